This is an optimization exercise on Yosys and OpenROAD, whose aim is small area and a short achievable clock period, not a production implementation.
Only simulation tests tie the RTL to the original design; equivalence was not proved.
Runs are listed by start time; runs that overlapped did not see each other's results, and the first one shown may already differ from the original design.
Not every run is shown, and edits may drop behaviour that the tests do not exercise.
Power and IR drop assume default switching activity.

$ cat flow/run.sh
#!/bin/bash
# synth_recipe.tcl (not shown) runs the flow's synth.tcl, then flattens the netlist and writes it again
# the make line also repeats each setting of config.mk as NAME=value (left out here)
make -C /OpenROAD-flow-scripts/flow DESIGN_CONFIG=/design/flow/config.mk WORK_HOME=/design/flow/orfs CLKGATE_MAP_FILE= SYNTH_SCRIPT=/design/flow/synth_recipe.tcl finish
$ cat flow/constraint.sdc
create_clock -name core_clock -period 16.0 [get_ports {clock}]
set_input_delay 3.2000 -clock core_clock [delete_from_list [all_inputs] [get_ports {clock}]]
set_output_delay 3.2000 -clock core_clock [all_outputs]
set_load 0.01 [all_outputs]
$ cat flow/config.mk
export PLATFORM = sky130hd
export DESIGN_NAME = CPU
export DESIGN_NICKNAME = CPU
export VERILOG_FILES = /design/flow/design.v
export SDC_FILE = /design/flow/constraint.sdc
export NUM_CORES = 4
export LEC_CHECK = 0
export CAP_MARGIN = 20
export CORE_MARGIN = 2
export CORE_UTILIZATION = 20
export PLACE_DENSITY = 0.26
export SETUP_SLACK_MARGIN = 0.2
export SLEW_MARGIN = 20
$ cat flow/design.v
module RegisterFile(
  input         clock,
  input         reset,
  input         io_write_enable,
  input  [4:0]  io_write_address,
  input  [31:0] io_write_data,
  input  [4:0]  io_read_address1,
  input  [4:0]  io_read_address2,
  output [31:0] io_read_data1,
  output [31:0] io_read_data2,
  input  [4:0]  io_debug_read_address,
  output [31:0] io_debug_read_data
);
  reg [31:0] registers_0;
  reg [31:0] registers_1;
  reg [31:0] registers_2;
  reg [31:0] registers_3;
  reg [31:0] registers_4;
  reg [31:0] registers_5;
  reg [31:0] registers_6;
  reg [31:0] registers_7;
  reg [31:0] registers_8;
  reg [31:0] registers_9;
  reg [31:0] registers_10;
  reg [31:0] registers_11;
  reg [31:0] registers_12;
  reg [31:0] registers_13;
  reg [31:0] registers_14;
  reg [31:0] registers_15;
  reg [31:0] registers_16;
  reg [31:0] registers_17;
  reg [31:0] registers_18;
  reg [31:0] registers_19;
  reg [31:0] registers_20;
  reg [31:0] registers_21;
  reg [31:0] registers_22;
  reg [31:0] registers_23;
  reg [31:0] registers_24;
  reg [31:0] registers_25;
  reg [31:0] registers_26;
  reg [31:0] registers_27;
  reg [31:0] registers_28;
  reg [31:0] registers_29;
  reg [31:0] registers_30;
  wire [4:0] _T_5 = io_write_address - 5'h1;
  wire  _io_read_data1_T = io_read_address1 == 5'h0;
  wire [4:0] _io_read_data1_T_2 = io_read_address1 - 5'h1;
  wire [31:0] _GEN_94 = 5'h1 == _io_read_data1_T_2 ? registers_1 : registers_0;
  wire [31:0] _GEN_95 = 5'h2 == _io_read_data1_T_2 ? registers_2 : _GEN_94;
  wire [31:0] _GEN_96 = 5'h3 == _io_read_data1_T_2 ? registers_3 : _GEN_95;
  wire [31:0] _GEN_97 = 5'h4 == _io_read_data1_T_2 ? registers_4 : _GEN_96;
  wire [31:0] _GEN_98 = 5'h5 == _io_read_data1_T_2 ? registers_5 : _GEN_97;
  wire [31:0] _GEN_99 = 5'h6 == _io_read_data1_T_2 ? registers_6 : _GEN_98;
  wire [31:0] _GEN_100 = 5'h7 == _io_read_data1_T_2 ? registers_7 : _GEN_99;
  wire [31:0] _GEN_101 = 5'h8 == _io_read_data1_T_2 ? registers_8 : _GEN_100;
  wire [31:0] _GEN_102 = 5'h9 == _io_read_data1_T_2 ? registers_9 : _GEN_101;
  wire [31:0] _GEN_103 = 5'ha == _io_read_data1_T_2 ? registers_10 : _GEN_102;
  wire [31:0] _GEN_104 = 5'hb == _io_read_data1_T_2 ? registers_11 : _GEN_103;
  wire [31:0] _GEN_105 = 5'hc == _io_read_data1_T_2 ? registers_12 : _GEN_104;
  wire [31:0] _GEN_106 = 5'hd == _io_read_data1_T_2 ? registers_13 : _GEN_105;
  wire [31:0] _GEN_107 = 5'he == _io_read_data1_T_2 ? registers_14 : _GEN_106;
  wire [31:0] _GEN_108 = 5'hf == _io_read_data1_T_2 ? registers_15 : _GEN_107;
  wire [31:0] _GEN_109 = 5'h10 == _io_read_data1_T_2 ? registers_16 : _GEN_108;
  wire [31:0] _GEN_110 = 5'h11 == _io_read_data1_T_2 ? registers_17 : _GEN_109;
  wire [31:0] _GEN_111 = 5'h12 == _io_read_data1_T_2 ? registers_18 : _GEN_110;
  wire [31:0] _GEN_112 = 5'h13 == _io_read_data1_T_2 ? registers_19 : _GEN_111;
  wire [31:0] _GEN_113 = 5'h14 == _io_read_data1_T_2 ? registers_20 : _GEN_112;
  wire [31:0] _GEN_114 = 5'h15 == _io_read_data1_T_2 ? registers_21 : _GEN_113;
  wire [31:0] _GEN_115 = 5'h16 == _io_read_data1_T_2 ? registers_22 : _GEN_114;
  wire [31:0] _GEN_116 = 5'h17 == _io_read_data1_T_2 ? registers_23 : _GEN_115;
  wire [31:0] _GEN_117 = 5'h18 == _io_read_data1_T_2 ? registers_24 : _GEN_116;
  wire [31:0] _GEN_118 = 5'h19 == _io_read_data1_T_2 ? registers_25 : _GEN_117;
  wire [31:0] _GEN_119 = 5'h1a == _io_read_data1_T_2 ? registers_26 : _GEN_118;
  wire [31:0] _GEN_120 = 5'h1b == _io_read_data1_T_2 ? registers_27 : _GEN_119;
  wire [31:0] _GEN_121 = 5'h1c == _io_read_data1_T_2 ? registers_28 : _GEN_120;
  wire [31:0] _GEN_122 = 5'h1d == _io_read_data1_T_2 ? registers_29 : _GEN_121;
  wire [31:0] _GEN_123 = 5'h1e == _io_read_data1_T_2 ? registers_30 : _GEN_122;
  wire  _io_read_data2_T = io_read_address2 == 5'h0;
  wire [4:0] _io_read_data2_T_2 = io_read_address2 - 5'h1;
  wire [31:0] _GEN_125 = 5'h1 == _io_read_data2_T_2 ? registers_1 : registers_0;
  wire [31:0] _GEN_126 = 5'h2 == _io_read_data2_T_2 ? registers_2 : _GEN_125;
  wire [31:0] _GEN_127 = 5'h3 == _io_read_data2_T_2 ? registers_3 : _GEN_126;
  wire [31:0] _GEN_128 = 5'h4 == _io_read_data2_T_2 ? registers_4 : _GEN_127;
  wire [31:0] _GEN_129 = 5'h5 == _io_read_data2_T_2 ? registers_5 : _GEN_128;
  wire [31:0] _GEN_130 = 5'h6 == _io_read_data2_T_2 ? registers_6 : _GEN_129;
  wire [31:0] _GEN_131 = 5'h7 == _io_read_data2_T_2 ? registers_7 : _GEN_130;
  wire [31:0] _GEN_132 = 5'h8 == _io_read_data2_T_2 ? registers_8 : _GEN_131;
  wire [31:0] _GEN_133 = 5'h9 == _io_read_data2_T_2 ? registers_9 : _GEN_132;
  wire [31:0] _GEN_134 = 5'ha == _io_read_data2_T_2 ? registers_10 : _GEN_133;
  wire [31:0] _GEN_135 = 5'hb == _io_read_data2_T_2 ? registers_11 : _GEN_134;
  wire [31:0] _GEN_136 = 5'hc == _io_read_data2_T_2 ? registers_12 : _GEN_135;
  wire [31:0] _GEN_137 = 5'hd == _io_read_data2_T_2 ? registers_13 : _GEN_136;
  wire [31:0] _GEN_138 = 5'he == _io_read_data2_T_2 ? registers_14 : _GEN_137;
  wire [31:0] _GEN_139 = 5'hf == _io_read_data2_T_2 ? registers_15 : _GEN_138;
  wire [31:0] _GEN_140 = 5'h10 == _io_read_data2_T_2 ? registers_16 : _GEN_139;
  wire [31:0] _GEN_141 = 5'h11 == _io_read_data2_T_2 ? registers_17 : _GEN_140;
  wire [31:0] _GEN_142 = 5'h12 == _io_read_data2_T_2 ? registers_18 : _GEN_141;
  wire [31:0] _GEN_143 = 5'h13 == _io_read_data2_T_2 ? registers_19 : _GEN_142;
  wire [31:0] _GEN_144 = 5'h14 == _io_read_data2_T_2 ? registers_20 : _GEN_143;
  wire [31:0] _GEN_145 = 5'h15 == _io_read_data2_T_2 ? registers_21 : _GEN_144;
  wire [31:0] _GEN_146 = 5'h16 == _io_read_data2_T_2 ? registers_22 : _GEN_145;
  wire [31:0] _GEN_147 = 5'h17 == _io_read_data2_T_2 ? registers_23 : _GEN_146;
  wire [31:0] _GEN_148 = 5'h18 == _io_read_data2_T_2 ? registers_24 : _GEN_147;
  wire [31:0] _GEN_149 = 5'h19 == _io_read_data2_T_2 ? registers_25 : _GEN_148;
  wire [31:0] _GEN_150 = 5'h1a == _io_read_data2_T_2 ? registers_26 : _GEN_149;
  wire [31:0] _GEN_151 = 5'h1b == _io_read_data2_T_2 ? registers_27 : _GEN_150;
  wire [31:0] _GEN_152 = 5'h1c == _io_read_data2_T_2 ? registers_28 : _GEN_151;
  wire [31:0] _GEN_153 = 5'h1d == _io_read_data2_T_2 ? registers_29 : _GEN_152;
  wire [31:0] _GEN_154 = 5'h1e == _io_read_data2_T_2 ? registers_30 : _GEN_153;
  wire  _io_debug_read_data_T = io_debug_read_address == 5'h0;
  wire [4:0] _io_debug_read_data_T_2 = io_debug_read_address - 5'h1;
  wire [31:0] _GEN_156 = 5'h1 == _io_debug_read_data_T_2 ? registers_1 : registers_0;
  wire [31:0] _GEN_157 = 5'h2 == _io_debug_read_data_T_2 ? registers_2 : _GEN_156;
  wire [31:0] _GEN_158 = 5'h3 == _io_debug_read_data_T_2 ? registers_3 : _GEN_157;
  wire [31:0] _GEN_159 = 5'h4 == _io_debug_read_data_T_2 ? registers_4 : _GEN_158;
  wire [31:0] _GEN_160 = 5'h5 == _io_debug_read_data_T_2 ? registers_5 : _GEN_159;
  wire [31:0] _GEN_161 = 5'h6 == _io_debug_read_data_T_2 ? registers_6 : _GEN_160;
  wire [31:0] _GEN_162 = 5'h7 == _io_debug_read_data_T_2 ? registers_7 : _GEN_161;
  wire [31:0] _GEN_163 = 5'h8 == _io_debug_read_data_T_2 ? registers_8 : _GEN_162;
  wire [31:0] _GEN_164 = 5'h9 == _io_debug_read_data_T_2 ? registers_9 : _GEN_163;
  wire [31:0] _GEN_165 = 5'ha == _io_debug_read_data_T_2 ? registers_10 : _GEN_164;
  wire [31:0] _GEN_166 = 5'hb == _io_debug_read_data_T_2 ? registers_11 : _GEN_165;
  wire [31:0] _GEN_167 = 5'hc == _io_debug_read_data_T_2 ? registers_12 : _GEN_166;
  wire [31:0] _GEN_168 = 5'hd == _io_debug_read_data_T_2 ? registers_13 : _GEN_167;
  wire [31:0] _GEN_169 = 5'he == _io_debug_read_data_T_2 ? registers_14 : _GEN_168;
  wire [31:0] _GEN_170 = 5'hf == _io_debug_read_data_T_2 ? registers_15 : _GEN_169;
  wire [31:0] _GEN_171 = 5'h10 == _io_debug_read_data_T_2 ? registers_16 : _GEN_170;
  wire [31:0] _GEN_172 = 5'h11 == _io_debug_read_data_T_2 ? registers_17 : _GEN_171;
  wire [31:0] _GEN_173 = 5'h12 == _io_debug_read_data_T_2 ? registers_18 : _GEN_172;
  wire [31:0] _GEN_174 = 5'h13 == _io_debug_read_data_T_2 ? registers_19 : _GEN_173;
  wire [31:0] _GEN_175 = 5'h14 == _io_debug_read_data_T_2 ? registers_20 : _GEN_174;
  wire [31:0] _GEN_176 = 5'h15 == _io_debug_read_data_T_2 ? registers_21 : _GEN_175;
  wire [31:0] _GEN_177 = 5'h16 == _io_debug_read_data_T_2 ? registers_22 : _GEN_176;
  wire [31:0] _GEN_178 = 5'h17 == _io_debug_read_data_T_2 ? registers_23 : _GEN_177;
  wire [31:0] _GEN_179 = 5'h18 == _io_debug_read_data_T_2 ? registers_24 : _GEN_178;
  wire [31:0] _GEN_180 = 5'h19 == _io_debug_read_data_T_2 ? registers_25 : _GEN_179;
  wire [31:0] _GEN_181 = 5'h1a == _io_debug_read_data_T_2 ? registers_26 : _GEN_180;
  wire [31:0] _GEN_182 = 5'h1b == _io_debug_read_data_T_2 ? registers_27 : _GEN_181;
  wire [31:0] _GEN_183 = 5'h1c == _io_debug_read_data_T_2 ? registers_28 : _GEN_182;
  wire [31:0] _GEN_184 = 5'h1d == _io_debug_read_data_T_2 ? registers_29 : _GEN_183;
  wire [31:0] _GEN_185 = 5'h1e == _io_debug_read_data_T_2 ? registers_30 : _GEN_184;
  assign io_read_data1 = _io_read_data1_T ? 32'h0 : _GEN_123;
  assign io_read_data2 = _io_read_data2_T ? 32'h0 : _GEN_154;
  assign io_debug_read_data = _io_debug_read_data_T ? 32'h0 : _GEN_185;
  always @(posedge clock) begin
    if (reset) begin
      registers_0 <= 32'h0;
    end else if (~reset) begin
      if (io_write_enable & io_write_address != 5'h0) begin
        if (5'h0 == _T_5) begin
          registers_0 <= io_write_data;
        end
      end
    end
    if (reset) begin
      registers_1 <= 32'h0;
    end else if (~reset) begin
      if (io_write_enable & io_write_address != 5'h0) begin
        if (5'h1 == _T_5) begin
          registers_1 <= io_write_data;
        end
      end
    end
    if (reset) begin
      registers_2 <= 32'h0;
    end else if (~reset) begin
      if (io_write_enable & io_write_address != 5'h0) begin
        if (5'h2 == _T_5) begin
          registers_2 <= io_write_data;
        end
      end
    end
    if (reset) begin
      registers_3 <= 32'h0;
    end else if (~reset) begin
      if (io_write_enable & io_write_address != 5'h0) begin
        if (5'h3 == _T_5) begin
          registers_3 <= io_write_data;
        end
      end
    end
    if (reset) begin
      registers_4 <= 32'h0;
    end else if (~reset) begin
      if (io_write_enable & io_write_address != 5'h0) begin
        if (5'h4 == _T_5) begin
          registers_4 <= io_write_data;
        end
      end
    end
    if (reset) begin
      registers_5 <= 32'h0;
    end else if (~reset) begin
      if (io_write_enable & io_write_address != 5'h0) begin
        if (5'h5 == _T_5) begin
          registers_5 <= io_write_data;
        end
      end
    end
    if (reset) begin
      registers_6 <= 32'h0;
    end else if (~reset) begin
      if (io_write_enable & io_write_address != 5'h0) begin
        if (5'h6 == _T_5) begin
          registers_6 <= io_write_data;
        end
      end
    end
    if (reset) begin
      registers_7 <= 32'h0;
    end else if (~reset) begin
      if (io_write_enable & io_write_address != 5'h0) begin
        if (5'h7 == _T_5) begin
          registers_7 <= io_write_data;
        end
      end
    end
    if (reset) begin
      registers_8 <= 32'h0;
    end else if (~reset) begin
      if (io_write_enable & io_write_address != 5'h0) begin
        if (5'h8 == _T_5) begin
          registers_8 <= io_write_data;
        end
      end
    end
    if (reset) begin
      registers_9 <= 32'h0;
    end else if (~reset) begin
      if (io_write_enable & io_write_address != 5'h0) begin
        if (5'h9 == _T_5) begin
          registers_9 <= io_write_data;
        end
      end
    end
    if (reset) begin
      registers_10 <= 32'h0;
    end else if (~reset) begin
      if (io_write_enable & io_write_address != 5'h0) begin
        if (5'ha == _T_5) begin
          registers_10 <= io_write_data;
        end
      end
    end
    if (reset) begin
      registers_11 <= 32'h0;
    end else if (~reset) begin
      if (io_write_enable & io_write_address != 5'h0) begin
        if (5'hb == _T_5) begin
          registers_11 <= io_write_data;
        end
      end
    end
    if (reset) begin
      registers_12 <= 32'h0;
    end else if (~reset) begin
      if (io_write_enable & io_write_address != 5'h0) begin
        if (5'hc == _T_5) begin
          registers_12 <= io_write_data;
        end
      end
    end
    if (reset) begin
      registers_13 <= 32'h0;
    end else if (~reset) begin
      if (io_write_enable & io_write_address != 5'h0) begin
        if (5'hd == _T_5) begin
          registers_13 <= io_write_data;
        end
      end
    end
    if (reset) begin
      registers_14 <= 32'h0;
    end else if (~reset) begin
      if (io_write_enable & io_write_address != 5'h0) begin
        if (5'he == _T_5) begin
          registers_14 <= io_write_data;
        end
      end
    end
    if (reset) begin
      registers_15 <= 32'h0;
    end else if (~reset) begin
      if (io_write_enable & io_write_address != 5'h0) begin
        if (5'hf == _T_5) begin
          registers_15 <= io_write_data;
        end
      end
    end
    if (reset) begin
      registers_16 <= 32'h0;
    end else if (~reset) begin
      if (io_write_enable & io_write_address != 5'h0) begin
        if (5'h10 == _T_5) begin
          registers_16 <= io_write_data;
        end
      end
    end
    if (reset) begin
      registers_17 <= 32'h0;
    end else if (~reset) begin
      if (io_write_enable & io_write_address != 5'h0) begin
        if (5'h11 == _T_5) begin
          registers_17 <= io_write_data;
        end
      end
    end
    if (reset) begin
      registers_18 <= 32'h0;
    end else if (~reset) begin
      if (io_write_enable & io_write_address != 5'h0) begin
        if (5'h12 == _T_5) begin
          registers_18 <= io_write_data;
        end
      end
    end
    if (reset) begin
      registers_19 <= 32'h0;
    end else if (~reset) begin
      if (io_write_enable & io_write_address != 5'h0) begin
        if (5'h13 == _T_5) begin
          registers_19 <= io_write_data;
        end
      end
    end
    if (reset) begin
      registers_20 <= 32'h0;
    end else if (~reset) begin
      if (io_write_enable & io_write_address != 5'h0) begin
        if (5'h14 == _T_5) begin
          registers_20 <= io_write_data;
        end
      end
    end
    if (reset) begin
      registers_21 <= 32'h0;
    end else if (~reset) begin
      if (io_write_enable & io_write_address != 5'h0) begin
        if (5'h15 == _T_5) begin
          registers_21 <= io_write_data;
        end
      end
    end
    if (reset) begin
      registers_22 <= 32'h0;
    end else if (~reset) begin
      if (io_write_enable & io_write_address != 5'h0) begin
        if (5'h16 == _T_5) begin
          registers_22 <= io_write_data;
        end
      end
    end
    if (reset) begin
      registers_23 <= 32'h0;
    end else if (~reset) begin
      if (io_write_enable & io_write_address != 5'h0) begin
        if (5'h17 == _T_5) begin
          registers_23 <= io_write_data;
        end
      end
    end
    if (reset) begin
      registers_24 <= 32'h0;
    end else if (~reset) begin
      if (io_write_enable & io_write_address != 5'h0) begin
        if (5'h18 == _T_5) begin
          registers_24 <= io_write_data;
        end
      end
    end
    if (reset) begin
      registers_25 <= 32'h0;
    end else if (~reset) begin
      if (io_write_enable & io_write_address != 5'h0) begin
        if (5'h19 == _T_5) begin
          registers_25 <= io_write_data;
        end
      end
    end
    if (reset) begin
      registers_26 <= 32'h0;
    end else if (~reset) begin
      if (io_write_enable & io_write_address != 5'h0) begin
        if (5'h1a == _T_5) begin
          registers_26 <= io_write_data;
        end
      end
    end
    if (reset) begin
      registers_27 <= 32'h0;
    end else if (~reset) begin
      if (io_write_enable & io_write_address != 5'h0) begin
        if (5'h1b == _T_5) begin
          registers_27 <= io_write_data;
        end
      end
    end
    if (reset) begin
      registers_28 <= 32'h0;
    end else if (~reset) begin
      if (io_write_enable & io_write_address != 5'h0) begin
        if (5'h1c == _T_5) begin
          registers_28 <= io_write_data;
        end
      end
    end
    if (reset) begin
      registers_29 <= 32'h0;
    end else if (~reset) begin
      if (io_write_enable & io_write_address != 5'h0) begin
        if (5'h1d == _T_5) begin
          registers_29 <= io_write_data;
        end
      end
    end
    if (reset) begin
      registers_30 <= 32'h0;
    end else if (~reset) begin
      if (io_write_enable & io_write_address != 5'h0) begin
        if (5'h1e == _T_5) begin
          registers_30 <= io_write_data;
        end
      end
    end
  end
endmodule
module InstructionFetch(
  input         clock,
  input         reset,
  input         io_jump_flag_id,
  input  [31:0] io_jump_address_id,
  input         io_interrupt_assert,
  input  [31:0] io_interrupt_handler_address,
  input  [31:0] io_instruction_read_data,
  input         io_instruction_valid,
  output [31:0] io_instruction_address,
  output [31:0] io_instruction
);
  reg [31:0] pc;
  wire [31:0] next_pc_sequential = pc + 32'h4;
  assign io_instruction_address = pc;
  assign io_instruction = io_instruction_valid ? io_instruction_read_data : 32'h13;
  always @(posedge clock) begin
    if (reset) begin
      pc <= 32'h1000;
    end else if (io_instruction_valid) begin
      if (io_interrupt_assert) begin
        pc <= io_interrupt_handler_address;
      end else if (io_jump_flag_id) begin
        pc <= io_jump_address_id;
      end else begin
        pc <= next_pc_sequential;
      end
    end
  end
endmodule
module InstructionDecode(
  input  [31:0] io_instruction,
  output [4:0]  io_regs_reg1_read_address,
  output [4:0]  io_regs_reg2_read_address,
  output [31:0] io_ex_immediate,
  output        io_ex_aluop1_source,
  output        io_ex_aluop2_source,
  output        io_memory_read_enable,
  output        io_memory_write_enable,
  output [1:0]  io_wb_reg_write_source,
  output        io_reg_write_enable,
  output [4:0]  io_reg_write_address,
  output [11:0] io_csr_reg_address,
  output        io_csr_reg_write_enable
);
  wire [6:0] opcode = io_instruction[6:0];
  wire [2:0] funct3 = io_instruction[14:12];
  wire [4:0] rs1 = io_instruction[19:15];
  wire [4:0] rs2 = io_instruction[24:20];
  wire [4:0] rd = io_instruction[11:7];
  wire  isLoad = opcode == 7'h3;
  wire  isStore = opcode == 7'h23;
  wire  isOpImm = opcode == 7'h13;
  wire  isOp = opcode == 7'h33;
  wire  isLui = opcode == 7'h37;
  wire  isAuipc = opcode == 7'h17;
  wire  isJal = opcode == 7'h6f;
  wire  isJalr = opcode == 7'h67;
  wire  isBranch = opcode == 7'h63;
  wire  isSystem = opcode == 7'h73;
  wire  isCsr = isSystem & funct3 != 3'h0;
  wire  csrImmIsZero = rs1 == 5'h0;
  wire  csrUsesImmediate = funct3[2] & isCsr;
  wire  _csrSourceZero_T_1 = ~csrUsesImmediate;
  wire  csrSourceZero = csrUsesImmediate & csrImmIsZero | ~csrUsesImmediate & csrImmIsZero;
  wire  _usesRs1_T_1 = isLoad | isStore | isOpImm;
  wire  usesRs1 = isLoad | isStore | isOpImm | isOp | isBranch | isJalr | isCsr & _csrSourceZero_T_1;
  wire  usesRs2 = isStore | isOp | isBranch;
  wire  _regWrite_T = isLoad | isOpImm;
  wire [1:0] _GEN_0 = isJal | isJalr ? 2'h3 : 2'h0;
  wire [1:0] _GEN_1 = isCsr ? 2'h2 : _GEN_0;
  wire  _T_4 = _regWrite_T | isJalr;
  wire [1:0] _GEN_6 = isStore ? 2'h2 : {{1'd0}, _T_4};
  wire [1:0] _GEN_7 = isBranch ? 2'h3 : _GEN_6;
  wire [2:0] _GEN_8 = isLui | isAuipc ? 3'h4 : {{1'd0}, _GEN_7};
  wire [2:0] immKind = isJal ? 3'h5 : _GEN_8;
  wire  _csrWrites_T_1 = funct3 == 3'h5;
  wire  _csrWrites_T_2 = funct3 == 3'h1 | _csrWrites_T_1;
  wire  _csrWrites_T_5 = funct3 == 3'h3;
  wire  _csrWrites_T_6 = funct3 == 3'h2 | _csrWrites_T_5;
  wire  _csrWrites_T_7 = funct3 == 3'h6;
  wire  _csrWrites_T_8 = _csrWrites_T_6 | _csrWrites_T_7;
  wire  _csrWrites_T_9 = funct3 == 3'h7;
  wire  _csrWrites_T_10 = _csrWrites_T_8 | _csrWrites_T_9;
  wire  _csrWrites_T_11 = ~csrSourceZero & _csrWrites_T_10;
  wire  _csrWrites_T_12 = _csrWrites_T_2 | _csrWrites_T_11;
  wire [19:0] _immI_T_1 = io_instruction[31] ? 20'hfffff : 20'h0;
  wire [31:0] immI = {_immI_T_1,io_instruction[31:20]};
  wire [31:0] immS = {_immI_T_1,io_instruction[31:25],rd};
  wire [18:0] _immB_T_1 = io_instruction[31] ? 19'h7ffff : 19'h0;
  wire [31:0] immB = {_immB_T_1,io_instruction[31],io_instruction[7],io_instruction[30:25],io_instruction[11:8],1'h0};
  wire [31:0] immU = {io_instruction[31:12],12'h0};
  wire [10:0] _immJ_T_1 = io_instruction[31] ? 11'h7ff : 11'h0;
  wire [31:0] immJ = {_immJ_T_1,io_instruction[31],io_instruction[19:12],io_instruction[20],io_instruction[30:21],1'h0};
  wire [31:0] _immediate_T_7 = 3'h1 == immKind ? immI : 32'h0;
  wire [31:0] _immediate_T_9 = 3'h2 == immKind ? immS : _immediate_T_7;
  wire [31:0] _immediate_T_11 = 3'h3 == immKind ? immB : _immediate_T_9;
  wire [31:0] _immediate_T_13 = 3'h4 == immKind ? immU : _immediate_T_11;
  assign io_regs_reg1_read_address = usesRs1 ? rs1 : 5'h0;
  assign io_regs_reg2_read_address = usesRs2 ? rs2 : 5'h0;
  assign io_ex_immediate = 3'h5 == immKind ? immJ : _immediate_T_13;
  assign io_ex_aluop1_source = isBranch | isAuipc | isJal;
  assign io_ex_aluop2_source = _usesRs1_T_1 | isBranch | isLui | isAuipc | isJal | isJalr;
  assign io_memory_read_enable = opcode == 7'h3;
  assign io_memory_write_enable = opcode == 7'h23;
  assign io_wb_reg_write_source = isLoad ? 2'h1 : _GEN_1;
  assign io_reg_write_enable = (isLoad | isOpImm | isOp | isLui | isAuipc | isJal | isJalr | isCsr) & rd != 5'h0;
  assign io_reg_write_address = io_instruction[11:7];
  assign io_csr_reg_address = io_instruction[31:20];
  assign io_csr_reg_write_enable = isCsr & _csrWrites_T_12;
endmodule
module ALU(
  input  [3:0]  io_func,
  input  [31:0] io_op1,
  input  [31:0] io_op2,
  output [31:0] io_result
);
  wire [31:0] _io_result_T_1 = io_op1 + io_op2;
  wire [31:0] _io_result_T_3 = io_op1 - io_op2;
  wire [62:0] _GEN_10 = {{31'd0}, io_op1};
  wire [62:0] _io_result_T_5 = _GEN_10 << io_op2[4:0];
  wire [31:0] _io_result_T_6 = io_op1;
  wire [31:0] _io_result_T_7 = io_op2;
  wire [31:0] _io_result_T_9 = io_op1 ^ io_op2;
  wire [31:0] _io_result_T_10 = io_op1 | io_op2;
  wire [31:0] _io_result_T_11 = io_op1 & io_op2;
  wire [31:0] _io_result_T_13 = io_op1 >> io_op2[4:0];
  wire [31:0] _io_result_T_17 = $signed(io_op1) >>> io_op2[4:0];
  wire  _GEN_0 = 4'ha == io_func & io_op1 < io_op2;
  wire [31:0] _GEN_1 = 4'h9 == io_func ? _io_result_T_17 : {{31'd0}, _GEN_0};
  wire [31:0] _GEN_2 = 4'h8 == io_func ? _io_result_T_13 : _GEN_1;
  wire [31:0] _GEN_3 = 4'h7 == io_func ? _io_result_T_11 : _GEN_2;
  wire [31:0] _GEN_4 = 4'h6 == io_func ? _io_result_T_10 : _GEN_3;
  wire [31:0] _GEN_5 = 4'h5 == io_func ? _io_result_T_9 : _GEN_4;
  wire [31:0] _GEN_6 = 4'h4 == io_func ? {{31'd0}, $signed(_io_result_T_6) < $signed(_io_result_T_7)} : _GEN_5;
  wire [62:0] _GEN_7 = 4'h3 == io_func ? _io_result_T_5 : {{31'd0}, _GEN_6};
  wire [62:0] _GEN_8 = 4'h2 == io_func ? {{31'd0}, _io_result_T_3} : _GEN_7;
  wire [62:0] _GEN_9 = 4'h1 == io_func ? {{31'd0}, _io_result_T_1} : _GEN_8;
  assign io_result = _GEN_9[31:0];
endmodule
module ALUControl(
  input  [6:0] io_opcode,
  input  [2:0] io_funct3,
  input  [6:0] io_funct7,
  output [3:0] io_alu_funct
);
  wire  funct7_5 = io_funct7[5];
  wire [3:0] _io_alu_funct_T = funct7_5 ? 4'h9 : 4'h8;
  wire  _io_alu_funct_T_1 = 3'h1 == io_funct3;
  wire [1:0] _io_alu_funct_T_2 = 3'h1 == io_funct3 ? 2'h3 : 2'h1;
  wire  _io_alu_funct_T_3 = 3'h2 == io_funct3;
  wire [2:0] _io_alu_funct_T_4 = 3'h2 == io_funct3 ? 3'h4 : {{1'd0}, _io_alu_funct_T_2};
  wire  _io_alu_funct_T_5 = 3'h3 == io_funct3;
  wire [3:0] _io_alu_funct_T_6 = 3'h3 == io_funct3 ? 4'ha : {{1'd0}, _io_alu_funct_T_4};
  wire  _io_alu_funct_T_7 = 3'h4 == io_funct3;
  wire [3:0] _io_alu_funct_T_8 = 3'h4 == io_funct3 ? 4'h5 : _io_alu_funct_T_6;
  wire  _io_alu_funct_T_9 = 3'h6 == io_funct3;
  wire [3:0] _io_alu_funct_T_10 = 3'h6 == io_funct3 ? 4'h6 : _io_alu_funct_T_8;
  wire  _io_alu_funct_T_11 = 3'h7 == io_funct3;
  wire [3:0] _io_alu_funct_T_12 = 3'h7 == io_funct3 ? 4'h7 : _io_alu_funct_T_10;
  wire  _io_alu_funct_T_13 = 3'h5 == io_funct3;
  wire [3:0] _io_alu_funct_T_14 = 3'h5 == io_funct3 ? _io_alu_funct_T : _io_alu_funct_T_12;
  wire [1:0] _io_alu_funct_T_15 = funct7_5 ? 2'h2 : 2'h1;
  wire [1:0] _io_alu_funct_T_18 = _io_alu_funct_T_1 ? 2'h3 : _io_alu_funct_T_15;
  wire [2:0] _io_alu_funct_T_20 = _io_alu_funct_T_3 ? 3'h4 : {{1'd0}, _io_alu_funct_T_18};
  wire [3:0] _io_alu_funct_T_22 = _io_alu_funct_T_5 ? 4'ha : {{1'd0}, _io_alu_funct_T_20};
  wire [3:0] _io_alu_funct_T_24 = _io_alu_funct_T_7 ? 4'h5 : _io_alu_funct_T_22;
  wire [3:0] _io_alu_funct_T_26 = _io_alu_funct_T_9 ? 4'h6 : _io_alu_funct_T_24;
  wire [3:0] _io_alu_funct_T_28 = _io_alu_funct_T_11 ? 4'h7 : _io_alu_funct_T_26;
  wire [3:0] _io_alu_funct_T_30 = _io_alu_funct_T_13 ? _io_alu_funct_T : _io_alu_funct_T_28;
  wire [3:0] _GEN_0 = 7'h33 == io_opcode ? _io_alu_funct_T_30 : 4'h1;
  assign io_alu_funct = 7'h13 == io_opcode ? _io_alu_funct_T_14 : _GEN_0;
endmodule
module Execute(
  input  [31:0] io_instruction,
  input  [31:0] io_instruction_address,
  input  [31:0] io_reg1_data,
  input  [31:0] io_reg2_data,
  input  [31:0] io_immediate,
  input         io_aluop1_source,
  input         io_aluop2_source,
  input  [31:0] io_csr_reg_read_data,
  output [31:0] io_mem_alu_result,
  output [31:0] io_csr_reg_write_data,
  output        io_if_jump_flag,
  output [31:0] io_if_jump_address
);
  wire [3:0] alu_io_func;
  wire [31:0] alu_io_op1;
  wire [31:0] alu_io_op2;
  wire [31:0] alu_io_result;
  wire [6:0] alu_ctrl_io_opcode;
  wire [2:0] alu_ctrl_io_funct3;
  wire [6:0] alu_ctrl_io_funct7;
  wire [3:0] alu_ctrl_io_alu_funct;
  wire [6:0] opcode = io_instruction[6:0];
  wire [2:0] funct3 = io_instruction[14:12];
  wire [31:0] csrSourceImmediate = {27'h0,io_instruction[19:15]};
  wire [31:0] csrSource = funct3[2] ? csrSourceImmediate : io_reg1_data;
  wire [31:0] _csrResult_T = io_csr_reg_read_data | csrSource;
  wire [31:0] _csrResult_T_2 = ~csrSource;
  wire [31:0] _csrResult_T_3 = io_csr_reg_read_data & _csrResult_T_2;
  wire  _csrResult_T_6 = 3'h1 == funct3;
  wire  _csrResult_T_8 = 3'h5 == funct3;
  wire [31:0] _csrResult_T_11 = 3'h2 == funct3 ? _csrResult_T : csrSource;
  wire  _csrResult_T_12 = 3'h6 == funct3;
  wire [31:0] _csrResult_T_13 = 3'h6 == funct3 ? _csrResult_T : _csrResult_T_11;
  wire [31:0] _csrResult_T_15 = 3'h3 == funct3 ? _csrResult_T_3 : _csrResult_T_13;
  wire  _csrResult_T_16 = 3'h7 == funct3;
  wire  _branchCondition_T = io_reg1_data == io_reg2_data;
  wire  _branchCondition_T_1 = io_reg1_data != io_reg2_data;
  wire  _branchCondition_T_2 = $signed(io_reg1_data) < $signed(io_reg2_data);
  wire  _branchCondition_T_3 = $signed(io_reg1_data) >= $signed(io_reg2_data);
  wire  _branchCondition_T_4 = io_reg1_data < io_reg2_data;
  wire  _branchCondition_T_5 = io_reg1_data >= io_reg2_data;
  wire  _branchCondition_T_9 = _csrResult_T_6 ? _branchCondition_T_1 : 3'h0 == funct3 & _branchCondition_T;
  wire  _branchCondition_T_11 = 3'h4 == funct3 ? _branchCondition_T_2 : _branchCondition_T_9;
  wire  _branchCondition_T_13 = _csrResult_T_8 ? _branchCondition_T_3 : _branchCondition_T_11;
  wire  _branchCondition_T_15 = _csrResult_T_12 ? _branchCondition_T_4 : _branchCondition_T_13;
  wire  branchCondition = _csrResult_T_16 ? _branchCondition_T_5 : _branchCondition_T_15;
  wire  isBranch = opcode == 7'h63;
  wire  isJal = opcode == 7'h6f;
  wire  isJalr = opcode == 7'h67;
  wire [31:0] branchTarget = $signed(io_instruction_address) + $signed(io_immediate);
  wire [31:0] jalrSum = $signed(io_reg1_data) + $signed(io_immediate);
  wire [31:0] jalrTarget = {jalrSum[31:1],1'h0};
  wire  branchTaken = isBranch & branchCondition;
  ALU alu (
    .io_func(alu_io_func),
    .io_op1(alu_io_op1),
    .io_op2(alu_io_op2),
    .io_result(alu_io_result)
  );
  ALUControl alu_ctrl (
    .io_opcode(alu_ctrl_io_opcode),
    .io_funct3(alu_ctrl_io_funct3),
    .io_funct7(alu_ctrl_io_funct7),
    .io_alu_funct(alu_ctrl_io_alu_funct)
  );
  assign io_mem_alu_result = alu_io_result;
  assign io_csr_reg_write_data = 3'h7 == funct3 ? _csrResult_T_3 : _csrResult_T_15;
  assign io_if_jump_flag = branchTaken | isJal | isJalr;
  assign io_if_jump_address = isJalr ? jalrTarget : branchTarget;
  assign alu_io_func = alu_ctrl_io_alu_funct;
  assign alu_io_op1 = io_aluop1_source ? io_instruction_address : io_reg1_data;
  assign alu_io_op2 = io_aluop2_source ? io_immediate : io_reg2_data;
  assign alu_ctrl_io_opcode = io_instruction[6:0];
  assign alu_ctrl_io_funct3 = io_instruction[14:12];
  assign alu_ctrl_io_funct7 = io_instruction[31:25];
endmodule
module MemoryAccess(
  input  [31:0] io_alu_result,
  input  [31:0] io_reg2_data,
  input         io_memory_read_enable,
  input         io_memory_write_enable,
  input  [2:0]  io_funct3,
  output [31:0] io_wb_memory_read_data,
  output [31:0] io_memory_bundle_address,
  output [31:0] io_memory_bundle_write_data,
  output        io_memory_bundle_write_enable,
  output        io_memory_bundle_write_strobe_0,
  output        io_memory_bundle_write_strobe_1,
  output        io_memory_bundle_write_strobe_2,
  output        io_memory_bundle_write_strobe_3,
  input  [31:0] io_memory_bundle_read_data
);
  wire [1:0] mem_address_index = io_alu_result[1:0];
  wire [23:0] _io_wb_memory_read_data_T_5 = io_memory_bundle_read_data[7] ? 24'hffffff : 24'h0;
  wire [31:0] _io_wb_memory_read_data_T_7 = {_io_wb_memory_read_data_T_5,io_memory_bundle_read_data[7:0]};
  wire [23:0] _io_wb_memory_read_data_T_9 = io_memory_bundle_read_data[15] ? 24'hffffff : 24'h0;
  wire [31:0] _io_wb_memory_read_data_T_11 = {_io_wb_memory_read_data_T_9,io_memory_bundle_read_data[15:8]};
  wire [23:0] _io_wb_memory_read_data_T_13 = io_memory_bundle_read_data[23] ? 24'hffffff : 24'h0;
  wire [31:0] _io_wb_memory_read_data_T_15 = {_io_wb_memory_read_data_T_13,io_memory_bundle_read_data[23:16]};
  wire [23:0] _io_wb_memory_read_data_T_17 = io_memory_bundle_read_data[31] ? 24'hffffff : 24'h0;
  wire [31:0] _io_wb_memory_read_data_T_19 = {_io_wb_memory_read_data_T_17,io_memory_bundle_read_data[31:24]};
  wire  _io_wb_memory_read_data_T_20 = 2'h1 == mem_address_index;
  wire [31:0] _io_wb_memory_read_data_T_21 = 2'h1 == mem_address_index ? _io_wb_memory_read_data_T_11 :
    _io_wb_memory_read_data_T_7;
  wire  _io_wb_memory_read_data_T_22 = 2'h2 == mem_address_index;
  wire [31:0] _io_wb_memory_read_data_T_23 = 2'h2 == mem_address_index ? _io_wb_memory_read_data_T_15 :
    _io_wb_memory_read_data_T_21;
  wire  _io_wb_memory_read_data_T_24 = 2'h3 == mem_address_index;
  wire [31:0] _io_wb_memory_read_data_T_25 = 2'h3 == mem_address_index ? _io_wb_memory_read_data_T_19 :
    _io_wb_memory_read_data_T_23;
  wire [31:0] _io_wb_memory_read_data_T_29 = {24'h0,io_memory_bundle_read_data[7:0]};
  wire [31:0] _io_wb_memory_read_data_T_31 = {24'h0,io_memory_bundle_read_data[15:8]};
  wire [31:0] _io_wb_memory_read_data_T_33 = {24'h0,io_memory_bundle_read_data[23:16]};
  wire [31:0] _io_wb_memory_read_data_T_35 = {24'h0,io_memory_bundle_read_data[31:24]};
  wire [31:0] _io_wb_memory_read_data_T_37 = _io_wb_memory_read_data_T_20 ? _io_wb_memory_read_data_T_31 :
    _io_wb_memory_read_data_T_29;
  wire [31:0] _io_wb_memory_read_data_T_39 = _io_wb_memory_read_data_T_22 ? _io_wb_memory_read_data_T_33 :
    _io_wb_memory_read_data_T_37;
  wire [31:0] _io_wb_memory_read_data_T_41 = _io_wb_memory_read_data_T_24 ? _io_wb_memory_read_data_T_35 :
    _io_wb_memory_read_data_T_39;
  wire  _io_wb_memory_read_data_T_43 = ~mem_address_index[1];
  wire [15:0] _io_wb_memory_read_data_T_45 = io_memory_bundle_read_data[15] ? 16'hffff : 16'h0;
  wire [31:0] _io_wb_memory_read_data_T_47 = {_io_wb_memory_read_data_T_45,io_memory_bundle_read_data[15:0]};
  wire [15:0] _io_wb_memory_read_data_T_49 = io_memory_bundle_read_data[31] ? 16'hffff : 16'h0;
  wire [31:0] _io_wb_memory_read_data_T_51 = {_io_wb_memory_read_data_T_49,io_memory_bundle_read_data[31:16]};
  wire [31:0] _io_wb_memory_read_data_T_52 = _io_wb_memory_read_data_T_43 ? _io_wb_memory_read_data_T_47 :
    _io_wb_memory_read_data_T_51;
  wire [31:0] _io_wb_memory_read_data_T_56 = {16'h0,io_memory_bundle_read_data[15:0]};
  wire [31:0] _io_wb_memory_read_data_T_58 = {16'h0,io_memory_bundle_read_data[31:16]};
  wire [31:0] _io_wb_memory_read_data_T_59 = _io_wb_memory_read_data_T_43 ? _io_wb_memory_read_data_T_56 :
    _io_wb_memory_read_data_T_58;
  wire [31:0] _io_wb_memory_read_data_T_61 = 3'h0 == io_funct3 ? _io_wb_memory_read_data_T_25 : 32'h0;
  wire [31:0] _io_wb_memory_read_data_T_63 = 3'h4 == io_funct3 ? _io_wb_memory_read_data_T_41 :
    _io_wb_memory_read_data_T_61;
  wire [31:0] _io_wb_memory_read_data_T_65 = 3'h1 == io_funct3 ? _io_wb_memory_read_data_T_52 :
    _io_wb_memory_read_data_T_63;
  wire [31:0] _io_wb_memory_read_data_T_67 = 3'h5 == io_funct3 ? _io_wb_memory_read_data_T_59 :
    _io_wb_memory_read_data_T_65;
  wire [31:0] _io_wb_memory_read_data_T_69 = 3'h2 == io_funct3 ? io_memory_bundle_read_data :
    _io_wb_memory_read_data_T_67;
  wire  _GEN_0 = 2'h0 == mem_address_index;
  wire [4:0] _io_memory_bundle_write_data_T_1 = {mem_address_index, 3'h0};
  wire [38:0] _GEN_36 = {{31'd0}, io_reg2_data[7:0]};
  wire [38:0] _io_memory_bundle_write_data_T_2 = _GEN_36 << _io_memory_bundle_write_data_T_1;
  wire [31:0] _io_memory_bundle_write_data_T_5 = {io_reg2_data[15:0], 16'h0};
  wire [31:0] _GEN_6 = _io_wb_memory_read_data_T_43 ? {{16'd0}, io_reg2_data[15:0]} : _io_memory_bundle_write_data_T_5;
  wire  _GEN_7 = _io_wb_memory_read_data_T_43 ? 1'h0 : 1'h1;
  wire  _T_4 = io_funct3 == 3'h2;
  wire  _GEN_13 = io_funct3 == 3'h1 ? _io_wb_memory_read_data_T_43 : _T_4;
  wire [31:0] _GEN_15 = io_funct3 == 3'h1 ? _GEN_6 : io_reg2_data;
  wire  _GEN_16 = io_funct3 == 3'h1 ? _GEN_7 : _T_4;
  wire  _GEN_18 = io_funct3 == 3'h0 ? _GEN_0 : _GEN_13;
  wire  _GEN_19 = io_funct3 == 3'h0 ? _io_wb_memory_read_data_T_20 : _GEN_13;
  wire  _GEN_20 = io_funct3 == 3'h0 ? _io_wb_memory_read_data_T_22 : _GEN_16;
  wire  _GEN_21 = io_funct3 == 3'h0 ? _io_wb_memory_read_data_T_24 : _GEN_16;
  wire [38:0] _GEN_22 = io_funct3 == 3'h0 ? _io_memory_bundle_write_data_T_2 : {{7'd0}, _GEN_15};
  wire [38:0] _GEN_23 = io_memory_write_enable ? _GEN_22 : 39'h0;
  wire  _GEN_25 = io_memory_write_enable & _GEN_18;
  wire  _GEN_26 = io_memory_write_enable & _GEN_19;
  wire  _GEN_27 = io_memory_write_enable & _GEN_20;
  wire  _GEN_28 = io_memory_write_enable & _GEN_21;
  wire [38:0] _GEN_30 = io_memory_read_enable ? 39'h0 : _GEN_23;
  assign io_wb_memory_read_data = io_memory_read_enable ? _io_wb_memory_read_data_T_69 : 32'h0;
  assign io_memory_bundle_address = io_alu_result;
  assign io_memory_bundle_write_data = _GEN_30[31:0];
  assign io_memory_bundle_write_enable = io_memory_read_enable ? 1'h0 : io_memory_write_enable;
  assign io_memory_bundle_write_strobe_0 = io_memory_read_enable ? 1'h0 : _GEN_25;
  assign io_memory_bundle_write_strobe_1 = io_memory_read_enable ? 1'h0 : _GEN_26;
  assign io_memory_bundle_write_strobe_2 = io_memory_read_enable ? 1'h0 : _GEN_27;
  assign io_memory_bundle_write_strobe_3 = io_memory_read_enable ? 1'h0 : _GEN_28;
endmodule
module WriteBack(
  input  [31:0] io_instruction_address,
  input  [31:0] io_alu_result,
  input  [31:0] io_memory_read_data,
  input  [31:0] io_csr_read_data,
  input  [1:0]  io_regs_write_source,
  output [31:0] io_regs_write_data
);
  wire [31:0] _io_regs_write_data_T_1 = io_instruction_address + 32'h4;
  wire [31:0] _io_regs_write_data_T_3 = 2'h1 == io_regs_write_source ? io_memory_read_data : io_alu_result;
  wire [31:0] _io_regs_write_data_T_5 = 2'h2 == io_regs_write_source ? io_csr_read_data : _io_regs_write_data_T_3;
  assign io_regs_write_data = 2'h3 == io_regs_write_source ? _io_regs_write_data_T_1 : _io_regs_write_data_T_5;
endmodule
module CSR(
  input         clock,
  input         reset,
  input  [11:0] io_reg_read_address_id,
  input         io_reg_write_enable_id,
  input  [11:0] io_reg_write_address_id,
  input  [31:0] io_reg_write_data_ex,
  input  [11:0] io_debug_reg_read_address,
  output [31:0] io_debug_reg_read_data,
  output [31:0] io_reg_read_data,
  output [31:0] io_clint_access_bundle_mstatus,
  output [31:0] io_clint_access_bundle_mepc,
  output [31:0] io_clint_access_bundle_mcause,
  output [31:0] io_clint_access_bundle_mtvec,
  output [31:0] io_clint_access_bundle_mie,
  input  [31:0] io_clint_access_bundle_mstatus_write_data,
  input  [31:0] io_clint_access_bundle_mepc_write_data,
  input  [31:0] io_clint_access_bundle_mcause_write_data,
  input         io_clint_access_bundle_direct_write_enable
);
  reg [31:0] mstatus;
  reg [31:0] mie;
  reg [31:0] mtvec;
  reg [31:0] mscratch;
  reg [31:0] mepc;
  reg [31:0] mcause;
  reg [63:0] cycles;
  wire [63:0] _cycles_T_0 = cycles + 64'h1;
  wire  mcycle_write_lo = io_reg_write_enable_id & io_reg_write_address_id == 12'hb00;
  wire  mcycle_write_hi = io_reg_write_enable_id & io_reg_write_address_id == 12'hb80;
  wire [63:0] _cycles_T_1 = {mcycle_write_hi ? io_reg_write_data_ex : _cycles_T_0[63:32],
    mcycle_write_lo ? io_reg_write_data_ex : _cycles_T_0[31:0]};
  wire [31:0] _io_reg_read_data_T_1 = 12'h300 == io_reg_read_address_id ? mstatus : 32'h0;
  wire [31:0] _io_reg_read_data_T_3 = 12'h304 == io_reg_read_address_id ? mie : _io_reg_read_data_T_1;
  wire [31:0] _io_reg_read_data_T_5 = 12'h305 == io_reg_read_address_id ? mtvec : _io_reg_read_data_T_3;
  wire [31:0] _io_reg_read_data_T_7 = 12'h340 == io_reg_read_address_id ? mscratch : _io_reg_read_data_T_5;
  wire [31:0] _io_reg_read_data_T_9 = 12'h341 == io_reg_read_address_id ? mepc : _io_reg_read_data_T_7;
  wire [31:0] _io_reg_read_data_T_11 = 12'h342 == io_reg_read_address_id ? mcause : _io_reg_read_data_T_9;
  wire [31:0] _io_reg_read_data_T_12 = 12'hb00 == io_reg_read_address_id ? cycles[31:0] : _io_reg_read_data_T_11;
  wire [31:0] _io_reg_read_data_T_12b = 12'hb80 == io_reg_read_address_id ? cycles[63:32] : _io_reg_read_data_T_12;
  wire [31:0] _io_reg_read_data_T_13 = 12'hc00 == io_reg_read_address_id ? cycles[31:0] : _io_reg_read_data_T_12b;
  wire [31:0] _io_debug_reg_read_data_T_1 = 12'h300 == io_debug_reg_read_address ? mstatus : 32'h0;
  wire [31:0] _io_debug_reg_read_data_T_3 = 12'h304 == io_debug_reg_read_address ? mie : _io_debug_reg_read_data_T_1;
  wire [31:0] _io_debug_reg_read_data_T_5 = 12'h305 == io_debug_reg_read_address ? mtvec : _io_debug_reg_read_data_T_3;
  wire [31:0] _io_debug_reg_read_data_T_7 = 12'h340 == io_debug_reg_read_address ? mscratch :
    _io_debug_reg_read_data_T_5;
  wire [31:0] _io_debug_reg_read_data_T_9 = 12'h341 == io_debug_reg_read_address ? mepc : _io_debug_reg_read_data_T_7;
  wire [31:0] _io_debug_reg_read_data_T_11 = 12'h342 == io_debug_reg_read_address ? mcause : _io_debug_reg_read_data_T_9
    ;
  wire [31:0] _io_debug_reg_read_data_T_12 = 12'hb00 == io_debug_reg_read_address ? cycles[31:0] :
    _io_debug_reg_read_data_T_11;
  wire [31:0] _io_debug_reg_read_data_T_12b = 12'hb80 == io_debug_reg_read_address ? cycles[63:32] :
    _io_debug_reg_read_data_T_12;
  wire [31:0] _io_debug_reg_read_data_T_13 = 12'hc00 == io_debug_reg_read_address ? cycles[31:0] :
    _io_debug_reg_read_data_T_12b;
  wire [31:0] _GEN_0 = io_reg_write_address_id == 12'h342 ? io_reg_write_data_ex : mcause;
  wire [31:0] _GEN_1 = io_reg_write_address_id == 12'h341 ? io_reg_write_data_ex : mepc;
  wire [31:0] _GEN_2 = io_reg_write_address_id == 12'h341 ? mcause : _GEN_0;
  wire [31:0] _GEN_12 = io_reg_write_address_id == 12'h340 ? io_reg_write_data_ex : mscratch;
  assign io_debug_reg_read_data = 12'hc80 == io_debug_reg_read_address ? cycles[63:32] : _io_debug_reg_read_data_T_13;
  assign io_reg_read_data = 12'hc80 == io_reg_read_address_id ? cycles[63:32] : _io_reg_read_data_T_13;
  assign io_clint_access_bundle_mstatus = mstatus;
  assign io_clint_access_bundle_mepc = mepc;
  assign io_clint_access_bundle_mcause = mcause;
  assign io_clint_access_bundle_mtvec = mtvec;
  assign io_clint_access_bundle_mie = mie;
  always @(posedge clock) begin
    if (reset) begin
      mstatus <= 32'h0;
    end else if (io_clint_access_bundle_direct_write_enable) begin
      mstatus <= io_clint_access_bundle_mstatus_write_data;
    end else if (io_reg_write_enable_id) begin
      if (io_reg_write_address_id == 12'h300) begin
        mstatus <= io_reg_write_data_ex;
      end
    end
    if (reset) begin
      mie <= 32'h0;
    end else if (io_reg_write_enable_id) begin
      if (io_reg_write_address_id == 12'h304) begin
        mie <= io_reg_write_data_ex;
      end
    end
    if (reset) begin
      mtvec <= 32'h0;
    end else if (io_reg_write_enable_id) begin
      if (!(io_reg_write_address_id == 12'h304)) begin
        if (io_reg_write_address_id == 12'h305) begin
          mtvec <= io_reg_write_data_ex;
        end
      end
    end
    if (reset) begin
      mscratch <= 32'h0;
    end else if (io_reg_write_enable_id) begin
      if (!(io_reg_write_address_id == 12'h304)) begin
        if (!(io_reg_write_address_id == 12'h305)) begin
          mscratch <= _GEN_12;
        end
      end
    end
    if (reset) begin
      mepc <= 32'h0;
    end else if (io_clint_access_bundle_direct_write_enable) begin
      mepc <= io_clint_access_bundle_mepc_write_data;
    end else if (io_reg_write_enable_id) begin
      if (!(io_reg_write_address_id == 12'h300)) begin
        mepc <= _GEN_1;
      end
    end
    if (reset) begin
      mcause <= 32'h0;
    end else if (io_clint_access_bundle_direct_write_enable) begin
      mcause <= io_clint_access_bundle_mcause_write_data;
    end else if (io_reg_write_enable_id) begin
      if (!(io_reg_write_address_id == 12'h300)) begin
        mcause <= _GEN_2;
      end
    end
    if (reset) begin
      cycles <= 64'h0;
    end else begin
      cycles <= _cycles_T_1;
    end
  end
endmodule
module CLINT(
  input  [31:0] io_interrupt_flag,
  input  [31:0] io_instruction,
  input  [31:0] io_instruction_address,
  input         io_jump_flag,
  input  [31:0] io_jump_address,
  output [31:0] io_interrupt_handler_address,
  output        io_interrupt_assert,
  input  [31:0] io_csr_bundle_mstatus,
  input  [31:0] io_csr_bundle_mepc,
  input  [31:0] io_csr_bundle_mcause,
  input  [31:0] io_csr_bundle_mtvec,
  input  [31:0] io_csr_bundle_mie,
  output [31:0] io_csr_bundle_mstatus_write_data,
  output [31:0] io_csr_bundle_mepc_write_data,
  output [31:0] io_csr_bundle_mcause_write_data,
  output        io_csr_bundle_direct_write_enable
);
  wire  interrupt_enable_global = io_csr_bundle_mstatus[3];
  wire  interrupt_enable_timer = io_csr_bundle_mie[7];
  wire  interrupt_enable_external = io_csr_bundle_mie[11];
  wire [31:0] _instruction_address_T_1 = io_instruction_address + 32'h4;
  wire [31:0] instruction_address = io_jump_flag ? io_jump_address : _instruction_address_T_1;
  wire  mpie = io_csr_bundle_mstatus[7];
  wire  _interrupt_source_enabled_T = io_interrupt_flag == 32'h1;
  wire  interrupt_source_enabled = _interrupt_source_enabled_T ? interrupt_enable_timer : interrupt_enable_external;
  wire [31:0] _io_csr_bundle_mstatus_write_data_T_4 = {io_csr_bundle_mstatus[31:13],2'h3,io_csr_bundle_mstatus[10:8],
    interrupt_enable_global,io_csr_bundle_mstatus[6:4],1'h0,io_csr_bundle_mstatus[2:0]};
  wire [30:0] _io_csr_bundle_mcause_write_data_T_1 = 32'h1 == io_interrupt_flag ? 31'h7 : 31'hb;
  wire [31:0] _io_csr_bundle_mcause_write_data_T_2 = {1'h1,_io_csr_bundle_mcause_write_data_T_1};
  wire [30:0] _io_csr_bundle_mcause_write_data_T_4 = 32'h100073 == io_instruction ? 31'h3 : 31'h0;
  wire [30:0] _io_csr_bundle_mcause_write_data_T_6 = 32'h73 == io_instruction ? 31'hb :
    _io_csr_bundle_mcause_write_data_T_4;
  wire [31:0] _io_csr_bundle_mcause_write_data_T_7 = {1'h0,_io_csr_bundle_mcause_write_data_T_6};
  wire  _T_6 = io_instruction == 32'h30200073;
  wire [31:0] _io_csr_bundle_mstatus_write_data_T_14 = {io_csr_bundle_mstatus[31:13],2'h3,io_csr_bundle_mstatus[10:8],1'h1
    ,io_csr_bundle_mstatus[6:4],mpie,io_csr_bundle_mstatus[2:0]};
  wire [31:0] _GEN_1 = io_instruction == 32'h30200073 ? io_csr_bundle_mepc : io_csr_bundle_mtvec;
  wire [31:0] _GEN_2 = io_instruction == 32'h30200073 ? _io_csr_bundle_mstatus_write_data_T_14 : io_csr_bundle_mstatus;
  wire  _GEN_5 = io_instruction == 32'h100073 | io_instruction == 32'h73 | _T_6;
  wire [31:0] _GEN_6 = io_instruction == 32'h100073 | io_instruction == 32'h73 ? io_csr_bundle_mtvec : _GEN_1;
  wire [31:0] _GEN_7 = io_instruction == 32'h100073 | io_instruction == 32'h73 ? _io_csr_bundle_mstatus_write_data_T_4
     : _GEN_2;
  wire [31:0] _GEN_8 = io_instruction == 32'h100073 | io_instruction == 32'h73 ? instruction_address :
    io_csr_bundle_mepc;
  wire [31:0] _GEN_9 = io_instruction == 32'h100073 | io_instruction == 32'h73 ? _io_csr_bundle_mcause_write_data_T_7 :
    io_csr_bundle_mcause;
  assign io_interrupt_handler_address = io_interrupt_flag != 32'h0 & interrupt_enable_global & interrupt_source_enabled
     ? io_csr_bundle_mtvec : _GEN_6;
  assign io_interrupt_assert = io_interrupt_flag != 32'h0 & interrupt_enable_global & interrupt_source_enabled | _GEN_5;
  assign io_csr_bundle_mstatus_write_data = io_interrupt_flag != 32'h0 & interrupt_enable_global &
    interrupt_source_enabled ? _io_csr_bundle_mstatus_write_data_T_4 : _GEN_7;
  assign io_csr_bundle_mepc_write_data = io_interrupt_flag != 32'h0 & interrupt_enable_global & interrupt_source_enabled
     ? instruction_address : _GEN_8;
  assign io_csr_bundle_mcause_write_data = io_interrupt_flag != 32'h0 & interrupt_enable_global &
    interrupt_source_enabled ? _io_csr_bundle_mcause_write_data_T_2 : _GEN_9;
  assign io_csr_bundle_direct_write_enable = io_interrupt_flag != 32'h0 & interrupt_enable_global &
    interrupt_source_enabled | _GEN_5;
endmodule
module CPU(
  input         clock,
  input         reset,
  output [31:0] io_instruction_address,
  input  [31:0] io_instruction,
  input         io_instruction_valid,
  input  [31:0] io_interrupt_flag,
  output [31:0] io_memory_bundle_address,
  output [31:0] io_memory_bundle_write_data,
  output        io_memory_bundle_write_enable,
  output        io_memory_bundle_write_strobe_0,
  output        io_memory_bundle_write_strobe_1,
  output        io_memory_bundle_write_strobe_2,
  output        io_memory_bundle_write_strobe_3,
  input  [31:0] io_memory_bundle_read_data,
  output [2:0]  io_deviceSelect,
  input  [4:0]  io_regs_debug_read_address,
  output [31:0] io_regs_debug_read_data,
  input  [11:0] io_csr_regs_debug_read_address,
  output [31:0] io_csr_regs_debug_read_data
);
  wire  regs_clock;
  wire  regs_reset;
  wire  regs_io_write_enable;
  wire [4:0] regs_io_write_address;
  wire [31:0] regs_io_write_data;
  wire [4:0] regs_io_read_address1;
  wire [4:0] regs_io_read_address2;
  wire [31:0] regs_io_read_data1;
  wire [31:0] regs_io_read_data2;
  wire [4:0] regs_io_debug_read_address;
  wire [31:0] regs_io_debug_read_data;
  wire  inst_fetch_clock;
  wire  inst_fetch_reset;
  wire  inst_fetch_io_jump_flag_id;
  wire [31:0] inst_fetch_io_jump_address_id;
  wire  inst_fetch_io_interrupt_assert;
  wire [31:0] inst_fetch_io_interrupt_handler_address;
  wire [31:0] inst_fetch_io_instruction_read_data;
  wire  inst_fetch_io_instruction_valid;
  wire [31:0] inst_fetch_io_instruction_address;
  wire [31:0] inst_fetch_io_instruction;
  wire [31:0] id_io_instruction;
  wire [4:0] id_io_regs_reg1_read_address;
  wire [4:0] id_io_regs_reg2_read_address;
  wire [31:0] id_io_ex_immediate;
  wire  id_io_ex_aluop1_source;
  wire  id_io_ex_aluop2_source;
  wire  id_io_memory_read_enable;
  wire  id_io_memory_write_enable;
  wire [1:0] id_io_wb_reg_write_source;
  wire  id_io_reg_write_enable;
  wire [4:0] id_io_reg_write_address;
  wire [11:0] id_io_csr_reg_address;
  wire  id_io_csr_reg_write_enable;
  wire [31:0] ex_io_instruction;
  wire [31:0] ex_io_instruction_address;
  wire [31:0] ex_io_reg1_data;
  wire [31:0] ex_io_reg2_data;
  wire [31:0] ex_io_immediate;
  wire  ex_io_aluop1_source;
  wire  ex_io_aluop2_source;
  wire [31:0] ex_io_csr_reg_read_data;
  wire [31:0] ex_io_mem_alu_result;
  wire [31:0] ex_io_csr_reg_write_data;
  wire  ex_io_if_jump_flag;
  wire [31:0] ex_io_if_jump_address;
  wire [31:0] mem_io_alu_result;
  wire [31:0] mem_io_reg2_data;
  wire  mem_io_memory_read_enable;
  wire  mem_io_memory_write_enable;
  wire [2:0] mem_io_funct3;
  wire [31:0] mem_io_wb_memory_read_data;
  wire [31:0] mem_io_memory_bundle_address;
  wire [31:0] mem_io_memory_bundle_write_data;
  wire  mem_io_memory_bundle_write_enable;
  wire  mem_io_memory_bundle_write_strobe_0;
  wire  mem_io_memory_bundle_write_strobe_1;
  wire  mem_io_memory_bundle_write_strobe_2;
  wire  mem_io_memory_bundle_write_strobe_3;
  wire [31:0] mem_io_memory_bundle_read_data;
  wire [31:0] wb_io_instruction_address;
  wire [31:0] wb_io_alu_result;
  wire [31:0] wb_io_memory_read_data;
  wire [31:0] wb_io_csr_read_data;
  wire [1:0] wb_io_regs_write_source;
  wire [31:0] wb_io_regs_write_data;
  wire  csr_regs_clock;
  wire  csr_regs_reset;
  wire [11:0] csr_regs_io_reg_read_address_id;
  wire  csr_regs_io_reg_write_enable_id;
  wire [11:0] csr_regs_io_reg_write_address_id;
  wire [31:0] csr_regs_io_reg_write_data_ex;
  wire [11:0] csr_regs_io_debug_reg_read_address;
  wire [31:0] csr_regs_io_debug_reg_read_data;
  wire [31:0] csr_regs_io_reg_read_data;
  wire [31:0] csr_regs_io_clint_access_bundle_mstatus;
  wire [31:0] csr_regs_io_clint_access_bundle_mepc;
  wire [31:0] csr_regs_io_clint_access_bundle_mcause;
  wire [31:0] csr_regs_io_clint_access_bundle_mtvec;
  wire [31:0] csr_regs_io_clint_access_bundle_mie;
  wire [31:0] csr_regs_io_clint_access_bundle_mstatus_write_data;
  wire [31:0] csr_regs_io_clint_access_bundle_mepc_write_data;
  wire [31:0] csr_regs_io_clint_access_bundle_mcause_write_data;
  wire  csr_regs_io_clint_access_bundle_direct_write_enable;
  wire [31:0] clint_io_interrupt_flag;
  wire [31:0] clint_io_instruction;
  wire [31:0] clint_io_instruction_address;
  wire  clint_io_jump_flag;
  wire [31:0] clint_io_jump_address;
  wire [31:0] clint_io_interrupt_handler_address;
  wire  clint_io_interrupt_assert;
  wire [31:0] clint_io_csr_bundle_mstatus;
  wire [31:0] clint_io_csr_bundle_mepc;
  wire [31:0] clint_io_csr_bundle_mcause;
  wire [31:0] clint_io_csr_bundle_mtvec;
  wire [31:0] clint_io_csr_bundle_mie;
  wire [31:0] clint_io_csr_bundle_mstatus_write_data;
  wire [31:0] clint_io_csr_bundle_mepc_write_data;
  wire [31:0] clint_io_csr_bundle_mcause_write_data;
  wire  clint_io_csr_bundle_direct_write_enable;
  RegisterFile regs (
    .clock(regs_clock),
    .reset(regs_reset),
    .io_write_enable(regs_io_write_enable),
    .io_write_address(regs_io_write_address),
    .io_write_data(regs_io_write_data),
    .io_read_address1(regs_io_read_address1),
    .io_read_address2(regs_io_read_address2),
    .io_read_data1(regs_io_read_data1),
    .io_read_data2(regs_io_read_data2),
    .io_debug_read_address(regs_io_debug_read_address),
    .io_debug_read_data(regs_io_debug_read_data)
  );
  InstructionFetch inst_fetch (
    .clock(inst_fetch_clock),
    .reset(inst_fetch_reset),
    .io_jump_flag_id(inst_fetch_io_jump_flag_id),
    .io_jump_address_id(inst_fetch_io_jump_address_id),
    .io_interrupt_assert(inst_fetch_io_interrupt_assert),
    .io_interrupt_handler_address(inst_fetch_io_interrupt_handler_address),
    .io_instruction_read_data(inst_fetch_io_instruction_read_data),
    .io_instruction_valid(inst_fetch_io_instruction_valid),
    .io_instruction_address(inst_fetch_io_instruction_address),
    .io_instruction(inst_fetch_io_instruction)
  );
  InstructionDecode id (
    .io_instruction(id_io_instruction),
    .io_regs_reg1_read_address(id_io_regs_reg1_read_address),
    .io_regs_reg2_read_address(id_io_regs_reg2_read_address),
    .io_ex_immediate(id_io_ex_immediate),
    .io_ex_aluop1_source(id_io_ex_aluop1_source),
    .io_ex_aluop2_source(id_io_ex_aluop2_source),
    .io_memory_read_enable(id_io_memory_read_enable),
    .io_memory_write_enable(id_io_memory_write_enable),
    .io_wb_reg_write_source(id_io_wb_reg_write_source),
    .io_reg_write_enable(id_io_reg_write_enable),
    .io_reg_write_address(id_io_reg_write_address),
    .io_csr_reg_address(id_io_csr_reg_address),
    .io_csr_reg_write_enable(id_io_csr_reg_write_enable)
  );
  Execute ex (
    .io_instruction(ex_io_instruction),
    .io_instruction_address(ex_io_instruction_address),
    .io_reg1_data(ex_io_reg1_data),
    .io_reg2_data(ex_io_reg2_data),
    .io_immediate(ex_io_immediate),
    .io_aluop1_source(ex_io_aluop1_source),
    .io_aluop2_source(ex_io_aluop2_source),
    .io_csr_reg_read_data(ex_io_csr_reg_read_data),
    .io_mem_alu_result(ex_io_mem_alu_result),
    .io_csr_reg_write_data(ex_io_csr_reg_write_data),
    .io_if_jump_flag(ex_io_if_jump_flag),
    .io_if_jump_address(ex_io_if_jump_address)
  );
  MemoryAccess mem (
    .io_alu_result(mem_io_alu_result),
    .io_reg2_data(mem_io_reg2_data),
    .io_memory_read_enable(mem_io_memory_read_enable),
    .io_memory_write_enable(mem_io_memory_write_enable),
    .io_funct3(mem_io_funct3),
    .io_wb_memory_read_data(mem_io_wb_memory_read_data),
    .io_memory_bundle_address(mem_io_memory_bundle_address),
    .io_memory_bundle_write_data(mem_io_memory_bundle_write_data),
    .io_memory_bundle_write_enable(mem_io_memory_bundle_write_enable),
    .io_memory_bundle_write_strobe_0(mem_io_memory_bundle_write_strobe_0),
    .io_memory_bundle_write_strobe_1(mem_io_memory_bundle_write_strobe_1),
    .io_memory_bundle_write_strobe_2(mem_io_memory_bundle_write_strobe_2),
    .io_memory_bundle_write_strobe_3(mem_io_memory_bundle_write_strobe_3),
    .io_memory_bundle_read_data(mem_io_memory_bundle_read_data)
  );
  WriteBack wb (
    .io_instruction_address(wb_io_instruction_address),
    .io_alu_result(wb_io_alu_result),
    .io_memory_read_data(wb_io_memory_read_data),
    .io_csr_read_data(wb_io_csr_read_data),
    .io_regs_write_source(wb_io_regs_write_source),
    .io_regs_write_data(wb_io_regs_write_data)
  );
  CSR csr_regs (
    .clock(csr_regs_clock),
    .reset(csr_regs_reset),
    .io_reg_read_address_id(csr_regs_io_reg_read_address_id),
    .io_reg_write_enable_id(csr_regs_io_reg_write_enable_id),
    .io_reg_write_address_id(csr_regs_io_reg_write_address_id),
    .io_reg_write_data_ex(csr_regs_io_reg_write_data_ex),
    .io_debug_reg_read_address(csr_regs_io_debug_reg_read_address),
    .io_debug_reg_read_data(csr_regs_io_debug_reg_read_data),
    .io_reg_read_data(csr_regs_io_reg_read_data),
    .io_clint_access_bundle_mstatus(csr_regs_io_clint_access_bundle_mstatus),
    .io_clint_access_bundle_mepc(csr_regs_io_clint_access_bundle_mepc),
    .io_clint_access_bundle_mcause(csr_regs_io_clint_access_bundle_mcause),
    .io_clint_access_bundle_mtvec(csr_regs_io_clint_access_bundle_mtvec),
    .io_clint_access_bundle_mie(csr_regs_io_clint_access_bundle_mie),
    .io_clint_access_bundle_mstatus_write_data(csr_regs_io_clint_access_bundle_mstatus_write_data),
    .io_clint_access_bundle_mepc_write_data(csr_regs_io_clint_access_bundle_mepc_write_data),
    .io_clint_access_bundle_mcause_write_data(csr_regs_io_clint_access_bundle_mcause_write_data),
    .io_clint_access_bundle_direct_write_enable(csr_regs_io_clint_access_bundle_direct_write_enable)
  );
  CLINT clint (
    .io_interrupt_flag(clint_io_interrupt_flag),
    .io_instruction(clint_io_instruction),
    .io_instruction_address(clint_io_instruction_address),
    .io_jump_flag(clint_io_jump_flag),
    .io_jump_address(clint_io_jump_address),
    .io_interrupt_handler_address(clint_io_interrupt_handler_address),
    .io_interrupt_assert(clint_io_interrupt_assert),
    .io_csr_bundle_mstatus(clint_io_csr_bundle_mstatus),
    .io_csr_bundle_mepc(clint_io_csr_bundle_mepc),
    .io_csr_bundle_mcause(clint_io_csr_bundle_mcause),
    .io_csr_bundle_mtvec(clint_io_csr_bundle_mtvec),
    .io_csr_bundle_mie(clint_io_csr_bundle_mie),
    .io_csr_bundle_mstatus_write_data(clint_io_csr_bundle_mstatus_write_data),
    .io_csr_bundle_mepc_write_data(clint_io_csr_bundle_mepc_write_data),
    .io_csr_bundle_mcause_write_data(clint_io_csr_bundle_mcause_write_data),
    .io_csr_bundle_direct_write_enable(clint_io_csr_bundle_direct_write_enable)
  );
  assign io_instruction_address = inst_fetch_io_instruction_address;
  assign io_memory_bundle_address = {3'h0,mem_io_memory_bundle_address[28:0]};
  assign io_memory_bundle_write_data = mem_io_memory_bundle_write_data;
  assign io_memory_bundle_write_enable = mem_io_memory_bundle_write_enable;
  assign io_memory_bundle_write_strobe_0 = mem_io_memory_bundle_write_strobe_0;
  assign io_memory_bundle_write_strobe_1 = mem_io_memory_bundle_write_strobe_1;
  assign io_memory_bundle_write_strobe_2 = mem_io_memory_bundle_write_strobe_2;
  assign io_memory_bundle_write_strobe_3 = mem_io_memory_bundle_write_strobe_3;
  assign io_deviceSelect = mem_io_memory_bundle_address[31:29];
  assign io_regs_debug_read_data = regs_io_debug_read_data;
  assign io_csr_regs_debug_read_data = csr_regs_io_debug_reg_read_data;
  assign regs_clock = clock;
  assign regs_reset = reset;
  assign regs_io_write_enable = id_io_reg_write_enable;
  assign regs_io_write_address = id_io_reg_write_address;
  assign regs_io_write_data = wb_io_regs_write_data;
  assign regs_io_read_address1 = id_io_regs_reg1_read_address;
  assign regs_io_read_address2 = id_io_regs_reg2_read_address;
  assign regs_io_debug_read_address = io_regs_debug_read_address;
  assign inst_fetch_clock = clock;
  assign inst_fetch_reset = reset;
  assign inst_fetch_io_jump_flag_id = ex_io_if_jump_flag;
  assign inst_fetch_io_jump_address_id = ex_io_if_jump_address;
  assign inst_fetch_io_interrupt_assert = clint_io_interrupt_assert;
  assign inst_fetch_io_interrupt_handler_address = clint_io_interrupt_handler_address;
  assign inst_fetch_io_instruction_read_data = io_instruction;
  assign inst_fetch_io_instruction_valid = io_instruction_valid;
  assign id_io_instruction = inst_fetch_io_instruction;
  assign ex_io_instruction = inst_fetch_io_instruction;
  assign ex_io_instruction_address = inst_fetch_io_instruction_address;
  assign ex_io_reg1_data = regs_io_read_data1;
  assign ex_io_reg2_data = regs_io_read_data2;
  assign ex_io_immediate = id_io_ex_immediate;
  assign ex_io_aluop1_source = id_io_ex_aluop1_source;
  assign ex_io_aluop2_source = id_io_ex_aluop2_source;
  assign ex_io_csr_reg_read_data = csr_regs_io_reg_read_data;
  assign mem_io_alu_result = ex_io_mem_alu_result;
  assign mem_io_reg2_data = regs_io_read_data2;
  assign mem_io_memory_read_enable = id_io_memory_read_enable;
  assign mem_io_memory_write_enable = id_io_memory_write_enable;
  assign mem_io_funct3 = inst_fetch_io_instruction[14:12];
  assign mem_io_memory_bundle_read_data = io_memory_bundle_read_data;
  assign wb_io_instruction_address = inst_fetch_io_instruction_address;
  assign wb_io_alu_result = ex_io_mem_alu_result;
  assign wb_io_memory_read_data = mem_io_wb_memory_read_data;
  assign wb_io_csr_read_data = csr_regs_io_reg_read_data;
  assign wb_io_regs_write_source = id_io_wb_reg_write_source;
  assign csr_regs_clock = clock;
  assign csr_regs_reset = reset;
  assign csr_regs_io_reg_read_address_id = id_io_csr_reg_address;
  assign csr_regs_io_reg_write_enable_id = id_io_csr_reg_write_enable;
  assign csr_regs_io_reg_write_address_id = id_io_csr_reg_address;
  assign csr_regs_io_reg_write_data_ex = ex_io_csr_reg_write_data;
  assign csr_regs_io_debug_reg_read_address = io_csr_regs_debug_read_address;
  assign csr_regs_io_clint_access_bundle_mstatus_write_data = clint_io_csr_bundle_mstatus_write_data;
  assign csr_regs_io_clint_access_bundle_mepc_write_data = clint_io_csr_bundle_mepc_write_data;
  assign csr_regs_io_clint_access_bundle_mcause_write_data = clint_io_csr_bundle_mcause_write_data;
  assign csr_regs_io_clint_access_bundle_direct_write_enable = clint_io_csr_bundle_direct_write_enable;
  assign clint_io_interrupt_flag = io_interrupt_flag;
  assign clint_io_instruction = inst_fetch_io_instruction;
  assign clint_io_instruction_address = inst_fetch_io_instruction_address;
  assign clint_io_jump_flag = ex_io_if_jump_flag;
  assign clint_io_jump_address = ex_io_if_jump_address;
  assign clint_io_csr_bundle_mstatus = csr_regs_io_clint_access_bundle_mstatus;
  assign clint_io_csr_bundle_mepc = csr_regs_io_clint_access_bundle_mepc;
  assign clint_io_csr_bundle_mcause = csr_regs_io_clint_access_bundle_mcause;
  assign clint_io_csr_bundle_mtvec = csr_regs_io_clint_access_bundle_mtvec;
  assign clint_io_csr_bundle_mie = csr_regs_io_clint_access_bundle_mie;
endmodule
==> results.json, run 1 <==
{
  "die_w_um": 701,
  "cp-startpoint": "io_instruction[6]",
  "clock-sinks": 1280,
  "drt-met1-wl_um": 443000,
  "synth_top_area_cell": "dfxtp_1",
  "fin_skew_ps": 74.0,
  "wl_met3_um": 96400,
  "rr_startpoint": "regs.registers_5[4]",
  "status": "complete, no violations",
  "routedWlPerCell_um": 47.4,
  "antenna_left": 0,
  "globalplace.congestion": 1.01,
  "slew_headroom": 0.122,
  "initial_core_util": 0.201,
  "track_usage": 0.391,
  "largest_reg_flops": 64,
  "crit_buf_inv": 10,
  "nFillCells": 53193,
  "ys_warn_count": 3,
  "drt_wl_total_um": 1010000,
  "antenna_found_initial": 122,
  "drcViolationCount": 0,
  "critical_path_depth": 39,
  "postPlaceCellArea_um2": 121000,
  "wl_met2_um": 408000,
  "cell_internal_pwr_uw": 6270,
  "rr_worst_depth": 28,
  "fmax_ghz": 0.0637,
  "syn2layout_area_growth_pct": 31.6,
  "dpl.hpwl_um": 787000,
  "io_buffer_count": 280,
  "arrival_ps": 12490,
  "io_pins": 284,
  "p_leak_uw": 0.0470,
  "period_minus_slack_ps": 15690,
  "multi_input_area_um2": 67000,
  "tns_ps": 0,
  "combinationalPowerShare": 0.195,
  "endpoint": "io_deviceSelect[2]",
  "cts_buffers": 187,
  "routed-via-count": 132413,
  "yosysUniqueCellTypes": 134,
  "layout-drive-gt1-share": 0.193,
  "synth_compound_area_frac": 0.383,
  "rows": 255,
  "grt_pass1_wl_um": 1290000,
  "gr-total-overflow": 0,
  "synthTopCellsByCount": "1612 x nor2_1, 1548 x nand2_1, 1280 x dfxtp_1",
  "power_density_nw_per_um2": 74.6,
  "finalNetCount": 14972,
  "fin_cells": 21283,
  "maxSlewViolCount": 0,
  "startpoint_type": "primary input",
  "design_area_um2": 128000,
  "worst_path_most_repeated_cell": "buf_4",
  "cap_viol_max_count": 0,
  "p_total_uw": 9530,
  "path_clk_slew_ps": 60,
  "synthesis.area_um2": 97100,
  "pwr-share-seq": 0.339,
  "cts_tree": "yes",
  "synth_edf_count": 0,
  "rsz0062_at_grt": "yes",
  "hold_viol": 0,
  "die_h_um": 701,
  "r2r_end": "inst_fetch.pc[12]",
  "grt_pass1_vias": 120195,
  "synth_xor_area_frac": 0.0130,
  "hold_class": "reg2reg",
  "ir_drop_uv": 94.2,
  "swShare": 0.342,
  "viasPerCell": 6.22,
  "required_ps": 12800,
  "finalSetupViolCount": 0,
  "first_pass_iters": 10,
  "synthCells": 13583,
  "drt-initial-drc-count": 21096,
  "slowest_delay_ps": 610,
  "h-tree-depth": 4,
  "dp_cells": 20879,
  "grt_max_degree": 142,
  "end_kind": "output pin",
  "core_area_um2": 483000,
  "cp_top_family": "compound AO/OA/AOI/OAI gates",
  "top_layer": "met5",
  "synth_ff_type": "dfxtp_1",
  "ff_latch_area_um2": 25600,
  "die-area_um2": 491000,
  "crit_path_max_fanout": 11,
  "clockBufferDepth": 4,
  "synth_top_area_frac": 0.264,
  "reg2reg_slack_ps": 6240,
  "synth_top_family_by_area": "compound AO/OA/AOI/OAI gates",
  "yosysMostFrequentCell": "nor2_1",
  "synthMuxAreaShare": 0.0235,
  "ys_seq_elements": 1280,
  "clkPwrFrac": 0.465,
  "worstSetupPathType": "in2out",
  "clock_latency_ps": 950,
  "cts-root-buf": "clkbuf_16",
  "yosys-top-cells-area": "dfxtp_1 26%, a21oi_1 6.2%, nor2_1 6.2%, nand2_1 6.0%, a211oi_1 4.7%",
  "synth_area_per_cell_um2": 7.15,
  "yosys.area_share.adder": 0.0256,
  "tightestPinTransition_ps": 1300,
  "p_switching_uw": 3260,
  "synth-async-reset-ratio": 0,
  "largest_register": "csr_regs.cycles",
  "ys_seq_area_frac": 0.264,
  "synth-simple-area-share": 0.226,
  "finalCritPeriodShare": 0.981,
  "crit_slowest_cell": "clkdlybuf4s50_1"
}
final cells by class:
| class | count | area share |
|---|---|---|
| Multi-Input combinational cell | 10771 | 0.525 |
| Sequential cell | 1280 | 0.201 |
| Timing Repair Buffer | 2246 | 0.157 |
| Tap cell | 6425 | 0.0629 |
| Clock buffer | 265 | 0.0425 |
| Clock inverter | 65 | 0.00589 |
| Inverter | 174 | 0.00521 |
| Antenna cell | 57 | 0.00112 |
metal layers:
metal | global-route usage | up-vias
met3 | 0.0995 | 1716
met1 | 0.538 | 67847
met4 | 0.197 | 44
li1 | - | 53792
met2 | 0.561 | 9014
met5 | 0 | -
placed cells by master, fill, tap and decap left out, types with 247 or more instances in the layout:
| cell | instances |
|---|---|
| dfxtp_1 | 1279 |
| nand3_1 | 462 |
| a21oi_1 | 1184 |
| o21ai_0 | 624 |
| nand2_1 | 1533 |
| buf_4 | 1757 |
| nor2_1 | 1524 |
| a22oi_1 | 247 |
| o22ai_1 | 566 |
| a211oi_1 | 600 |
| nor3_1 | 294 |
worst min-delay path by stage:
stage | from | end | depth (start not counted)
detailed placement | csr_regs.mstatus[28] | csr_regs.mstatus[28] | 2
CTS | csr_regs.mstatus[28] | csr_regs.mstatus[28] | 2
global route | csr_regs.mscratch[18] | csr_regs.mscratch[18] | 2
floorplan | csr_regs.mstatus[0] | csr_regs.mstatus[0] | 2
global placement | csr_regs.mscratch[9] | csr_regs.mscratch[9] | 2
finish | csr_regs.mstatus[28] | csr_regs.mstatus[28] | 2
per-stage QoR:
step | hold slack [ps] | worst slack, ps | utilization
6_report | 472 | 310 | 0.264
5_1_grt | 488 | 118 | 0.264
4_1_cts | 470 | 93.3 | 0.264
3_5_place_dp | 462 | -1270 | 0.250
3_3_place_gp | 456 | -1430 | 0.250
2_1_floorplan | 448 | 1250 | -
kinds of logic after synthesis:
group / count (synthesis)
muxes: 210
other: 1
AOI/OAI and AO/OA: 5372
adders and majority gates: 196
DFF: 1280
xor gates and xnor gates: 144
buffers and inverters: 1535
and+or+nand+nor: 4845
tightest hold or removal path: stages, from the launching register on:
cell and delay, ps:
dfxtp_1 320, nand2_1 50, a21oi_1 50
power groups by stage:
stage	sequential, uW	combinational [uW]	clock, uW
finish	3240	1860	4440
global route	3230	1850	4590
CTS	3230	1770	4490
detailed placement	3300	1760	0
global placement	3300	1770	0
floorplan	3280	643	0
timing repair:
action / CTS / global route
pin swaps: 19 / 21
gates resized for setup: 97 / 48
setup buffers: 12 / 1
gates cloned: 1 / 0
setup endpoints to repair: 47 / 45
hold buffers: 0 / 0
==> inputs of run 2 (changes only) <==
==> flow/design.v (replaced) <==
module CPU(
  input         clock,
  input         reset,
  output [31:0] io_instruction_address,
  input  [31:0] io_instruction,
  input         io_instruction_valid,
  input  [31:0] io_interrupt_flag,
  output [31:0] io_memory_bundle_address,
  output [31:0] io_memory_bundle_write_data,
  output        io_memory_bundle_write_enable,
  output        io_memory_bundle_write_strobe_0,
  output        io_memory_bundle_write_strobe_1,
  output        io_memory_bundle_write_strobe_2,
  output        io_memory_bundle_write_strobe_3,
  input  [31:0] io_memory_bundle_read_data,
  output [2:0]  io_deviceSelect,
  input  [4:0]  io_regs_debug_read_address,
  output [31:0] io_regs_debug_read_data,
  input  [11:0] io_csr_regs_debug_read_address,
  output [31:0] io_csr_regs_debug_read_data
);
  reg [31:0] pc;
  reg [31:0] regs [1:31];
  reg [31:0] mstatus, mie, mtvec, mscratch, mepc, mcause;
  reg [63:0] cycles;
  wire        v    = io_instruction_valid;
  wire [31:0] ins  = io_instruction;
  wire [6:0]  opc  = ins[6:0];
  wire [2:0]  f3   = ins[14:12];
  wire [4:0]  rs1  = ins[19:15];
  wire [4:0]  rs2  = ins[24:20];
  wire [4:0]  rd   = ins[11:7];
  wire isLoad   = opc == 7'h03;
  wire isStore  = opc == 7'h23;
  wire isOpImm  = opc == 7'h13;
  wire isOp     = opc == 7'h33;
  wire isLui    = opc == 7'h37;
  wire isAuipc  = opc == 7'h17;
  wire isJal    = opc == 7'h6f;
  wire isJalr   = opc == 7'h67;
  wire isBranch = opc == 7'h63;
  wire isSystem = opc == 7'h73;
  wire isCsr    = isSystem & (f3 != 3'h0);
  wire isEcall  = ins == 32'h00000073;
  wire isEbreak = ins == 32'h00100073;
  wire isMret   = ins == 32'h30200073;
  wire [31:0] rv1 = (rs1 == 5'd0) ? 32'h0 : regs[rs1];
  wire [31:0] rv2 = (rs2 == 5'd0) ? 32'h0 : regs[rs2];
  assign io_regs_debug_read_data = (io_regs_debug_read_address == 5'd0) ? 32'h0 : regs[io_regs_debug_read_address];
  wire [31:0] immI = {{20{ins[31]}}, ins[31:20]};
  wire [31:0] immU = {ins[31:12], 12'h0};
  wire [31:0] immB = {{20{ins[31]}}, ins[7], ins[30:25], ins[11:8], 1'b0};
  wire [31:0] immJ = {{12{ins[31]}}, ins[19:12], ins[20], ins[30:21], 1'b0};
  wire [4:0]  immLo = (ins[5] & ~ins[6]) ? ins[11:7] : ins[24:20];
  wire [31:0] immA = {{20{ins[31]}}, ins[31:25], immLo};
  wire [31:0] addr = rv1 + immA;
  assign io_memory_bundle_address = {3'h0, addr[28:0]};
  assign io_deviceSelect = addr[31:29];
  wire [31:0] pcImm = isJal ? immJ : (isBranch ? immB : immU);
  wire [31:0] pcRel = pc + pcImm;
  wire [31:0] pc4   = pc + 32'h4;
  wire [31:0] op2   = isOp ? rv2 : immI;
  wire        sub   = isOp & ins[30] & (f3 == 3'h0);
  wire [31:0] sum   = rv1 + (sub ? ~op2 : op2) + {31'h0, sub};
  wire [32:0] diff  = {1'b0, rv1} - {1'b0, (isOpImm ? immI : rv2)};
  wire        ltu   = diff[32];
  wire        lts   = (rv1[31] ^ op2c[31]) ? rv1[31] : diff[32];
  wire [31:0] op2c  = isOpImm ? immI : rv2;
  wire        eq    = rv1 == rv2;
  wire [4:0]  shamt = op2[4:0];
  wire [31:0] sll   = rv1 << shamt;
  wire [31:0] sr    = $signed({ins[30] & rv1[31], rv1}) >>> shamt;
  reg  [31:0] alu;
  always @* begin
    case (f3)
      3'h0: alu = sum;
      3'h1: alu = sll;
      3'h2: alu = {31'h0, lts};
      3'h3: alu = {31'h0, ltu};
      3'h4: alu = rv1 ^ op2;
      3'h5: alu = sr;
      3'h6: alu = rv1 | op2;
      default: alu = rv1 & op2;
    endcase
  end
  reg brCond;
  always @* begin
    case (f3)
      3'h0: brCond = eq;
      3'h1: brCond = ~eq;
      3'h4: brCond = lts;
      3'h5: brCond = ~lts;
      3'h6: brCond = ltu;
      3'h7: brCond = ~ltu;
      default: brCond = 1'b0;
    endcase
  end
  wire        jump  = (isBranch & brCond) | isJal | isJalr;
  wire [31:0] jaddr = isJalr ? {addr[31:1], 1'b0} : pcRel;
  wire [31:0] rdat = io_memory_bundle_read_data;
  wire [7:0]  lbyte = addr[1] ? (addr[0] ? rdat[31:24] : rdat[23:16])
                              : (addr[0] ? rdat[15:8]  : rdat[7:0]);
  wire [15:0] lhalf = addr[1] ? rdat[31:16] : rdat[15:0];
  reg  [31:0] ldata;
  always @* begin
    case (f3)
      3'h0: ldata = {{24{lbyte[7]}}, lbyte};
      3'h1: ldata = {{16{lhalf[15]}}, lhalf};
      3'h2: ldata = rdat;
      3'h4: ldata = {24'h0, lbyte};
      3'h5: ldata = {16'h0, lhalf};
      default: ldata = 32'h0;
    endcase
  end
  assign io_memory_bundle_write_enable = v & isStore;
  assign io_memory_bundle_write_data = {
    f3[1] ? rv2[31:24] : (f3[0] ? rv2[15:8] : rv2[7:0]),
    f3[1] ? rv2[23:16] : rv2[7:0],
    (f3[1] | f3[0]) ? rv2[15:8] : rv2[7:0],
    rv2[7:0]};
  wire stB = f3 == 3'h0;
  wire stH = f3 == 3'h1;
  wire stW = f3 == 3'h2;
  assign io_memory_bundle_write_strobe_0 = isStore & (stW | (stH & ~addr[1]) | (stB & ~addr[1] & ~addr[0]));
  assign io_memory_bundle_write_strobe_1 = isStore & (stW | (stH & ~addr[1]) | (stB & ~addr[1] &  addr[0]));
  assign io_memory_bundle_write_strobe_2 = isStore & (stW | (stH &  addr[1]) | (stB &  addr[1] & ~addr[0]));
  assign io_memory_bundle_write_strobe_3 = isStore & (stW | (stH &  addr[1]) | (stB &  addr[1] &  addr[0]));
  wire [11:0] caddr = ins[31:20];
  wire [11:0] daddr = io_csr_regs_debug_read_address;
  reg  [31:0] crd, cdbg;
  always @* begin
    case (caddr)
      12'h300: crd = mstatus;
      12'h304: crd = mie;
      12'h305: crd = mtvec;
      12'h340: crd = mscratch;
      12'h341: crd = mepc;
      12'h342: crd = mcause;
      12'hb00, 12'hc00: crd = cycles[31:0];
      12'hb80, 12'hc80: crd = cycles[63:32];
      default: crd = 32'h0;
    endcase
  end
  always @* begin
    case (daddr)
      12'h300: cdbg = mstatus;
      12'h304: cdbg = mie;
      12'h305: cdbg = mtvec;
      12'h340: cdbg = mscratch;
      12'h341: cdbg = mepc;
      12'h342: cdbg = mcause;
      12'hb00, 12'hc00: cdbg = cycles[31:0];
      12'hb80, 12'hc80: cdbg = cycles[63:32];
      default: cdbg = 32'h0;
    endcase
  end
  assign io_csr_regs_debug_read_data = cdbg;
  wire [31:0] csrc = f3[2] ? {27'h0, rs1} : rv1;
  wire [31:0] cwd  = f3[1] ? (f3[0] ? (crd & ~csrc) : (crd | csrc)) : csrc;
  wire        cwe  = v & isSystem & ((f3[1:0] == 2'b01) | (f3[1] & (rs1 != 5'd0)));
  wire irqSrcEn = (io_interrupt_flag == 32'h1) ? mie[7] : mie[11];
  wire irq   = (io_interrupt_flag != 32'h0) & mstatus[3] & irqSrcEn;
  wire exc   = v & (isEcall | isEbreak);
  wire mret  = v & isMret;
  wire trap  = irq | exc;
  wire dwe   = trap | mret;
  wire [31:0] nextSeq = (v & jump) ? jaddr : pc4;
  wire [31:0] mstatusTrap = {mstatus[31:13], 2'h3, mstatus[10:8], mstatus[3], mstatus[6:4], 1'b0, mstatus[2:0]};
  wire [31:0] mstatusMret = {mstatus[31:13], 2'h3, mstatus[10:8], 1'b1, mstatus[6:4], mstatus[7], mstatus[2:0]};
  wire [31:0] mcauseTrap = irq ? {1'b1, 27'h0, (io_interrupt_flag == 32'h1) ? 4'h7 : 4'hb}
                               : {28'h0, isEbreak ? 4'h3 : 4'hb};
  wire rwe = v & (rd != 5'd0) & (isLoad | isOpImm | isOp | isLui | isAuipc | isJal | isJalr | isCsr);
  reg [31:0] wd;
  always @* begin
    if (isLoad)               wd = ldata;
    else if (isCsr)           wd = crd;
    else if (isJal | isJalr)  wd = pc4;
    else if (isLui)           wd = immU;
    else if (isAuipc)         wd = pcRel;
    else                      wd = alu;
  end
  integer i;
  always @(posedge clock) begin
    for (i = 1; i < 32; i = i + 1)
      if (reset) regs[i] <= 32'h0;
      else if (rwe && rd == i) regs[i] <= wd;
  end
  always @(posedge clock) begin
    if (reset) pc <= 32'h1000;
    else if (v) begin
      if (trap | mret) pc <= mret & ~trap ? mepc : mtvec;
      else if (jump) pc <= jaddr;
      else pc <= pc4;
    end
  end
  wire [63:0] cyc1 = cycles + 64'h1;
  always @(posedge clock) begin
    if (reset) begin
      mstatus <= 32'h0; mie <= 32'h0; mtvec <= 32'h0; mscratch <= 32'h0;
      mepc <= 32'h0; mcause <= 32'h0; cycles <= 64'h0;
    end else begin
      if (dwe) mstatus <= trap ? mstatusTrap : mstatusMret;
      else if (cwe && caddr == 12'h300) mstatus <= cwd;
      if (cwe && caddr == 12'h304) mie <= cwd;
      if (cwe && caddr == 12'h305) mtvec <= cwd;
      if (cwe && caddr == 12'h340) mscratch <= cwd;
      if (trap) mepc <= nextSeq;
      else if (!dwe && cwe && caddr == 12'h341) mepc <= cwd;
      if (trap) mcause <= mcauseTrap;
      else if (!dwe && cwe && caddr == 12'h342) mcause <= cwd;
      cycles[31:0]  <= (cwe && caddr == 12'hb00) ? cwd : cyc1[31:0];
      cycles[63:32] <= (cwe && caddr == 12'hb80) ? cwd : cyc1[63:32];
    end
  end
  assign io_instruction_address = pc;
endmodule
==> run 2 against run 1 <==
  * Still clean
  * Clock-buffer cell count decreased by 10
  * Clock skew rose by 67 ps
  * Register-to-register slack better by 1500 ps
  * Utilization fell by 2.4 points
  * Critical path depth decreased by 20
  * Global-route usage decreased by 2.1 points
  * Die area down 9.4%
  * Area after synthesis fell by 9.5%
  * Worst hold slack lost 6.5 ps
  * Final cell count decreased by 16%
  * Via count is 15% lower
  * Critical path type unchanged
==> results.json, run 2 <==
{
  "status": "complete, no violations",
  "clock-sinks": 1280,
  "clock_latency_ps": 990,
  "ir_drop_uv": 89.6,
  "yosysMostFrequentCell": "dfxtp_1",
  "crit_path_max_fanout": 35,
  "rr_startpoint": "regs[7][0]",
  "startpoint_type": "primary input",
  "synth-async-reset-ratio": 0,
  "clkPwrFrac": 0.489,
  "die-area_um2": 445000,
  "grt_max_degree": 201,
  "arrival_ps": 11400,
  "dpl.hpwl_um": 617000,
  "tns_ps": 0,
  "largest_reg_flops": 992,
  "synthesis.area_um2": 87900,
  "clockBufferDepth": 4,
  "drcViolationCount": 0,
  "cell_internal_pwr_uw": 5960,
  "finalCritPeriodShare": 0.912,
  "grt_pass1_vias": 102497,
  "fmax_ghz": 0.0685,
  "swShare": 0.332,
  "maxSlewViolCount": 0,
  "die_h_um": 667,
  "synth_top_area_frac": 0.292,
  "p_leak_uw": 0.0353,
  "yosysUniqueCellTypes": 99,
  "rows": 243,
  "tightestPinTransition_ps": 1350,
  "combinationalPowerShare": 0.152,
  "synth_area_per_cell_um2": 7.30,
  "path_clk_slew_ps": 50,
  "rr_worst_depth": 23,
  "synth_ff_type": "dfxtp_1",
  "power_density_nw_per_um2": 84.7,
  "die_w_um": 667,
  "ys_seq_area_frac": 0.292,
  "viasPerCell": 6.30,
  "ys_warn_count": 34,
  "layout_commonest_cell": "dfxtp_1",
  "cap_viol_max_count": 0,
  "end_kind": "output pin",
  "antenna_left": 0,
  "initial_core_util": 0.201,
  "finalSetupViolCount": 0,
  "worstSetupPathType": "in2out",
  "routed-via-count": 112136,
  "ys_seq_elements": 1280,
  "synth_top_area_cell": "dfxtp_1",
  "track_usage": 0.371,
  "cts_resized": 0,
  "grt_pass1_wl_um": 1110000,
  "hold_viol": 0,
  "gr-total-overflow": 0,
  "post-route-util": 0.241,
  "cts-root-buf": "clkbuf_16",
  "hp-start": "mie[21]",
  "io_buffer_count": 280,
  "synth_edf_count": 0,
  "antenna_found_initial": 101,
  "layout-drive-gt1-share": 0.111,
  "slew_headroom": 0.0986,
  "p_total_uw": 8930,
  "r2r_end": "regs[16][30]",
  "hold_buffers": 0,
  "rsz0062_at_grt": "no",
  "cts_tree": "yes",
  "fin_skew_ps": 141,
  "finalNetCount": 12140,
  "worstHoldEndpoint": "mie[21]",
  "largest_register": "regs",
  "yosys-top-cells-area": "dfxtp_1 29%, nand3_1 6.9%, a211oi_1 6.4%, nor2_1 5.2%, nand2_1 4.9%",
  "drt-initial-drc-count": 17472,
  "drt_wl_total_um": 863000,
  "syn2layout_area_growth_pct": 19.9,
  "cts_buffers": 182,
  "h-tree-depth": 4,
  "io_pins": 284,
  "period_minus_slack_ps": 14600,
  "reg2reg_slack_ps": 7780,
  "p_switching_uw": 2960,
  "routedWlPerCell_um": 48.5,
  "core_area_um2": 438000,
  "required_ps": 12800,
  "hold_class": "reg2reg",
  "postCtsSetupRepairBufs": 0,
  "synthTopCellsByCount": "1280 x dfxtp_1, 1228 x nor2_1, 1216 x nand3_1",
  "hold_depth": 2,
  "nFillCells": 48058,
  "reg_top3": "regs (992), cycles (64)",
  "first_pass_iters": 10,
  "final_cell_mix": "1280 x dfxtp_1, 1215 x nand3_1, 1149 x nand2_1, 1120 x nor2_1, 771 x a21oi_1",
  "synthCells": 12045,
  "pwr-share-seq": 0.359,
  "globalplace.congestion": 1.01
}
run 2: changes by cell type after synthesis, sizes merged, moves of 141 or more:
cell,delta
nand4,+319
a22oi,+151
nand2,-396
a21oi,-397
o22ai,-521
o21ai,-328
nand3,+745
nor3,-141
and3,+249
a31oi,-166
nor2,-385
run 2: cell families after synthesis:
logic type      count (synthesis)  share of synthesized area
flops                        1280                      0.292
simple gates                 5220                      0.290
buf+inv                      1384                     0.0618
fa+ha+maj                     192                     0.0276
other cells                     1                  0.0000427
xor+xnor                      225                     0.0224
mux                           182                     0.0223
compound gates               3561                      0.285
run 2: power groups by stage:
stage	registers, uW	clock network, uW	logic [uW]
2_1_floorplan	3270	0	566
5_1_grt	3200	4530	1350
6_report	3200	4360	1360
3_5_place_dp	3270	0	1310
3_3_place_gp	3270	0	1310
4_1_cts	3200	4430	1310
run 2: metrics by stage:
| stage | instance area [um^2] | worst slack, ps | instances | hold WS [ps] |
|---|---|---|---|---|
| 4_1_cts | 105000 | 1740 | 17734 | 470 |
| 3_3_place_gp | 99000 | 1730 | 17402 | 456 |
| 3_5_place_dp | 99100 | 1770 | 17404 | 464 |
| 5_1_grt | 105000 | 1460 | 17739 | 492 |
| 6_report | 105000 | 1400 | 17788 | 466 |
| 2_1_floorplan | 87900 | 4970 | 12047 | 444 |
run 2: per-layer routing:
metal	track usage	routed length (um)	up-vias
met2	0.587	385000	7817
met3	0.0738	66600	2034
met1	0.461	349000	57174
li1	-	-	45075
met5	0	228	-
met4	0.230	62600	36
run 2: critical path, stage by stage:
cell and delay [ps]:
buf_4 510, nand2b_1 610, nor2_2 400, a221o_1 530, nor4_1 710, a21oi_2 420, buf_4 340, fa_1 430
a21o_1 190, a21oi_1 290, o21a_1 180, o21ai_0 180, a2111oi_0 1040, o31a_1 350, o21ai_0 180, a21oi_1 260
o21bai_1 110, xor2_1 620, clkdlybuf4s50_1 690
run 2: cell type report:
class                           instances  area (um^2)  area share
Antenna cell                           53          133     0.00126
Clock buffer                          255         5290      0.0502
Clock inverter                         75          857     0.00813
Inverter                              122          458     0.00435
Multi-Input combinational cell       9383        58500       0.555
Sequential cell                      1280        25600       0.243
Tap cell                             5757         7200      0.0684
Timing Repair Buffer                  863         7290      0.0692
run 2: worst max path at each step:
stage | to | start
after floorplan | io_deviceSelect[2] | io_instruction[17]
after global placement | io_memory_bundle_address[28] | io_instruction[18]
after detailed placement | io_memory_bundle_address[28] | io_instruction[16]
after CTS | io_memory_bundle_address[28] | io_instruction[16]
after global routing | io_memory_bundle_address[28] | io_instruction[16]
final | io_memory_bundle_address[28] | io_instruction[16]
==> inputs of run 3 (changes only) <==
--- a/flow/design.v
+++ b/flow/design.v
@@ -55,3 +55,17 @@
   wire [31:0] immA = {{20{ins[31]}}, ins[31:25], immLo};
-  wire [31:0] addr = rv1 + immA;
+  reg [31:0] ksG, ksP, ksGn, ksPn;
+  integer kl, ki;
+  always @* begin
+    ksG = rv1 & immA; ksP = rv1 | immA;
+    for (kl = 0; kl < 5; kl = kl + 1) begin
+      ksGn = ksG; ksPn = ksP;
+      for (ki = 0; ki < 32; ki = ki + 1)
+        if (ki >= (1 << kl)) begin
+          ksGn[ki] = ksG[ki] | (ksP[ki] & ksG[ki - (1 << kl)]);
+          ksPn[ki] = ksP[ki] & ksP[ki - (1 << kl)];
+        end
+      ksG = ksGn; ksP = ksPn;
+    end
+  end
+  wire [31:0] addr = (rv1 ^ {ksG[30:0], 1'b0}) ^ immA;
   assign io_memory_bundle_address = {3'h0, addr[28:0]};
@@ -62,12 +76,17 @@
   wire [31:0] op2   = isOp ? rv2 : immI;
-  wire        sub   = isOp & ins[30] & (f3 == 3'h0);
-  wire [31:0] sum   = rv1 + (sub ? ~op2 : op2) + {31'h0, sub};
-  wire [32:0] diff  = {1'b0, rv1} - {1'b0, (isOpImm ? immI : rv2)};
-  wire        ltu   = diff[32];
-  wire        lts   = (rv1[31] ^ op2c[31]) ? rv1[31] : diff[32];
-  wire [31:0] op2c  = isOpImm ? immI : rv2;
+  wire        inv   = f3[1] | (isOp & ins[30]);
+  wire [32:0] sum   = {1'b0, rv1} + {1'b0, op2 ^ {32{inv}}} + {32'h0, inv};
+  wire        ltu   = ~sum[32];
+  wire        lts   = (rv1[31] ^ op2[31]) ? rv1[31] : sum[31];
   wire        eq    = rv1 == rv2;
+  wire        bltu  = rv1 < rv2;
+  wire        blts  = (rv1[31] ^ rv2[31]) ? rv1[31] : bltu;
   wire [4:0]  shamt = op2[4:0];
-  wire [31:0] sll   = rv1 << shamt;
-  wire [31:0] sr    = $signed({ins[30] & rv1[31], rv1}) >>> shamt;
+  reg  [31:0] rv1r;
+  integer k;
+  always @* for (k = 0; k < 32; k = k + 1) rv1r[k] = rv1[31-k];
+  wire [31:0] shin  = f3[2] ? rv1 : rv1r;
+  wire [31:0] sr    = $signed({f3[2] & ins[30] & rv1[31], shin}) >>> shamt;
+  reg  [31:0] srr;
+  always @* for (k = 0; k < 32; k = k + 1) srr[k] = sr[31-k];
   reg  [31:0] alu;
@@ -75,4 +94,4 @@
     case (f3)
-      3'h0: alu = sum;
-      3'h1: alu = sll;
+      3'h0: alu = sum[31:0];
+      3'h1: alu = srr;
       3'h2: alu = {31'h0, lts};
@@ -90,6 +109,6 @@
       3'h1: brCond = ~eq;
-      3'h4: brCond = lts;
-      3'h5: brCond = ~lts;
-      3'h6: brCond = ltu;
-      3'h7: brCond = ~ltu;
+      3'h4: brCond = blts;
+      3'h5: brCond = ~blts;
+      3'h6: brCond = bltu;
+      3'h7: brCond = ~bltu;
       default: brCond = 1'b0;
@@ -123,6 +142,6 @@
   wire stW = f3 == 3'h2;
-  assign io_memory_bundle_write_strobe_0 = isStore & (stW | (stH & ~addr[1]) | (stB & ~addr[1] & ~addr[0]));
-  assign io_memory_bundle_write_strobe_1 = isStore & (stW | (stH & ~addr[1]) | (stB & ~addr[1] &  addr[0]));
-  assign io_memory_bundle_write_strobe_2 = isStore & (stW | (stH &  addr[1]) | (stB &  addr[1] & ~addr[0]));
-  assign io_memory_bundle_write_strobe_3 = isStore & (stW | (stH &  addr[1]) | (stB &  addr[1] &  addr[0]));
+  assign io_memory_bundle_write_strobe_0 = v & isStore & (stW | (stH & ~addr[1]) | (stB & ~addr[1] & ~addr[0]));
+  assign io_memory_bundle_write_strobe_1 = v & isStore & (stW | (stH & ~addr[1]) | (stB & ~addr[1] &  addr[0]));
+  assign io_memory_bundle_write_strobe_2 = v & isStore & (stW | (stH &  addr[1]) | (stB &  addr[1] & ~addr[0]));
+  assign io_memory_bundle_write_strobe_3 = v & isStore & (stW | (stH &  addr[1]) | (stB &  addr[1] &  addr[0]));
   wire [11:0] caddr = ins[31:20];
@@ -181,2 +200,3 @@
   end
+  wire [31:0] wdr = reset ? 32'h0 : wd;
   integer i;
@@ -184,30 +204,31 @@
     for (i = 1; i < 32; i = i + 1)
-      if (reset) regs[i] <= 32'h0;
-      else if (rwe && rd == i) regs[i] <= wd;
-  end
-  always @(posedge clock) begin
-    if (reset) pc <= 32'h1000;
-    else if (v) begin
-      if (trap | mret) pc <= mret & ~trap ? mepc : mtvec;
-      else if (jump) pc <= jaddr;
-      else pc <= pc4;
-    end
-  end
+      if (reset | (rwe && rd == i)) regs[i] <= wdr;
+  end
+  wire [31:0] pcNext = (trap | mret) ? ((mret & ~trap) ? mepc : mtvec) : (jump ? jaddr : pc4);
+  always @(posedge clock)
+    if (reset | v) pc <= reset ? 32'h1000 : pcNext;
+  wire [31:0] cwdr = reset ? 32'h0 : cwd;
+  wire csrW300 = cwe & (caddr == 12'h300);
+  wire csrW304 = cwe & (caddr == 12'h304);
+  wire csrW305 = cwe & (caddr == 12'h305);
+  wire csrW340 = cwe & (caddr == 12'h340);
+  wire csrW341 = cwe & (caddr == 12'h341);
+  wire csrW342 = cwe & (caddr == 12'h342);
+  wire csrWb00 = cwe & (caddr == 12'hb00);
+  wire csrWb80 = cwe & (caddr == 12'hb80);
   wire [63:0] cyc1 = cycles + 64'h1;
   always @(posedge clock) begin
-    if (reset) begin
-      mstatus <= 32'h0; mie <= 32'h0; mtvec <= 32'h0; mscratch <= 32'h0;
-      mepc <= 32'h0; mcause <= 32'h0; cycles <= 64'h0;
-    end else begin
-      if (dwe) mstatus <= trap ? mstatusTrap : mstatusMret;
-      else if (cwe && caddr == 12'h300) mstatus <= cwd;
-      if (cwe && caddr == 12'h304) mie <= cwd;
-      if (cwe && caddr == 12'h305) mtvec <= cwd;
-      if (cwe && caddr == 12'h340) mscratch <= cwd;
-      if (trap) mepc <= nextSeq;
-      else if (!dwe && cwe && caddr == 12'h341) mepc <= cwd;
-      if (trap) mcause <= mcauseTrap;
-      else if (!dwe && cwe && caddr == 12'h342) mcause <= cwd;
-      cycles[31:0]  <= (cwe && caddr == 12'hb00) ? cwd : cyc1[31:0];
-      cycles[63:32] <= (cwe && caddr == 12'hb80) ? cwd : cyc1[63:32];
+    if (reset | dwe | csrW300)
+      mstatus <= reset ? 32'h0 : dwe ? (trap ? mstatusTrap : mstatusMret) : cwd;
+    if (reset | csrW304) mie <= cwdr;
+    if (reset | csrW305) mtvec <= cwdr;
+    if (reset | csrW340) mscratch <= cwdr;
+    if (reset | trap | (~dwe & csrW341))
+      mepc <= reset ? 32'h0 : trap ? nextSeq : cwd;
+    if (reset | trap | (~dwe & csrW342))
+      mcause <= reset ? 32'h0 : trap ? mcauseTrap : cwd;
+    if (reset) cycles <= 64'h0;
+    else begin
+      cycles[31:0]  <= csrWb00 ? cwd : cyc1[31:0];
+      cycles[63:32] <= csrWb80 ? cwd : cyc1[63:32];
     end
==> flow/flow/run.sh (new file) <==
#!/bin/bash
# The standard layout (standard.sh: standard synthesis, floorplan, place,
# CTS, routing) with three repair settings changed:
#  - port buffers are buf_4 cells instead of the clkdlybuf4s50_1 delay cells
#    that buffer_ports picks by default (every port still gets its own buffer);
#  - MATCH_CELL_FOOTPRINT 0, so repair_timing may resize a cell to any cell of
#    the same function, not only to cells of the same footprint.
set -euo pipefail
bash standard.sh \
  SETUP_SLACK_MARGIN=7 \
  MATCH_CELL_FOOTPRINT=0 \
  "BUFFER_PORTS_ARGS=-buffer_cell sky130_fd_sc_hd__buf_4" \
  finish > standard.log 2>&1
==> flow/standard.sh (new file) <==
#!/bin/bash
# synth_recipe.tcl (not shown) runs the flow's synth.tcl, then flattens the netlist and writes it again
# the make line also repeats each setting of config.mk as NAME=value (left out here)
make -C /OpenROAD-flow-scripts/flow DESIGN_CONFIG=/design/flow/config.mk WORK_HOME=/design/flow/orfs CLKGATE_MAP_FILE= SYNTH_SCRIPT=/design/flow/synth_recipe.tcl "${@:-finish}"
--- a/flow/config.mk
+++ b/flow/config.mk
@@ -9,5 +9,4 @@
 export CORE_MARGIN = 2
-export CORE_UTILIZATION = 20
-export PLACE_DENSITY = 0.26
-export SETUP_SLACK_MARGIN = 0.2
+export CORE_UTILIZATION = 40
+export PLACE_DENSITY = 0.5
 export SLEW_MARGIN = 20
removed: flow/run.sh
==> run 3 against run 2 <==
  * The run now fails in global routing (5_1_grt)
  * Synthesized cell count down 34%
  * Area after synthesis down 9.2%
==> results.json, run 3 <==
{
  "status": "did not finish",
  "haltStage": "global routing (5_1_grt)",
  "error_line": "[ERROR GRT-0232] Routing congestion too high. Check the congestion heatmap in the GUI.",
  "hold_buffers": 0,
  "cts_buffers": 144,
  "ys_seq_area_frac": 0.474,
  "initial_core_util": 0.403,
  "yosys.area_share.adder": 0.0268,
  "synthMuxAreaShare": 0.0296,
  "rows": 163,
  "ys_seq_elements": 1280,
  "synth-async-reset-ratio": 0,
  "ys_warn_count": 34,
  "yosysMostFrequentCell": "edfxtp_1",
  "gr-total-overflow": 9,
  "synth-simple-area-share": 0.164,
  "clock-sinks": 1280,
  "yosysUniqueCellTypes": 118,
  "dpl.hpwl_um": 387000,
  "synthTopCellsByCount": "1216 x edfxtp_1, 668 x a22oi_1, 653 x nand2_1",
  "die_w_um": 451,
  "track_usage": 0.597,
  "grt_max_degree": 80,
  "synth_top_area_frac": 0.458,
  "die_h_um": 451,
  "synthCells": 7898,
  "io_pins": 284,
  "io_buffer_count": 280,
  "synth_edf_count": 1216,
  "globalplace.congestion": 1.09,
  "clockBufferDepth": 3,
  "yosys-top-cells-area": "edfxtp_1 46%, a22oi_1 6.3%, a21oi_1 3.2%, nand2_1 3.1%, a221oi_1 2.7%",
  "synth_xor_area_frac": 0.0241,
  "synthesis.area_um2": 79800,
  "synth_compound_area_frac": 0.241,
  "synth_top_family_by_area": "compound AO/OA/AOI/OAI gates",
  "cts-root-buf": "clkbuf_16",
  "h-tree-depth": 4,
  "synth_ff_type": "edfxtp_1",
  "synth_top_area_cell": "edfxtp_1",
  "synth_area_per_cell_um2": 10.1
}
[run 3: changes by cell type after synthesis, moves of 128 or more]
| cell | delta |
|---|---|
| a211oi_1 | -683 |
| a21oi_1 | -300 |
| a22oi_1 | +270 |
| clkbuf_1 | -515 |
| dfxtp_1 | -1216 |
| edfxtp_1 | +1216 |
| nand2_1 | -499 |
| nand3_1 | -886 |
| nand4_1 | -193 |
| nor2_1 | -730 |
| o21ai_0 | -128 |
[run 3: logic make-up after synthesis]
group | Yosys count
flip-flops | 1280
other | 1
XOR/XNOR | 219
AO/OA/AOI/OAI | 2634
adder cells (fa/ha/maj) | 170
AND/OR/NAND/NOR | 2600
buffers and inverters | 796
multiplexers | 198
[run 3: through the flow]
stage          setup slack (ps)  std cells  power [uW]   util  cell area [um^2]
3_3_place_gp               3090      10534        6960  0.439             86800
4_1_cts                    5520      11195       10700  0.503             99500
3_5_place_dp               3080      10536        6940  0.439             86800
2_1_floorplan              5820       7900        5490      -             80300
[run 3: per-layer routing]
layer / GRT overflow / GRT usage
met1: 5 / 0.643
met2: 0 / 0.790
met4: 2 / 0.579
met5: 0 / 0.0876
met3: 2 / 0.351
[run 3: timing repair]
action | CTS
pin swaps | 177
buffers inserted | 348
endpoints found under the setup margin | 1154
gates cloned | 46
resized for setup | 889
[run 3: power by group through the flow]
stage / Sequential, uW / Clock, uW / Combinational, uW
after CTS: 4420 / 3440 / 2860
after detailed placement: 4490 / 0 / 2450
after global placement: 4510 / 0 / 2450
after floorplan: 4280 / 0 / 1200
[run 3: worst max-delay path by stage]
stage / endpoint / slack [ps] / cells past startpoint
after floorplan: io_memory_bundle_address[22] / 5820 / 20
after global placement: io_deviceSelect[2] / 3090 / 17
after CTS: io_memory_bundle_address[24] / 5520 / 22
after detailed placement: io_memory_bundle_address[24] / 3080 / 20
==> inputs of run 4 (changes only) <==
==> flow/run.sh (new file) <==
#!/bin/bash
# synth_recipe.tcl (not shown) runs the flow's synth.tcl, then flattens the netlist and writes it again
# the make line also repeats each setting of config.mk as NAME=value (left out here)
make -C /OpenROAD-flow-scripts/flow DESIGN_CONFIG=/design/flow/config.mk WORK_HOME=/design/flow/orfs CLKGATE_MAP_FILE= SYNTH_SCRIPT=/design/flow/synth_recipe.tcl finish
--- a/flow/config.mk
+++ b/flow/config.mk
@@ -9,4 +9,5 @@
 export CORE_MARGIN = 2
-export CORE_UTILIZATION = 40
-export PLACE_DENSITY = 0.5
+export CORE_UTILIZATION = 20
+export PLACE_DENSITY = 0.26
+export SETUP_SLACK_MARGIN = 5
 export SLEW_MARGIN = 20
removed: flow/flow/run.sh
removed: flow/standard.sh
==> run 4 against run 3 <==
  * The run now finishes clean
  * Area after synthesis unchanged
  * Synthesized cell count unchanged
==> results.json, run 4 <==
{
  "globalplace.congestion": 0.975,
  "hold_class": "reg2reg",
  "syn2layout_area_growth_pct": 26.8,
  "status": "complete, no violations",
  "synthCells": 7898,
  "p_leak_uw": 0.0363,
  "tns_ps": 0,
  "startpoint_type": "primary input",
  "antenna_found_initial": 84,
  "die_w_um": 636,
  "design_area_um2": 101000,
  "core_area_um2": 397000,
  "dpl.hpwl_um": 504000,
  "io_pins": 284,
  "synth_edf_count": 1216,
  "cts-root-buf": "clkbuf_16",
  "routedWlPerCell_um": 54.0,
  "synth_area_per_cell_um2": 10.1,
  "p_switching_uw": 4420,
  "worstSetupPathType": "in2out",
  "synthTopCellsByCount": "1216 x edfxtp_1, 668 x a22oi_1, 653 x nand2_1",
  "yosys.area_share.adder": 0.0268,
  "nFillCells": 42019,
  "yosysMostFrequentCell": "edfxtp_1",
  "fmax_ghz": 0.0896,
  "synth_ff_type": "edfxtp_1",
  "path_clk_slew_ps": 60,
  "clkPwrFrac": 0.356,
  "viasPerCell": 6.36,
  "final_cell_mix": "1216 x edfxtp_1, 666 x a22oi_1, 615 x nand2_1, 522 x buf_4, 479 x a21oi_1",
  "worst_slack_ps": 4840,
  "largest_register": "regs",
  "grt_pass1_vias": 82182,
  "ys_warn_count": 34,
  "synthMuxAreaShare": 0.0296,
  "arrival_ps": 7960,
  "power_density_nw_per_um2": 117,
  "synth-simple-area-share": 0.164,
  "finalCritPeriodShare": 0.698,
  "rsz0062_at_grt": "no",
  "required_ps": 12800,
  "yosysUniqueCellTypes": 118,
  "die_h_um": 636,
  "track_usage": 0.353,
  "fin_skew_ps": 97.5,
  "routed-via-count": 87678,
  "yosys-top-cells-area": "edfxtp_1 46%, a22oi_1 6.3%, a21oi_1 3.2%, nand2_1 3.1%, a221oi_1 2.7%",
  "maxSlewViolCount": 0,
  "drt_wl_total_um": 745000,
  "synth_top_family_by_area": "compound AO/OA/AOI/OAI gates",
  "clock-sinks": 1280,
  "ys_seq_elements": 1280,
  "drt-initial-drc-count": 15826,
  "initial_core_util": 0.201,
  "drcViolationCount": 0,
  "p_total_uw": 11800,
  "rows": 231,
  "end_kind": "output pin",
  "synth_top_area_cell": "edfxtp_1",
  "io_buffer_count": 280,
  "synth-async-reset-ratio": 0,
  "period_minus_slack_ps": 11160,
  "layout-drive-gt1-share": 0.171,
  "cap_viol_max_count": 0,
  "place_ws_ps": 2140,
  "hold_viol": 0,
  "cell_internal_pwr_uw": 7370,
  "slew_headroom": 0.113,
  "combinationalPowerShare": 0.260,
  "clockBufferDepth": 4,
  "first_pass_iters": 10,
  "crit_path_max_fanout": 29,
  "synth_top_area_frac": 0.458,
  "cts_tree": "yes",
  "holdWs_ps": 584,
  "grt_pass1_wl_um": 936000,
  "ys_seq_area_frac": 0.474,
  "clock_latency_ps": 940,
  "layout_commonest_cell": "edfxtp_1",
  "synthesis.area_um2": 79800,
  "grt_max_degree": 124,
  "swShare": 0.375,
  "synth_compound_area_frac": 0.241,
  "antenna_left": 0,
  "finalNetCount": 8638,
  "h-tree-depth": 4,
  "cts_buffers": 177,
  "gr-total-overflow": 0,
  "die-area_um2": 404000,
  "finalSetupViolCount": 0,
  "postPlaceCellArea_um2": 91500,
  "ir_drop_uv": 80.6,
  "pwr-share-seq": 0.384,
  "tightestPinTransition_ps": 1320,
  "reg_top3": "regs (992), cycles (64)",
  "synth_xor_area_frac": 0.0241,
  "largest_reg_flops": 992
}
[run 4: cell counts after synthesis]
Identical to the previous run, type by type.
[run 4: critical path: stages]
cell and delay, ps:
buf_16 150, nand3b_1 210, buf_4 180, buf_4 140, nor2_4 190, buf_4 250
buf_4 290, buf_6 290, a22oi_1 140, nand3_1 170, nor4_2 60, buf_4 180
a22oi_2 170, buf_6 280, clkinvlp_4 300, nand3_4 220, nor4_1 70, o21ai_1 240
o31ai_4 140, buf_4 160, buf_4 130, mux2i_2 160, a21oi_2 230, clkdlybuf4s15_2 260
[run 4: power by group through the flow]
stage	Combinational (uW)	Clock [uW]	Sequential [uW]
floorplan	1160	0	4290
global placement	2800	0	4590
detailed placement	2780	0	4550
CTS	2960	4260	4490
global route	3100	4360	4510
finish	3070	4200	4530
[run 4: area by class of cell]
| cell class | count | area (um^2) | share of cell area |
|---|---|---|---|
| Timing Repair Buffer | 923 | 8860 | 0.0876 |
| Tap cell | 5242 | 6560 | 0.0648 |
| Multi-Input combinational cell | 5827 | 41400 | 0.409 |
| Inverter | 150 | 588 | 0.00581 |
| Clock inverter | 113 | 1210 | 0.0120 |
| Antenna cell | 41 | 103 | 0.00101 |
| Clock buffer | 209 | 4670 | 0.0462 |
| Sequential cell | 1280 | 37800 | 0.374 |
[run 4: final timing paths]
kind | cells after the start | from | slack, ps | to
worst max-delay path | 24 | io_instruction[16] | 4840 | io_deviceSelect[0]
worst min-delay path | 2 | cycles[62] | 580 | cycles[62]
worst max register to register | 25 | regs[2][3] | 8260 | regs[6][30]
worst min register to register | 2 | cycles[62] | 580 | cycles[62]
[run 4: routing by layer]
| metal | global-route usage | part of all wire | vias to the layer above |
|---|---|---|---|
| met5 | 0 | 0.00016 | - |
| met2 | 0.558 | 0.45 | 7308 |
| li1 | - | - | 32669 |
| met4 | 0.248 | 0.086 | 18 |
| met3 | 0.0771 | 0.085 | 2247 |
| met1 | 0.425 | 0.38 | 45436 |
[run 4: stage by stage]
step,instances,util
2_1_floorplan,7900,-
3_3_place_gp,13223,0.231
3_5_place_dp,13226,0.231
4_1_cts,13707,0.253
5_1_grt,13746,0.255
6_report,13785,0.255
[run 4: logic make-up after synthesis]
logic type,Yosys count
XOR/XNOR,219
other,1
flip-flops,1280
multiplexers,198
AND/OR/NAND/NOR,2600
AO/OA/AOI/OAI,2634
buffers and inverters,796
adder cells (fa/ha/maj),170
[run 4: repair_timing]
action,CTS,global route
setup buffers,149,34
gates resized for setup,312,73
hold buffers,0,0
endpoints found under the setup margin,389,153
cloned,10,3
pin swaps,74,33

-- afterwards: timing with drivers on the ports --
In the flow no input, the clock included, has a driving cell. The finished layouts below were timed again as built, in two steps.
Step 1, drivers: a clkbuf_16 drives clock and a buf_2 each remaining input, both assumed.
Step 2 moves the port delays by t, midway between the first and last clock arrival at a register: inputs arrive t later, outputs are due t later. That takes back most of the time a late clock gives input paths.
a / b / c = no drivers / after step 1 / after step 2; a / b = the first two.
| run | shift t [ns] | setup slack, ns | hold WS [ns] | slew at the worst register clock pin (ns) | worst slew at a driven data input, ns |
|---|---|---|---|---|---|
| run 1 | 1.035 | 0.310 / 0.280 / 0.280 | 0.472 / 0.472 / 0.472 | 0.08 / 0.08 | 0.22 |
| run 2 | 1.046 | 1.403 / 1.373 / 1.373 | 0.466 / 0.466 / 0.466 | 0.08 / 0.08 | 0.15 |
| run 4 | 1.002 | 4.838 / 4.555 / 4.216 | 0.584 / 0.584 / 0.584 | 0.07 / 0.07 | 0.42 |
After both steps setup and hold are still met in every run listed. The setup slack of run 4, which loses most, moves by -0.283 ns with the drivers and by -0.622 ns with both steps.
